From an optimization exercise on the open Yosys and OpenROAD flow, aimed at small area, a short achievable clock period and few clock cycles; shortcuts taken in it are not production practice.
Only simulation tests tie the RTL to the original design; equivalence was not proved.
Runs are listed by start time; runs that overlapped did not see each other's results, and the first one shown may already differ from the original design.
The series may have gaps, and a smaller design here may also do less where the tests do not look.
Power figures rest on the tool's default switching activity, not on a simulated workload.

===== design/flow/design.v =====
module simple_ram #(
	parameter AddrBusWidth     = 16,
	parameter DataBusByteWidth = 4
) 
(
	input  wire                          clk   ,
	input  wire                          rst   ,
	input  wire                          re    ,
	input  wire [      AddrBusWidth-1:0] r_addr,
	input  wire                          we    ,
	input  wire [8*DataBusByteWidth-1:0] w_data,
	input  wire [      AddrBusWidth-1:0] w_addr,
	input  wire [  DataBusByteWidth-1:0] w_sel ,
	output reg  [8*DataBusByteWidth-1:0] r_data
);
	reg [8*DataBusByteWidth-1:0] data[(1<<AddrBusWidth)-1:0];
	always @ (posedge clk) begin
		if (!rst && we) begin
			if(w_sel[0]) data[w_addr][7:0] <= w_data[7:0];
			if(w_sel[1]) data[w_addr][15:8] <= w_data[15:8];
			if(w_sel[2]) data[w_addr][23:16] <= w_data[23:16];
			if(w_sel[3]) data[w_addr][31:24] <= w_data[31:24];
		end
	end
	always @ (posedge clk) begin
		if (rst) begin
			r_data <= 0;
		end else if (re) begin
			r_data <= data[r_addr];
		end else begin
			r_data <= 0;
		end
	end
endmodule  
module cache #(
	parameter WORD_SELECT_BIT = 3,  
	parameter INDEX_BIT       = 2,  
	parameter NASSOC          = 4
) (
	input             clk           ,
	input             rst           ,
	input      [ 1:0] rw_flag_      ,  
	input      [31:0] addr_         ,
	output     [31:0] read_data     ,
	input      [31:0] write_data_   ,
	input      [ 3:0] write_mask_   ,
	output reg        busy          ,
	output reg        done          ,
	input             flush_flag    ,
	input      [31:0] flush_addr    ,
	output reg [ 1:0] mem_rw_flag   ,
	output reg [31:0] mem_addr      ,
	input      [31:0] mem_read_data ,
	output reg [31:0] mem_write_data,
	output reg [ 3:0] mem_write_mask,
	input             mem_busy      ,
	input             mem_done
);
	localparam TAG_BIT			= 32 - 2 - INDEX_BIT - WORD_SELECT_BIT;
	localparam BYTE_SELECT_BIT	= WORD_SELECT_BIT + 2;
	localparam SET_SELECT_BIT	= 
	((NASSOC <= 0)		? -1 : 
	(NASSOC == 1)		? 0 : 
	(NASSOC <= 2) 		? 1 : 
	(NASSOC <= 4) 		? 2 : 
	(NASSOC <= 8) 		? 3 : 
	(NASSOC <= 16) 		? 4 : 
	(NASSOC <= 32)		? 5 : 
	(NASSOC <= 64)		? 6 : 
	(NASSOC <= 128)		? 7 : 
	(NASSOC <= 256)		? 8 : 
	(NASSOC <= 512)		? 9 : 
	(NASSOC <= 1024)		? 10 : 
	(NASSOC <= 2048)		? 11 : 
	(NASSOC <= 4096)		? 12 : 
	(NASSOC <= 8192)		? 13 : 
	(NASSOC <= 16384)	? 14 : 
	(NASSOC <= 32768)	? 15 : 
	(NASSOC <= 65536)	? 16 : 
	(NASSOC <= 131072)	? 17 : 
	(NASSOC <= 262144)	? 18 : 
	(NASSOC <= 524288)	? 19 : 
	(NASSOC <= 1048576)	? 20 : -1);
	localparam NBLOCK 			= 1 << INDEX_BIT;
	localparam NWORD			= 1 << WORD_SELECT_BIT;
	localparam BLOCK_SIZE 		= (1 << WORD_SELECT_BIT) * 4 * 8;
	reg [1:0]	pending_rw_flag;
	reg [31:0]	pending_addr;
	reg [31:0]	pending_write_data;
	reg [3:0]	pending_write_mask;
	wire [1:0]	rw_flag			= busy ? pending_rw_flag	: rw_flag_;
	wire [31:0]	addr			= busy ? pending_addr		: addr_;
	wire [31:0]	write_data_in	= busy ? pending_write_data : write_data_;
	wire [3:0]	write_mask_in	= busy ? pending_write_mask : write_mask_;
	wire [TAG_BIT-1:0] 			addr_tag 	= addr[31:31-TAG_BIT+1];
	wire [INDEX_BIT-1:0]		addr_index	= addr[BYTE_SELECT_BIT+INDEX_BIT-1:BYTE_SELECT_BIT];
	wire [WORD_SELECT_BIT-1:0]	addr_ws		= addr[WORD_SELECT_BIT+2-1:2];
	wire [TAG_BIT-1:0]			addr_flush_tag		= flush_addr[31:31-TAG_BIT+1];
	wire [INDEX_BIT-1:0]		addr_flush_index	= flush_addr[BYTE_SELECT_BIT+INDEX_BIT-1:BYTE_SELECT_BIT];
	reg [TAG_BIT-1:0]			tag[NASSOC-1:0][NBLOCK-1:0];
	reg 						valid[NASSOC-1:0][NBLOCK-1:0];
	reg [SET_SELECT_BIT-1:0]	recuse[NASSOC-1:0][NBLOCK-1:0];
	reg [SET_SELECT_BIT-1:0]	recent_use_counter[NBLOCK-1:0];
	wire [NASSOC-1:0]			found_in_cache, found_in_cache_flush;
	wire [SET_SELECT_BIT-1:0]	one_hot_lookup[(1<<NASSOC)-1:0];
	wire [SET_SELECT_BIT-1:0]	lru_tmp[(1<<SET_SELECT_BIT)*2-1:1];
	wire [SET_SELECT_BIT-1:0]	mru_tmp[(1<<SET_SELECT_BIT)*2-1:1];
	wire [SET_SELECT_BIT-1:0]	lru_id_tmp[(1<<SET_SELECT_BIT)*2-1:1];
	wire [SET_SELECT_BIT-1:0]	mru_id_tmp[(1<<SET_SELECT_BIT)*2-1:1];
	genvar i;
	generate
		for(i=0; i<(1<<NASSOC); i=i+1) begin: cinst
			assign one_hot_lookup[i] = 
	((i <= 0)		? -1 : 
	(i == 1)		? 0 : 
	(i <= 2) 		? 1 : 
	(i <= 4) 		? 2 : 
	(i <= 8) 		? 3 : 
	(i <= 16) 		? 4 : 
	(i <= 32)		? 5 : 
	(i <= 64)		? 6 : 
	(i <= 128)		? 7 : 
	(i <= 256)		? 8 : 
	(i <= 512)		? 9 : 
	(i <= 1024)		? 10 : 
	(i <= 2048)		? 11 : 
	(i <= 4096)		? 12 : 
	(i <= 8192)		? 13 : 
	(i <= 16384)	? 14 : 
	(i <= 32768)	? 15 : 
	(i <= 65536)	? 16 : 
	(i <= 131072)	? 17 : 
	(i <= 262144)	? 18 : 
	(i <= 524288)	? 19 : 
	(i <= 1048576)	? 20 : -1);
		end
		for(i=0; i<NASSOC; i=i+1) begin: dinst
			assign found_in_cache[i] 		= valid[i][addr_index] && tag[i][addr_index] == addr_tag;
			assign found_in_cache_flush[i]	= valid[i][addr_flush_index] && tag[i][addr_flush_index] == addr_flush_tag;
		end
		for(i=0; i<NASSOC; i=i+1) begin: einst
			assign lru_tmp[i+(1<<SET_SELECT_BIT)]		= recent_use_counter[addr_index] - recuse[i][addr_index];
			assign mru_tmp[i+(1<<SET_SELECT_BIT)]		= recent_use_counter[addr_index] - recuse[i][addr_index];
			assign lru_id_tmp[i+(1<<SET_SELECT_BIT)]	= i;
			assign mru_id_tmp[i+(1<<SET_SELECT_BIT)]	= i;
		end
		for(i=NASSOC; i<(1<<SET_SELECT_BIT); i=i+1) begin: finst
			assign lru_tmp[i+(1<<SET_SELECT_BIT)]		= {SET_SELECT_BIT{1'b1}};
			assign mru_tmp[i+(1<<SET_SELECT_BIT)]		= 0;
			assign lru_id_tmp[i+(1<<SET_SELECT_BIT)]	= 0;
			assign mru_id_tmp[i+(1<<SET_SELECT_BIT)]	= 0;
		end
		for(i=1; i<(1<<SET_SELECT_BIT); i=i+1) begin: hinst
			assign lru_tmp[i]		= lru_tmp[i*2] >= lru_tmp[i*2+1] ? lru_tmp[i*2]		: lru_tmp[i*2+1];
			assign mru_tmp[i]		= mru_tmp[i*2] <  mru_tmp[i*2+1] ? mru_tmp[i*2]		: mru_tmp[i*2+1];
			assign lru_id_tmp[i]	= lru_tmp[i*2] >= lru_tmp[i*2+1] ? lru_id_tmp[i*2]	: lru_id_tmp[i*2+1];
			assign mru_id_tmp[i]	= mru_tmp[i*2] <  mru_tmp[i*2+1] ? mru_id_tmp[i*2]	: mru_id_tmp[i*2+1];
		end
	endgenerate
	wire [SET_SELECT_BIT-1:0]	lru_id, mru_id;
	assign lru_id = lru_id_tmp[1];
	assign mru_id = mru_id_tmp[1];
	task use_cache;
		input [NASSOC-1:0]		cache_id;
		if(cache_id != mru_id) begin
			recent_use_counter[addr_index] <= recent_use_counter[addr_index] + 1;
			recuse[cache_id][addr_index] <= recent_use_counter[addr_index] + 1;
		end else if(recuse[cache_id][addr_index] != recent_use_counter[addr_index])
			$display("Assertion Failed: recuse[cache_id][addr_index] == recent_use_counter");
	endtask
	localparam STATE_IDLE					= 0;
	localparam STATE_WAIT_FOR_READ_PHASE_1	= 1;	 
	localparam STATE_WAIT_FOR_READ_PHASE_2	= 2;	 
	localparam STATE_WAIT_FOR_WRITE			= 4;
	reg [2:0] state;
	reg [2:0] next_state;
	reg [SET_SELECT_BIT-1:0]	current_cache;
	reg [TAG_BIT-1:0]			current_tag;
	reg [INDEX_BIT-1:0]			current_block;
	reg [WORD_SELECT_BIT-1:0]	current_word;
	reg [WORD_SELECT_BIT-1:0]	critical_word;
	reg signed [SET_SELECT_BIT:0]	write_cache;	 
	reg [INDEX_BIT-1:0]				write_block;
	reg [WORD_SELECT_BIT-1:0]		write_word;
	reg [31:0]						write_data;
	reg [3:0]						write_mask;
	reg signed [SET_SELECT_BIT:0]	read_cache;		 
	reg [INDEX_BIT-1:0]				read_block;
	reg [WORD_SELECT_BIT-1:0]		read_word;
	reg [SET_SELECT_BIT-1:0]	valid_cache;
	reg [INDEX_BIT-1:0]			valid_block;
	reg 						valid_flag;
	reg [TAG_BIT-1:0]			valid_tag;
	reg 						next_done;
	reg [NASSOC-1:0]			next_current_cache;
	reg [TAG_BIT-1:0]			next_current_tag;
	reg [INDEX_BIT-1:0]			next_current_block;
	reg [WORD_SELECT_BIT-1:0]	next_current_word;
	reg [WORD_SELECT_BIT-1:0]	next_critical_word;
	wire [31:0]					RAM_read_data[NASSOC-1:0];
	reg [SET_SELECT_BIT-1:0]	RAM_read_select;
	assign read_data = RAM_read_data[RAM_read_select];
	generate
		for(i=0; i<NASSOC; i=i+1) begin: jinst
			wire RAM_read_flag = read_cache == i;
			wire RAM_write_flag = write_cache == i;
			simple_ram #(.AddrBusWidth(INDEX_BIT+WORD_SELECT_BIT), .DataBusByteWidth(4)) RAM(
				clk, rst, RAM_read_flag,  {read_block, read_word}, 
				RAM_write_flag, write_data, {write_block, write_word}, write_mask, RAM_read_data[i]); 
		end
	endgenerate
	always @(posedge clk) begin
		if(rst) begin
			busy <= 0;
			pending_rw_flag		<= 0;
			pending_addr		<= 0;
			pending_write_data	<= 0;
			pending_write_mask 	<= 0;
		end else if (!busy) begin
			if(!next_done && rw_flag_ != 0) begin
				busy <= 1;
				pending_rw_flag		<= rw_flag_;
				pending_addr		<= addr_;
				pending_write_data	<= write_data_;
				pending_write_mask	<= write_mask_;
			end
		end else if (next_done)
			busy <= 0;
	end
	integer j, k;
	always @(posedge clk ) begin
		if(rst) begin
			done <= 0;
			for(j=0; j<NASSOC; j=j+1)
				for(k=0; k<NBLOCK; k=k+1) begin
					recuse[j][k] <= 0;
					valid[j][k] <= 0;
				end
			for(j=0; j<NBLOCK; j=j+1)
				recent_use_counter[j] <= 0;
			state <= STATE_IDLE;
			current_cache <= 0;
			current_block <= 0;
			current_block <= 0;
			current_word <= 0;
			critical_word <= 0;
			RAM_read_select <= 0;
		end else begin
			if(!read_cache[SET_SELECT_BIT]) begin
				if(read_block != addr_index)
					$display("Assertion Failed: read_block == addr_index");
				RAM_read_select <= read_cache[SET_SELECT_BIT-1:0];
				use_cache(read_cache);
			end
			if(valid_flag) begin
				valid[valid_cache][valid_block] <= 1;
				tag[valid_cache][valid_block] <= valid_tag;
			end
			if(flush_flag)
				valid[one_hot_lookup[found_in_cache_flush]][addr_flush_index] <= 0;
			state <= next_state;
			done <= next_done;
			current_cache <= next_current_cache;
			current_tag <= next_current_tag;
			current_block <= next_current_block;
			current_word <= next_current_word;
			critical_word <= next_critical_word;
		end
	end
	always @(*) begin
		next_state = state;
		next_current_cache = current_cache;
		next_current_tag = current_tag;
		next_current_block = current_block;
		next_current_word = current_word;
		next_critical_word = critical_word;
		next_done = 0;
		read_cache = -1;
		read_block = 0;
		read_word = 0;
		write_cache = -1;
		write_block = 0;
		write_word = 0;
		write_mask = 0;
		write_data = 0;
		valid_cache = 0;
		valid_block = 0;
		valid_flag = 0;
		valid_tag = 0;
		mem_rw_flag = 0;
		mem_addr = 0;
		mem_write_data = 0;
		mem_write_mask = 0;
		case(state)
		STATE_IDLE: begin
			case(1'b1)
			rw_flag[0]: begin
				if(found_in_cache != 0) begin
					read_cache = one_hot_lookup[found_in_cache];
					read_block = addr_index;
					read_word = addr_ws;
					next_done = 1;
				end else begin
					mem_rw_flag = 1;
					mem_addr = {addr_tag, addr_index, addr_ws, 2'b00};
					next_current_cache = lru_id;
					next_current_tag = addr_tag;
					next_current_block = addr_index;
					next_current_word = addr_ws;
					next_critical_word = addr_ws;
					next_state = STATE_WAIT_FOR_READ_PHASE_1;
					valid_cache = lru_id;
					valid_block = addr_index;
					valid_flag = 1;
					valid_tag = addr_tag;
				end
			end
			rw_flag[1]: begin
				if(found_in_cache != 0) begin
					write_cache = one_hot_lookup[found_in_cache];
					write_block = addr_index;
					write_word = addr_ws;
					write_data = write_data_in;
					write_mask = write_mask_in;
				end
				mem_rw_flag = 2;
				mem_addr = {addr_tag, addr_index, addr_ws, 2'b00};
				mem_write_data = write_data_in;
				mem_write_mask = write_mask_in;
				next_state = STATE_WAIT_FOR_WRITE;
				next_done = 1;
			end
			endcase
		end
		STATE_WAIT_FOR_READ_PHASE_1: begin
			if(mem_done) begin
				write_cache = current_cache;
				write_block = current_block;
				write_word = current_word;
				write_data = mem_read_data;
				write_mask = 4'b1111;
				next_current_word = critical_word == 0 ? 1 : 0;
				mem_rw_flag = 1;
				mem_addr = {current_tag, current_block, next_current_word, 2'b00};
				next_state = STATE_WAIT_FOR_READ_PHASE_2;
			end
		end
		STATE_WAIT_FOR_READ_PHASE_2: begin
			if(mem_done) begin
				write_cache = current_cache;
				write_block = current_block;
				write_word = current_word;
				write_data = mem_read_data;
				write_mask = 4'b1111;
				next_current_word = critical_word == current_word + 1 ? current_word + 2 : current_word + 1;
				if(next_current_word != 0) begin
					mem_rw_flag = 1;
					mem_addr = {current_tag, current_block, next_current_word, 2'b00};
				end else 
					next_state = STATE_IDLE;
			end
			if(rw_flag[0]) begin
				if(found_in_cache != 0) begin
					if(one_hot_lookup[found_in_cache] == current_cache && addr_index == current_block) begin
						if(addr_ws < current_word) begin
							read_cache = current_cache;
							read_block = current_block;
							read_word = addr_ws;
							next_done = 1;
						end
					end else begin
						read_cache = one_hot_lookup[found_in_cache];
						read_block = addr_index;
						read_word = addr_ws;
						next_done = 1;
					end
				end
			end
		end
		STATE_WAIT_FOR_WRITE: begin
			if(mem_done) begin
				next_state <= STATE_IDLE;
			end
		end
		endcase
	end
endmodule  
module dcache (
	input         clk           ,
	input         rst           ,
	input  [ 1:0] rw_flag       ,
	input  [31:0] addr          ,
	input  [31:0] write_data    ,
	input  [ 3:0] write_mask    ,
	output [31:0] read_data     ,
	output        busy          ,
	output        done          ,
	output [ 1:0] mem_rw_flag   ,
	output [31:0] mem_addr      ,
	output [31:0] mem_write_data,
	output [ 3:0] mem_write_mask,
	input  [31:0] mem_read_data ,
	input         mem_done
);
	cache dcache0 (
		.clk           (clk           ),
		.rst           (rst           ),
		.rw_flag_      (rw_flag       ),
		.addr_         (addr          ),
		.read_data     (read_data     ),
		.write_data_   (write_data    ),
		.write_mask_   (write_mask    ),
		.busy          (busy          ),
		.done          (done          ),
		.flush_flag    (1'b0          ),
		.flush_addr    (32'd0         ),
		.mem_rw_flag   (mem_rw_flag   ),
		.mem_addr      (mem_addr      ),
		.mem_read_data (mem_read_data ),
		.mem_write_data(mem_write_data),
		.mem_write_mask(mem_write_mask),
		.mem_busy      (1'b0          ),
		.mem_done      (mem_done      )
	);
endmodule

===== design/flow/run.sh =====
#!/bin/bash
# synth_recipe.tcl (not shown) runs the flow's synth.tcl, then flattens the netlist and writes it again
# the make line also repeats each setting of config.mk as NAME=value (left out here)
make -C /OpenROAD-flow-scripts/flow DESIGN_CONFIG=/design/flow/config.mk WORK_HOME=/design/flow/orfs CLKGATE_MAP_FILE= SYNTH_SCRIPT=/design/flow/synth_recipe.tcl finish

===== design/flow/config.mk =====
export PLATFORM = sky130hd
export DESIGN_NAME = dcache
export DESIGN_NICKNAME = dcache
export VERILOG_FILES = /design/flow/design.v
export SDC_FILE = /design/flow/constraint.sdc
export NUM_CORES = 4
export LEC_CHECK = 0
export CAP_MARGIN = 20
export CORE_MARGIN = 2
export CORE_UTILIZATION = 40
export SLEW_MARGIN = 20

===== design/flow/constraint.sdc =====
create_clock -name core_clock -period 9.0 [get_ports {clk}]
set_input_delay 1.8000 -clock core_clock [delete_from_list [all_inputs] [get_ports {clk}]]
set_output_delay 1.8000 -clock core_clock [all_outputs]
set_load 0.01 [all_outputs]

==> results_dict.tcl, run 1 <==
set metrics [dict create \
    drtIter0Drc 15300 \
    min_period_ps 8880 \
    num_vias 120000 \
    place_ws_ps 265 \
    worstSkewPairLatency_ps 1060 \
    wl_um 608000 \
    crit_chain "clkdlybuf4s50_1 -> mux2i_4 -> buf_4 -> and3_1 -> a2111oi_0 -> xnor2_1 -> nand3_1 -> nor4b_1 -> buf_4 -> and2_1 -> nor4_1 -> or2_2 -> nand3_1 -> buf_12 -> o22ai_1 -> clkdlybuf4s50_1" \
    ys_seq_elements 4790 \
    ys_warn_count 2 \
    max_freq_mhz 113 \
    avgSynthCellArea_um2 14.4 \
    grt_max_degree 145 \
    wl_per_cell_um 29.8 \
    pwr-share-clk 0.373 \
    slowest_delay_ps 780 \
    min_from "dcache0.valid[4]" \
    ys.flop_type "edfxtp_1" \
    cp-start-kind "input port" \
    post_cts_resized 0 \
    dp.cells 19500 \
    antenna_found_initial 46 \
    final_core_util 0.470 \
    gp_congestion 0.882 \
    rsz0062_at_grt "no" \
    leakage_nw 73.4 \
    critPathKind "in -> out" \
    fin_nets 13900 \
    start_util 0.402 \
    met1_usage 0.337 \
    p_sw_frac 0.266 \
    end_kind "output port" \
    dieArea_mm2 0.474 \
    cts_tree "yes" \
    via_per_inst 5.88 \
    internal_power_w 0.0388 \
    cts-buffers-inserted 472 \
    hold_buffers 0 \
    crit_start "addr[6]" \
    synthesis.area_mm2 0.188 \
    die_x_um 689 \
    ant_nets 0 \
    fin_area_mm2 0.220 \
    fin_ws_ps 116 \
    grt_overflow 0 \
    final_cells 20400 \
    layout_common_cells "edfxtp_1 (4,561), nand2_1 (1,687), nor2_1 (1,207), buf_4 (826), a21oi_1 (654)" \
    p_comb_frac 0.141 \
    hold_path_class "reg -> reg" \
    synthArstFlopShare 0 \
    path_buf_inv 5 \
    clkTransAtPathRegs_ps 50 \
    root_buffer "clkbuf_16" \
    grt_pass1_wl_um 855000 \
    drc 0 \
    clock_sinks 4790 \
    synth_cell_types 108 \
    top_usage_layer "met2" \
    grt_pass1_vias 114000 \
    timing.slew.headroom 0.144 \
    r2r-start "dcache0.busy" \
    portBuffers 204 \
    fin_crit_sh 0.987 \
    synth_cells 13000 \
    firstDrtPassIters 6 \
    power.density_mw_per_mm2 241 \
    grt_util_met3 0.0504 \
    synthToLayoutAreaGrowth_pct 17.0 \
    cp_max_fo 28 \
    clk_path_buf_depth 4 \
    pwr-share-seq 0.486 \
    dieHeight_um 689 \
    ioPinCount 209 \
    drive_gt1_frac 0.136 \
    htree_levels 5 \
    status "finished clean" \
    setup_viol 0 \
    critPathSlowestCell "a2111oi_0" \
    core_area_mm2 0.467 \
    timing.final.hold_violations 0 \
    place_hpwl_um 373000 \
    ir_worst_vdd_mv 0.192 \
    yosysSeqAreaShare 0.755 \
    tightest_slew_ps 1280 \
    grt_util_all_layers 0.250 \
    post_dp_cell_area_mm2 0.204 \
    path_delay_family "buffers and inverters" \
    synth_edf_count 4561 \
    fin_skew_ps 97.9 \
    switchingPower_w 0.0141 \
    cap_violations 0 \
    crit_arrival_ps 7080 \
    met2_usage 0.394 \
    post_cts_buffers 0 \
    rows 251 \
    report.final.slew_viol_count 0 \
    required_ps 7200 \
    final_common_cell "edfxtp_1" \
    finalSetupTns_ps 0 \
]
## final cells by class
class | instances | area (um^2)
Fill cell | 40100 | 247000
Sequential cell | 4790 | 142000
Multi-Input combinational cell | 7269 | 43100
Clock buffer | 668 | 13300
Timing Repair Buffer | 1187 | 11400
Tap cell | 6198 | 7750
Clock inverter | 220 | 2180
Inverter | 48 | 188
Antenna cell | 20 | 50.0
## synth_stat cells (all sizes together) (38+ instances only)
| cell | instances | area, um^2 |
|---|---|---|
| edfxtp | 4561 | 137000 |
| nand2 | 1728 | 6490 |
| nor2 | 1237 | 4650 |
| clkbuf | 687 | 2580 |
| a21oi | 658 | 3300 |
| o21ai | 547 | 2740 |
| mux2i | 498 | 5020 |
| o22ai | 258 | 1610 |
| nand3 | 248 | 1240 |
| buf | 234 | 1190 |
| dfxtp | 229 | 4580 |
| a31oi | 219 | 1370 |
| o211ai | 185 | 1390 |
| a2111oi | 184 | 1660 |
| o32ai | 158 | 1380 |
| nor3 | 147 | 736 |
| xnor2 | 142 | 1240 |
| and2 | 110 | 688 |
| nand4 | 87 | 544 |
| o32a | 67 | 671 |
| o221ai | 58 | 508 |
| nor4 | 57 | 378 |
| inv | 46 | 173 |
| a32o | 43 | 430 |
| o21a | 41 | 308 |
| a21o | 40 | 300 |
| a221o | 39 | 390 |
| and3 | 38 | 238 |
## worst reg2reg max path, cell delays in order, from the launching register on
cell and delay (ps):
dfxtp_4 870, mux2_8 590, buf_12 280, buf_4 380, mux2i_1 280, xnor2_1 90
nor3_1 560, o211ai_1 240, or4_1 540, a2111o_1 430, a211oi_2 460, o31ai_1 270
nor4_4 370, buf_4 410, nor2_4 180, buf_12 220, a2111oi_0 700, buf_4 230
o32ai_1 100
## registers in the layout, summed over array words and instances (netlist names)
register,cells
dcache0.RAM_read_select,2
dcache0.busy,1
dcache0.critical_word,3
dcache0.current_block,2
dcache0.current_cache,2
dcache0.current_tag,25
dcache0.current_word,3
dcache0.done,1
dcache0.jinst.RAM.data,4096
dcache0.jinst.RAM.r_data,128
dcache0.pending_addr,30
dcache0.pending_rw_flag,2
dcache0.pending_write_data,32
dcache0.pending_write_mask,4
dcache0.recent_use_counter,8
dcache0.recuse,32
dcache0.state,3
dcache0.tag,400
dcache0.valid,16
## through the flow
step / total power, W / hold WS [ps]
floorplan: 0.0302 / 426
global route: 0.0543 / 470
finish: 0.0528 / 451
global placement: 0.0334 / 433
detailed placement: 0.0335 / 439
CTS: 0.0530 / 454
## power by group through the flow
stage               logic [W]  clock network (W)  registers (W)
finish                0.00746             0.0197         0.0257
global placement      0.00730                  0         0.0261
CTS                   0.00740             0.0199         0.0257
floorplan             0.00400                  0         0.0262
detailed placement    0.00738                  0         0.0261
global route          0.00789             0.0207         0.0257
## logic make-up (layout without fill, tap and decap cells)
logic type | after synthesis | in the layout | synth area share
other | 1 | 22 | 0.0000200
AO/OA/AOI/OAI | 2814 | 2814 | 0.101
adder cells (fa/ha/maj) | 19 | 19 | 0.00127
multiplexers | 548 | 548 | 0.0320
buffers and inverters | 969 | 2123 | 0.0211
XOR/XNOR | 146 | 146 | 0.00682
AND/OR/NAND/NOR | 3740 | 3740 | 0.0836
flip-flops | 4790 | 4790 | 0.755
## worst paths after layout
kind	end	slack, ps	cells past startpoint
min	dcache0.valid[4]	450	1
min reg2reg	dcache0.valid[4]	450	1
max reg2reg	dcache0.jinst[2].RAM.r_data[5]	1680	18
max	mem_addr[4]	120	16
## routing by layer
layer / wire [um] / share of wire / vias up
met5: 215 / 0.00035 / -
li1: - / - / 51500
met2: 281000 / 0.46 / 6067
met4: 29800 / 0.049 / 34
met3: 60000 / 0.099 / 1023
met1: 237000 / 0.39 / 61400
Testbench counts, summed over its fixed seeds: cycles 182,230.
==> inputs of run 2 (changes only) <==
==> design/flow/design.v (replaced) <==
module simple_ram (
	input             clk   ,
	input             we    ,
	input      [ 6:0] w_idx ,
	input      [ 3:0] w_sel ,
	input      [31:0] w_data,
	input      [ 4:0] r_idx ,  
	output     [127:0] r_data  
);
	wire [31:0] q [0:127];
	genvar i, b;
	generate
		for (i = 0; i < 128; i = i + 1) begin : word
			reg [31:0] d;
			wire hit = we && (w_idx == i);
			for (b = 0; b < 4; b = b + 1) begin : byte_
				always @(posedge clk)
					if (hit && w_sel[b])
						d[8*b+7:8*b] <= w_data[8*b+7:8*b];
			end
			assign q[i] = d;
		end
		for (i = 0; i < 4; i = i + 1) begin : way
			assign r_data[32*i+31:32*i] = q[{i[1:0], r_idx}];
		end
	endgenerate
endmodule
module cache (
	input         clk           ,
	input         rst           ,
	input  [ 1:0] rw_flag       ,
	input  [31:0] addr          ,
	input  [31:0] write_data    ,
	input  [ 3:0] write_mask    ,
	output [31:0] read_data     ,
	output        busy          ,
	output        done          ,
	output [ 1:0] mem_rw_flag   ,
	output [31:0] mem_addr      ,
	output [31:0] mem_write_data,
	output [ 3:0] mem_write_mask,
	input  [31:0] mem_read_data ,
	input         mem_done
);
	function [1:0] mru_way;
		input [1:0] c;
		input [7:0] r;
		reg [1:0] a0, a1, a2, a3, am0, am1;
		reg [1:0] m0, m1;
		begin
			a0 = c - r[1:0];
			a1 = c - r[3:2];
			a2 = c - r[5:4];
			a3 = c - r[7:6];
			m0  = (a0 < a1) ? 2'd0 : 2'd1;
			am0 = (a0 < a1) ? a0 : a1;
			m1  = (a2 < a3) ? 2'd2 : 2'd3;
			am1 = (a2 < a3) ? a2 : a3;
			mru_way = (am0 < am1) ? m0 : m1;
		end
	endfunction
	function [1:0] lru_way;
		input [1:0] c;
		input [7:0] r;
		reg [1:0] a0, a1, a2, a3, al0, al1;
		reg [1:0] l0, l1;
		begin
			a0 = c - r[1:0];
			a1 = c - r[3:2];
			a2 = c - r[5:4];
			a3 = c - r[7:6];
			l0  = (a0 >= a1) ? 2'd0 : 2'd1;
			al0 = (a0 >= a1) ? a0 : a1;
			l1  = (a2 >= a3) ? 2'd2 : 2'd3;
			al1 = (a2 >= a3) ? a2 : a3;
			lru_way = (al0 >= al1) ? l0 : l1;
		end
	endfunction
	function [1:0] enc4;
		input [3:0] oh;
		enc4 = {oh[3] | oh[2], oh[3] | oh[1]};
	endfunction
	function [3:0] dec4;
		input [1:0] v;
		dec4 = 4'b0001 << v;
	endfunction
	reg         req_v;       
	reg         req_w;
	reg  [31:2] req_addr;
	reg  [31:0] req_wdata;
	reg  [ 3:0] req_mask;
	reg  [ 3:0] req_hit;     
	reg         done_r;
	reg  [31:0] rdata_r;
	reg  [15:0] valid;       
	reg  [ 7:0] cnt;         
	reg  [31:0] stamp;       
	reg         fill_active;
	reg  [31:5] fill_line;
	reg  [ 1:0] fill_way;
	reg  [ 2:0] fill_crit;
	reg  [ 2:0] fill_cur;    
	reg  [ 2:0] fill_next;   
	reg  [ 2:0] fill_rem;    
	reg  [ 7:0] filled;
	reg         mo;          
	reg         mo_read;     
	reg  [ 1:0] wb_cnt;
	reg  [31:2] wb0_addr, wb1_addr;
	reg  [31:0] wb0_data, wb1_data;
	reg  [ 3:0] wb0_mask, wb1_mask;
	wire        rd_in   = rw_flag[0];
	wire        wr_in   = rw_flag[1];
	wire [ 1:0] set_in  = addr[6:5];
	wire [ 2:0] word_in = addr[4:2];
	wire [24:0] tag_q [0:15];
	wire [ 3:0] hit_in;
	genvar gi;
	generate
		for (gi = 0; gi < 4; gi = gi + 1) begin : cmp
			assign hit_in[gi] = valid[{gi[1:0], set_in}] && tag_q[{gi[1:0], set_in}] == addr[31:7];
		end
	endgenerate
	wire        hit_any_in = |hit_in;
	wire        arr_now   = mem_done && mo_read;    
	wire        infill_in = fill_active && set_in == fill_line[6:5] && hit_in[fill_way];
	wire        unf_in    = infill_in && !filled[word_in];
	wire        match_in  = arr_now && word_in == fill_cur;
	wire [ 1:0] req_set   = req_addr[6:5];
	wire [ 2:0] req_word  = req_addr[4:2];
	wire        req_hany  = |req_hit;
	wire        infill_r  = fill_active && req_set == fill_line[6:5] && req_hit[fill_way];
	wire        unf_r     = infill_r && !filled[req_word];
	wire        memfree   = !mo || mem_done;
	wire        fill_more = fill_rem != 3'd0;
	wire        wb_any    = wb_cnt != 2'd0;
	wire        iss_fill  = fill_more && mem_done;
	wire        iss_wb    = !fill_more && wb_any && memfree;
	wire        iss_miss  = !fill_more && !wb_any && req_v && !req_w && !req_hany && memfree;
	wire        wb_ok     = wb_cnt != 2'd2 || iss_wb;
	assign mem_rw_flag    = {iss_wb, iss_fill || iss_miss};
	assign mem_addr       = fill_more ? {fill_line, fill_next, 2'b00} :
	                        wb_any    ? {wb0_addr, 2'b00} : {req_addr, 2'b00};
	assign mem_write_data = wb0_data;
	assign mem_write_mask = wb0_mask;
	wire        rd_fast   = rd_in && hit_any_in && (!unf_in || match_in);
	wire        wr_ok_in  = wr_in && wb_ok && !(hit_any_in && (arr_now || unf_in));
	wire        byp       = req_v && !req_w && req_hany && arr_now && fill_cur == req_word;
	wire        wr_ok_r   = req_v && req_w && wb_ok && !(req_hany && (arr_now || unf_r));
	assign done      = done_r || byp;
	assign read_data = byp ? mem_read_data : rdata_r;
	assign busy      = 1'b0;
	wire        wr_arr_in = wr_ok_in && hit_any_in;
	wire        wr_arr_r  = wr_ok_r && req_hany;
	wire        ram_we    = arr_now || wr_arr_in || wr_arr_r;
	wire [ 6:0] ram_widx  = arr_now ? {fill_way, fill_line[6:5], fill_cur} :
	                        wr_in   ? {enc4(hit_in), set_in, word_in} :
	                                  {enc4(req_hit), req_set, req_word};
	wire [ 3:0] ram_wsel  = arr_now ? 4'b1111 : wr_in ? write_mask : req_mask;
	wire [31:0] ram_wdata = arr_now ? mem_read_data : wr_in ? write_data : req_wdata;
	wire [127:0] ram_q;
	simple_ram ram (
		.clk   (clk      ),
		.we    (ram_we   ),
		.w_idx (ram_widx ),
		.w_sel (ram_wsel ),
		.w_data(ram_wdata),
		.r_idx ({set_in, word_in}),
		.r_data(ram_q    )
	);
	wire [31:0] rd_word = ({32{hit_in[0]}} & ram_q[ 31: 0]) |
	                      ({32{hit_in[1]}} & ram_q[ 63:32]) |
	                      ({32{hit_in[2]}} & ram_q[ 95:64]) |
	                      ({32{hit_in[3]}} & ram_q[127:96]);
	wire [ 1:0] victim  = lru_way(cnt[2*req_set +: 2], stamp[8*req_set +: 8]);
	wire        use_en  = (rd_in && hit_any_in) || iss_miss;
	wire [ 1:0] use_set = rd_in ? set_in : req_set;
	wire [ 1:0] use_way = rd_in ? enc4(hit_in) : victim;
	wire [ 1:0] use_c   = cnt[2*use_set +: 2];
	wire        use_upd = use_en && use_way != mru_way(use_c, stamp[8*use_set +: 8]);
	always @(posedge clk) begin
		if (rst) begin
			valid <= 16'd0;
			cnt   <= 8'd0;
			stamp <= 32'd0;
		end else begin
			if (use_upd) begin
				cnt[2*use_set +: 2] <= use_c + 2'd1;
				stamp[8*use_set + 2*use_way +: 2] <= use_c + 2'd1;
			end
			if (iss_miss)
				valid[{victim, req_set}] <= 1'b1;
		end
	end
	generate
		for (gi = 0; gi < 16; gi = gi + 1) begin : tags
			reg [24:0] t;
			always @(posedge clk)
				if (iss_miss && {victim, req_set} == gi)
					t <= req_addr[31:7];
			assign tag_q[gi] = t;
		end
	endgenerate
	always @(posedge clk) begin
		if (rst) begin
			req_v  <= 1'b0;
			done_r <= 1'b0;
		end else begin
			done_r <= rd_fast || wr_ok_in || wr_ok_r;
			if (rd_in || wr_in)
				req_v <= (rd_in && !rd_fast) || (wr_in && !wr_ok_in);
			else if (byp || wr_ok_r)
				req_v <= 1'b0;
		end
		if (rd_in || wr_in) begin
			req_w     <= wr_in;
			req_addr  <= addr[31:2];
			req_wdata <= write_data;
			req_mask  <= write_mask;
			req_hit   <= hit_in;
		end else if (iss_miss)
			req_hit   <= dec4(victim);
		if (rd_in)
			rdata_r <= match_in && unf_in ? mem_read_data : rd_word;
	end
	always @(posedge clk) begin
		if (rst) begin
			fill_active <= 1'b0;
			fill_rem    <= 3'd0;
			mo          <= 1'b0;
			mo_read     <= 1'b0;
		end else begin
			if (iss_miss) begin
				fill_active <= 1'b1;
				fill_line   <= req_addr[31:5];
				fill_way    <= victim;
				fill_crit   <= req_word;
				fill_cur    <= req_word;
				fill_next   <= (req_word == 3'd0) ? 3'd1 : 3'd0;
				fill_rem    <= 3'd7;
				filled      <= 8'd0;
			end else if (arr_now) begin
				filled[fill_cur] <= 1'b1;
				if (fill_more) begin
					fill_cur  <= fill_next;
					fill_next <= (fill_next + 3'd1 == fill_crit) ? fill_next + 3'd2 : fill_next + 3'd1;
					fill_rem  <= fill_rem - 3'd1;
				end else
					fill_active <= 1'b0;
			end
			if (iss_fill || iss_miss || iss_wb) begin
				mo      <= 1'b1;
				mo_read <= !iss_wb;
			end else if (mem_done) begin
				mo      <= 1'b0;
				mo_read <= 1'b0;
			end
		end
	end
	wire        push   = wr_ok_in || wr_ok_r;
	wire [31:2] p_addr = wr_in ? addr[31:2] : req_addr;
	wire [31:0] p_data = wr_in ? write_data : req_wdata;
	wire [ 3:0] p_mask = wr_in ? write_mask : req_mask;
	always @(posedge clk) begin
		if (rst)
			wb_cnt <= 2'd0;
		else
			wb_cnt <= wb_cnt + {1'b0, push} - {1'b0, iss_wb};
		if (iss_wb) begin
			wb0_addr <= (push && wb_cnt == 2'd1) ? p_addr : wb1_addr;
			wb0_data <= (push && wb_cnt == 2'd1) ? p_data : wb1_data;
			wb0_mask <= (push && wb_cnt == 2'd1) ? p_mask : wb1_mask;
		end else if (push && wb_cnt == 2'd0) begin
			wb0_addr <= p_addr;
			wb0_data <= p_data;
			wb0_mask <= p_mask;
		end
		if (push && (iss_wb ? wb_cnt == 2'd2 : wb_cnt == 2'd1)) begin
			wb1_addr <= p_addr;
			wb1_data <= p_data;
			wb1_mask <= p_mask;
		end
	end
endmodule
module dcache (
	input         clk           ,
	input         rst           ,
	input  [ 1:0] rw_flag       ,
	input  [31:0] addr          ,
	input  [31:0] write_data    ,
	input  [ 3:0] write_mask    ,
	output [31:0] read_data     ,
	output        busy          ,
	output        done          ,
	output [ 1:0] mem_rw_flag   ,
	output [31:0] mem_addr      ,
	output [31:0] mem_write_data,
	output [ 3:0] mem_write_mask,
	input  [31:0] mem_read_data ,
	input         mem_done
);
	cache dcache0 (
		.clk           (clk           ),
		.rst           (rst           ),
		.rw_flag       (rw_flag       ),
		.addr          (addr          ),
		.write_data    (write_data    ),
		.write_mask    (write_mask    ),
		.read_data     (read_data     ),
		.busy          (busy          ),
		.done          (done          ),
		.mem_rw_flag   (mem_rw_flag   ),
		.mem_addr      (mem_addr      ),
		.mem_write_data(mem_write_data),
		.mem_write_mask(mem_write_mask),
		.mem_read_data (mem_read_data ),
		.mem_done      (mem_done      )
	);
endmodule
==> run 2 against run 1 <==
Sequential share of layout area is 3.4 points higher. Synthesized cell count is 22% lower. Non-clock buffer count is 145 lower. Maximum frequency is 19% higher. Flip-flop and latch count is 53 higher. Area after synthesis is 2.4% lower. Clock-buffer cell count is 114 lower. Combinational power is 52% lower.
==> results_dict.tcl, run 2 <==
set metrics [dict create \
    timing.final.hold_violations 0 \
    ir_worst_vdd_mv 0.195 \
    grt_overflow 0 \
    synth_fa_ha_area_frac 0.00280 \
    final_common_cell "edfxtp_1" \
    dp.cells 16400 \
    hold_ws_ps 482 \
    timing.slew.headroom 0.0576 \
    layout_common_cells "edfxtp_1 (4,777), a221oi_1 (832), a22o_1 (827), buf_4 (775), nor3_1 (511)" \
    grt_pass1_vias 108000 \
    wl_um 626000 \
    slowest_delay_ps 720 \
    avgSynthCellArea_um2 18.1 \
    rows 248 \
    yosysTopAreaCell "edfxtp_1" \
    clk_path_buf_depth 4 \
    largest_reg_flops 4096 \
    rr_worst_depth 22 \
    synthSimpleGateAreaFrac 0.0406 \
    final_core_util 0.467 \
    met2_usage 0.405 \
    met1_usage 0.361 \
    cts-buffers-inserted 464 \
    drive_gt1_frac 0.174 \
    ioPinCount 209 \
    post_cts_buffers 0 \
    r2r-start "dcache0.req_addr[5]" \
    tightest_slew_ps 1410 \
    synth_cells 10100 \
    critPathSlowestCell "o21ai_1" \
    fin_skew_ps 86.9 \
    clock_sinks 4843 \
    firstDrtPassIters 7 \
    cpMostUsedCell "ha_1" \
    power.density_mw_per_mm2 232 \
    status "finished clean" \
    synthTopCellsByArea "edfxtp_1 (78%), a221oi_1 (4.0%), a22o_1 (4.0%)" \
    drc 0 \
    multi_input_area_mm2 0.0360 \
    core_area_mm2 0.456 \
    top_register "dcache0.ram.word.d" \
    dieArea_mm2 0.463 \
    whs_path_depth 2 \
    synth.top_cells.by_count "edfxtp_1 (4,777), a221oi_1 (832), a22o_1 (827)" \
    regToRegEndpoint "dcache0.stamp[12]" \
    min_to "dcache0.valid[15]" \
    leakage_nw 67.0 \
    synthesis.area_mm2 0.183 \
    grt_util_all_layers 0.263 \
    setup_viol 0 \
    cp-start-kind "flop" \
    min_period_ps 7450 \
    synth-xor-area-share 0.00641 \
    ys.flop_type "edfxtp_1" \
    pwr-share-clk 0.405 \
    synthMuxAreaShare 0.0313 \
    required_ps 9840 \
    rsz0062_at_grt "no" \
    root_buffer "clkbuf_16" \
    drtIter0Drc 18500 \
    min_from "dcache0.valid[15]" \
    synth_edf_count 4777 \
    ant_nets 0 \
    place_hpwl_um 370000 \
    yosysSeqAreaShare 0.791 \
    top_regs "dcache0.ram.word.d x4096, dcache0.tags.t x400" \
    grt_util_met3 0.0630 \
    start_util 0.401 \
    ys_seq_elements 4843 \
    fin_crit_sh 0.828 \
    internal_power_w 0.0381 \
    cp_max_fo 11 \
    synth_compound_area_frac 0.111 \
    grt_pass1_wl_um 861000 \
    switchingPower_w 0.0113 \
    dieHeight_um 681 \
    post_cts_resized 0 \
    clkTransAtPathRegs_ps 70 \
    pwr-share-seq 0.524 \
    path_buf_inv 2 \
    p_comb_frac 0.072 \
    end_kind "flop" \
    wl_per_cell_um 36.1 \
    seqCellArea_mm2 0.145 \
    path_delay_family "compound AO/OA/AOI/OAI gates" \
    report.final.slew_viol_count 0 \
    top_usage_layer "met2" \
    yosysMostFrequentCell "edfxtp_1" \
    synthToLayoutAreaGrowth_pct 16.4 \
    reg2reg_slack_ps 1550 \
    fillers 38100 \
    gp_congestion 0.902 \
    die_x_um 681 \
    via_per_inst 6.49 \
    finalSetupTns_ps 0 \
    max_freq_mhz 134 \
    cts_tree "yes" \
    crit_chain "buf_4 -> mux4_2 -> ha_1 -> xnor2_1 -> xor2_1 -> ha_1 -> o21bai_1 -> nor2_1 -> a21oi_1 -> ha_1 -> nand2b_1 -> a21oi_1 -> buf_4 -> nand2b_1 -> nand2_1 -> o21ai_1 -> o21a_1 -> ha_1 -> and3_1 -> nand2_1 -> a2111oi_4 -> mux2_1" \
    hold_path_class "reg -> reg" \
    final_cells 17300 \
    p_sw_frac 0.229 \
    num_vias 112000 \
    fin_nets 11100 \
    ys_warn_count 2 \
    cap_violations 0 \
    hold_buffers 0 \
    critPathKind "reg -> reg" \
    grt_max_degree 129 \
    portBuffers 203 \
    synth_top_area_share 0.783 \
    synth_cell_types 89 \
    antenna_found_initial 35 \
    worstSkewPairLatency_ps 1030 \
    synth_top_family_by_area "compound AO/OA/AOI/OAI gates" \
    crit_arrival_ps 8300 \
    htree_levels 5 \
    synthArstFlopShare 0 \
]
[run 2: cell types whose count changed in the layout (fill, tap and decap cells not counted), sizes merged, moves of 206 or more]
cell,delta
a21oi,-561
a221oi,+820
a22o,+790
a22oi,+346
a31oi,-206
edfxtp,+216
mux2i,-365
nand2,-1542
nor2,-1009
nor3,+394
o21ai,-405
o22ai,-247
[run 2: kinds of logic (layout without fill, tap and decap cells)]
group	after synthesis	in the layout
buffers and inverters	768	1944
AOI/OAI and AO/OA	2461	2461
xor gates and xnor gates	134	134
adders and majority gates	41	41
other	1	16
muxes	433	433
and+or+nand+nor	1457	1457
DFF	4843	4843
[run 2: metal layers]
layer  routed length, um  vias up
li1                    -    44300
met1              233000    58200
met2              283000     8621
met3               81900     1426
met4               27800       24
met5                 175        -
[run 2: worst max path at each step]
stage / from / endpoint / slack [ps] / cells past startpoint
6_report: dcache0.req_addr[5] / dcache0.stamp[12] / 1550 / 22
5_1_grt: dcache0.req_addr[5] / dcache0.stamp[12] / 1130 / 21
4_1_cts: dcache0.req_addr[5] / dcache0.stamp[12] / 1580 / 21
3_5_place_dp: addr[5] / dcache0.ram.word[12].d[8] / 1120 / 15
3_3_place_gp: addr[5] / dcache0.ram.word[14].d[31] / 1100 / 13
2_1_floorplan: addr[5] / dcache0.stamp[8] / 2040 / 23
[run 2: power by group through the flow]
stage	sequential, W	combinational [W]	clock [W]
after CTS	0.0259	0.00349	0.0201
after detailed placement	0.0263	0.00348	0
after floorplan	0.0264	0.00170	0
after global routing	0.0259	0.00370	0.0209
final	0.0259	0.00355	0.0200
after global placement	0.0263	0.00341	0
[run 2: final cells by class]
cell class	instances	area share
Antenna cell	13	0.000153
Clock buffer	554	0.0565
Clock inverter	308	0.0161
Inverter	40	0.000716
Multi-Input combinational cell	4529	0.169
Sequential cell	4843	0.679
Tap cell	6000	0.0352
Timing Repair Buffer	1042	0.0432
[run 2: per-stage QoR]
step | cell area (um^2) | power [W] | worst slack [ps]
after floorplan | 183000 | 0.0281 | 2040
final | 213000 | 0.0494 | 1550
after global routing | 213000 | 0.0505 | 1130
after CTS | 213000 | 0.0494 | 1580
after global placement | 197000 | 0.0297 | 1100
after detailed placement | 197000 | 0.0298 | 1120
[run 2: worst register-to-register path, cell delays in order, from the launching register on]
cell and delay [ps]:
edfxtp_1 690, buf_4 360, mux4_2 560, ha_1 230
xnor2_1 190, xor2_1 220, ha_1 270, o21bai_1 480
nor2_1 90, a21oi_1 190, ha_1 260, nand2b_1 140
a21oi_1 150, buf_4 210, nand2b_1 560, nand2_1 250
o21ai_1 720, o21a_1 220, ha_1 190, and3_1 420
nand2_1 160, a2111oi_4 420, mux2_1 360
Testbench counts for the RTL of run 2, summed over its fixed seeds: cycles 134,254.
==> inputs of run 3 (changes only) <==
--- a/design/flow/design.v
+++ b/design/flow/design.v
@@ -80,18 +80,20 @@
 		input [3:0] oh;
 		enc4 = {oh[3] | oh[2], oh[3] | oh[1]};
 	endfunction
-	function [3:0] dec4;
-		input [1:0] v;
-		dec4 = 4'b0001 << v;
-	endfunction
 	reg         req_v;       
 	reg         req_w;
 	reg  [31:2] req_addr;
 	reg  [31:0] req_wdata;
 	reg  [ 3:0] req_mask;
 	reg  [ 3:0] req_hit;     
+	reg  [ 1:0] req_victim;  
+	reg         req_vupd;    
+	reg         rsel;        
+	reg         rr;          
+	reg         req_unf;     
 	reg         done_r;
-	reg  [31:0] rdata_r;
+	reg  [ 3:0] hit_q;       
+	reg  [127:0] word_q;     
 	reg  [15:0] valid;       
 	reg  [ 7:0] cnt;         
 	reg  [31:0] stamp;       
@@ -114,50 +116,59 @@
 	wire [ 1:0] set_in  = addr[6:5];
 	wire [ 2:0] word_in = addr[4:2];
 	wire [24:0] tag_q [0:15];
+	wire [15:0] match;       
+	wire [ 3:0] set_oh  = 4'b0001 << set_in;
 	wire [ 3:0] hit_in;
 	genvar gi;
 	generate
-		for (gi = 0; gi < 4; gi = gi + 1) begin : cmp
-			assign hit_in[gi] = valid[{gi[1:0], set_in}] && tag_q[{gi[1:0], set_in}] == addr[31:7];
+		for (gi = 0; gi < 16; gi = gi + 1) begin : cmp
+			assign match[gi] = valid[gi] && tag_q[gi] == addr[31:7];
+		end
+		for (gi = 0; gi < 4; gi = gi + 1) begin : sel
+			assign hit_in[gi] = |(match[4*gi +: 4] & set_oh);
 		end
 	endgenerate
 	wire        hit_any_in = |hit_in;
 	wire        arr_now   = mem_done && mo_read;    
 	wire        infill_in = fill_active && set_in == fill_line[6:5] && hit_in[fill_way];
 	wire        unf_in    = infill_in && !filled[word_in];
-	wire        match_in  = arr_now && word_in == fill_cur;
+	wire        match_in  = mo_read && word_in == fill_cur;  
 	wire [ 1:0] req_set   = req_addr[6:5];
 	wire [ 2:0] req_word  = req_addr[4:2];
 	wire        req_hany  = |req_hit;
-	wire        infill_r  = fill_active && req_set == fill_line[6:5] && req_hit[fill_way];
-	wire        unf_r     = infill_r && !filled[req_word];
+	wire        req_wmatch = fill_cur == req_word;
 	wire        memfree   = !mo || mem_done;
 	wire        fill_more = fill_rem != 3'd0;
 	wire        wb_any    = wb_cnt != 2'd0;
+	wire        wb_ok     = wb_cnt != 2'd2 || (!fill_more && memfree);
+	wire        wr_go     = req_v && req_w && wb_ok && !(req_hany && (arr_now || req_unf));
 	wire        iss_fill  = fill_more && mem_done;
 	wire        iss_wb    = !fill_more && wb_any && memfree;
+	wire        iss_wreq  = !fill_more && !wb_any && memfree && wr_go;
 	wire        iss_miss  = !fill_more && !wb_any && req_v && !req_w && !req_hany && memfree;
-	wire        wb_ok     = wb_cnt != 2'd2 || iss_wb;
-	assign mem_rw_flag    = {iss_wb, iss_fill || iss_miss};
+	wire        push      = wr_go && !iss_wreq;
+	assign mem_rw_flag    = {iss_wb || iss_wreq, iss_fill || iss_miss};
 	assign mem_addr       = fill_more ? {fill_line, fill_next, 2'b00} :
 	                        wb_any    ? {wb0_addr, 2'b00} : {req_addr, 2'b00};
-	assign mem_write_data = wb0_data;
-	assign mem_write_mask = wb0_mask;
-	wire        rd_fast   = rd_in && hit_any_in && (!unf_in || match_in);
-	wire        wr_ok_in  = wr_in && wb_ok && !(hit_any_in && (arr_now || unf_in));
-	wire        byp       = req_v && !req_w && req_hany && arr_now && fill_cur == req_word;
-	wire        wr_ok_r   = req_v && req_w && wb_ok && !(req_hany && (arr_now || unf_r));
-	assign done      = done_r || byp;
-	assign read_data = byp ? mem_read_data : rdata_r;
+	assign mem_write_data = wb_any ? wb0_data : req_wdata;
+	assign mem_write_mask = wb_any ? wb0_mask : req_mask;
+	wire        byp       = rsel && req_wmatch && arr_now;
+	wire        wr_hit_go = wr_go && req_hany;
+	wire [ 4:0] in_idx    = {set_in, word_in};
+	wire        raw_in    = wr_hit_go && in_idx == req_addr[6:2];
+	wire        rd_fast   = rd_in && hit_any_in && !unf_in && !raw_in;
+	assign done      = done_r || byp || wr_go;
+	assign read_data = rsel ? mem_read_data :
+	                   ({32{hit_q[0]}} & word_q[ 31: 0]) |
+	                   ({32{hit_q[1]}} & word_q[ 63:32]) |
+	                   ({32{hit_q[2]}} & word_q[ 95:64]) |
+	                   ({32{hit_q[3]}} & word_q[127:96]);
 	assign busy      = 1'b0;
-	wire        wr_arr_in = wr_ok_in && hit_any_in;
-	wire        wr_arr_r  = wr_ok_r && req_hany;
-	wire        ram_we    = arr_now || wr_arr_in || wr_arr_r;
+	wire        ram_we    = arr_now || wr_hit_go;
 	wire [ 6:0] ram_widx  = arr_now ? {fill_way, fill_line[6:5], fill_cur} :
-	                        wr_in   ? {enc4(hit_in), set_in, word_in} :
 	                                  {enc4(req_hit), req_set, req_word};
-	wire [ 3:0] ram_wsel  = arr_now ? 4'b1111 : wr_in ? write_mask : req_mask;
-	wire [31:0] ram_wdata = arr_now ? mem_read_data : wr_in ? write_data : req_wdata;
+	wire [ 3:0] ram_wsel  = arr_now ? 4'b1111 : req_mask;
+	wire [31:0] ram_wdata = arr_now ? mem_read_data : req_wdata;
 	wire [127:0] ram_q;
 	simple_ram ram (
 		.clk   (clk      ),
@@ -165,28 +176,41 @@
 		.w_idx (ram_widx ),
 		.w_sel (ram_wsel ),
 		.w_data(ram_wdata),
-		.r_idx ({set_in, word_in}),
+		.r_idx (rr ? req_addr[6:2] : in_idx),
 		.r_data(ram_q    )
 	);
-	wire [31:0] rd_word = ({32{hit_in[0]}} & ram_q[ 31: 0]) |
-	                      ({32{hit_in[1]}} & ram_q[ 63:32]) |
-	                      ({32{hit_in[2]}} & ram_q[ 95:64]) |
-	                      ({32{hit_in[3]}} & ram_q[127:96]);
-	wire [ 1:0] victim  = lru_way(cnt[2*req_set +: 2], stamp[8*req_set +: 8]);
-	wire        use_en  = (rd_in && hit_any_in) || iss_miss;
-	wire [ 1:0] use_set = rd_in ? set_in : req_set;
-	wire [ 1:0] use_way = rd_in ? enc4(hit_in) : victim;
-	wire [ 1:0] use_c   = cnt[2*use_set +: 2];
-	wire        use_upd = use_en && use_way != mru_way(use_c, stamp[8*use_set +: 8]);
+	always @(posedge clk) begin
+		word_q <= ram_q;
+		hit_q  <= rr ? req_hit : hit_in;
+	end
+	wire [ 1:0] c_in    = cnt[2*set_in +: 2];
+	wire [ 7:0] r_in    = stamp[8*set_in +: 8];
+	wire [ 1:0] mru_in  = mru_way(c_in, r_in);
+	wire [ 1:0] lru_in  = lru_way(c_in, r_in);
+	wire [ 3:0] nmru_in = ~(4'b0001 << mru_in);
+	wire [ 1:0] c_inc   = c_in + 2'd1;
+	wire [ 3:0] use_w   = {4{rd_in}} & hit_in & nmru_in;   
+	wire        use_hit = |use_w;
+	wire [ 1:0] victim  = req_victim;
+	wire        use_vic = iss_miss && req_vupd;
+	wire [ 1:0] c_req   = cnt[2*req_set +: 2];
+	integer s, w;
 	always @(posedge clk) begin
 		if (rst) begin
 			valid <= 16'd0;
 			cnt   <= 8'd0;
 			stamp <= 32'd0;
 		end else begin
-			if (use_upd) begin
-				cnt[2*use_set +: 2] <= use_c + 2'd1;
-				stamp[8*use_set + 2*use_way +: 2] <= use_c + 2'd1;
+			for (s = 0; s < 4; s = s + 1) begin
+				if (set_oh[s] && use_hit)
+					cnt[2*s +: 2] <= c_inc;
+				for (w = 0; w < 4; w = w + 1)
+					if (set_oh[s] && use_w[w])
+						stamp[8*s + 2*w +: 2] <= c_inc;
+			end
+			if (use_vic) begin
+				cnt[2*req_set +: 2] <= c_req + 2'd1;
+				stamp[8*req_set + 2*victim +: 2] <= c_req + 2'd1;
 			end
 			if (iss_miss)
 				valid[{victim, req_set}] <= 1'b1;
@@ -205,23 +229,38 @@
 		if (rst) begin
 			req_v  <= 1'b0;
 			done_r <= 1'b0;
+			rsel   <= 1'b0;
+			rr     <= 1'b0;
 		end else begin
-			done_r <= rd_fast || wr_ok_in || wr_ok_r;
-			if (rd_in || wr_in)
-				req_v <= (rd_in && !rd_fast) || (wr_in && !wr_ok_in);
-			else if (byp || wr_ok_r)
-				req_v <= 1'b0;
+			done_r <= rd_fast || rr;
+			if (rd_in || wr_in) begin
+				req_v <= !rd_fast;
+				rsel  <= rd_in && hit_any_in && unf_in && !(mem_done && match_in);
+				rr    <= rd_in && hit_any_in && ((unf_in && mem_done && match_in) || (!unf_in && raw_in));
+			end else begin
+				if (byp || wr_go || rr)
+					req_v <= 1'b0;
+				if (iss_miss)
+					rsel <= 1'b1;
+				else if (byp)
+					rsel <= 1'b0;
+				rr <= 1'b0;
+			end
 		end
+		if (rd_in || wr_in)
+			req_unf    <= unf_in && !(mem_done && match_in);
+		else if (arr_now && req_wmatch)
+			req_unf    <= 1'b0;
 		if (rd_in || wr_in) begin
-			req_w     <= wr_in;
-			req_addr  <= addr[31:2];
-			req_wdata <= write_data;
-			req_mask  <= write_mask;
-			req_hit   <= hit_in;
+			req_w      <= wr_in;
+			req_addr   <= addr[31:2];
+			req_wdata  <= write_data;
+			req_mask   <= write_mask;
+			req_hit    <= hit_in;
+			req_victim <= lru_in;
+			req_vupd   <= lru_in != mru_in;
 		end else if (iss_miss)
-			req_hit   <= dec4(victim);
-		if (rd_in)
-			rdata_r <= match_in && unf_in ? mem_read_data : rd_word;
+			req_hit    <= 4'b0001 << victim;
 	end
 	always @(posedge clk) begin
 		if (rst) begin
@@ -248,37 +287,33 @@
 				end else
 					fill_active <= 1'b0;
 			end
-			if (iss_fill || iss_miss || iss_wb) begin
+			if (iss_fill || iss_miss || iss_wb || iss_wreq) begin
 				mo      <= 1'b1;
-				mo_read <= !iss_wb;
+				mo_read <= iss_fill || iss_miss;
 			end else if (mem_done) begin
 				mo      <= 1'b0;
 				mo_read <= 1'b0;
 			end
 		end
 	end
-	wire        push   = wr_ok_in || wr_ok_r;
-	wire [31:2] p_addr = wr_in ? addr[31:2] : req_addr;
-	wire [31:0] p_data = wr_in ? write_data : req_wdata;
-	wire [ 3:0] p_mask = wr_in ? write_mask : req_mask;
 	always @(posedge clk) begin
 		if (rst)
 			wb_cnt <= 2'd0;
 		else
 			wb_cnt <= wb_cnt + {1'b0, push} - {1'b0, iss_wb};
 		if (iss_wb) begin
-			wb0_addr <= (push && wb_cnt == 2'd1) ? p_addr : wb1_addr;
-			wb0_data <= (push && wb_cnt == 2'd1) ? p_data : wb1_data;
-			wb0_mask <= (push && wb_cnt == 2'd1) ? p_mask : wb1_mask;
+			wb0_addr <= (push && wb_cnt == 2'd1) ? req_addr  : wb1_addr;
+			wb0_data <= (push && wb_cnt == 2'd1) ? req_wdata : wb1_data;
+			wb0_mask <= (push && wb_cnt == 2'd1) ? req_mask  : wb1_mask;
 		end else if (push && wb_cnt == 2'd0) begin
-			wb0_addr <= p_addr;
-			wb0_data <= p_data;
-			wb0_mask <= p_mask;
+			wb0_addr <= req_addr;
+			wb0_data <= req_wdata;
+			wb0_mask <= req_mask;
 		end
 		if (push && (iss_wb ? wb_cnt == 2'd2 : wb_cnt == 2'd1)) begin
-			wb1_addr <= p_addr;
-			wb1_data <= p_data;
-			wb1_mask <= p_mask;
+			wb1_addr <= req_addr;
+			wb1_data <= req_wdata;
+			wb1_mask <= req_mask;
 		end
 	end
 endmodule
==> design/flow/flow/run.sh (new file) <==
#!/bin/bash
set -euo pipefail
bash standard.sh BUFFER_PORTS_ARGS="-buffer_cell sky130_fd_sc_hd__buf_4" finish > make.log 2>&1
==> design/flow/standard.sh (new file) <==
#!/bin/bash
# synth_recipe.tcl (not shown) runs the flow's synth.tcl, then flattens the netlist and writes it again
# the make line also repeats each setting of config.mk as NAME=value (left out here)
make -C /OpenROAD-flow-scripts/flow DESIGN_CONFIG=/design/flow/config.mk WORK_HOME=/design/flow/orfs CLKGATE_MAP_FILE= SYNTH_SCRIPT=/design/flow/synth_recipe.tcl "${@:-finish}"
--- a/design/flow/config.mk
+++ b/design/flow/config.mk
@@ -7,5 +7,9 @@
 export LEC_CHECK = 0
 export CAP_MARGIN = 20
 export CORE_MARGIN = 2
-export CORE_UTILIZATION = 40
+export CORE_UTILIZATION = 60
+export CTS_BUF_LIST = sky130_fd_sc_hd__clkbuf_16
+export CTS_CLUSTER_DIAMETER = 60
+export CTS_CLUSTER_SIZE = 25
+export SETUP_SLACK_MARGIN = 4.5
 export SLEW_MARGIN = 20
removed: design/flow/run.sh
==> run 3 against run 2 <==
Still clean. Area after synthesis up 0.31%. Die area fell by 33%. Sequential power is 2% higher. Clock skew shrank 31 ps. Flip-flop and latch count grew 106. Global-route usage increased by 12 points. Combinational power increased by 8.2%. Design area is 3.7% lower. Synthesized cell count is 3.3% higher. Non-clock buffer count shrank 531. Clock power is about 20% lower. Critical path type is now in -> reg.
==> results_dict.tcl, run 3 <==
set metrics [dict create \
    status "finished clean" \
    synth_cell_types 78 \
    grt_util_all_layers 0.384 \
    ioPinCount 209 \
    grt_pass1_wl_um 823000 \
    path_delay_family "simple AND/OR/NAND/NOR gates" \
    path_buf_inv 3 \
    ir_worst_vdd_mv 0.256 \
    setup_viol 0 \
    fin_crit_sh 0.525 \
    drive_gt1_frac 0.174 \
    clk_path_buf_depth 4 \
    yosysMostFrequentCell "edfxtp_1" \
    cts-buffers-inserted 316 \
    grt_overflow 0 \
    whs_path_depth 1 \
    finalSetupTns_ps 0 \
    top_register "dcache0.ram.word.d" \
    drtIter0Drc 19300 \
    dp.cells 14400 \
    leakage_nw 63.5 \
    fin_nets 10800 \
    synth.top_cells.by_count "edfxtp_1 (4,749), a22oi_1 (1,136), nor2_1 (640)" \
    regToRegEndpoint "dcache0.word_q[108]" \
    end_kind "flop" \
    clock_sinks 4949 \
    synthesis.area_mm2 0.184 \
    min_period_ps 4730 \
    post_dp_cell_area_mm2 0.191 \
    fin_area_mm2 0.205 \
    rr_worst_depth 9 \
    finalPower_w 0.0460 \
    ys.flop_type "edfxtp_1" \
    antenna_found_initial 35 \
    r2r-start "dcache0.req_addr[5]" \
    cts_tree "yes" \
    synth_top_area_share 0.776 \
    grt_pass1_vias 102000 \
    rsz0062_at_grt "yes" \
    clkTransAtPathRegs_ps 100 \
    fillers 20400 \
    firstDrtPassIters 6 \
    grt_max_degree 110 \
    synthTopCellsByArea "edfxtp_1 (78%), a22oi_1 (4.6%), a22o_1 (2.3%)" \
    reg2reg_slack_ps 4500 \
    fin_skew_ps 56.1 \
    die_x_um 557 \
    htree_levels 5 \
    report.final.slew_viol_count 0 \
    gp_congestion 0.907 \
    timing.final.hold_violations 0 \
    seqCellArea_mm2 0.147 \
    num_vias 109000 \
    required_ps 9560 \
    timing.slew.headroom 0.162 \
    yosysTopAreaCell "edfxtp_1" \
    crit_arrival_ps 5280 \
    avgSynthCellArea_um2 17.5 \
    final_cells 15000 \
    wl_um 602000 \
    wl_per_cell_um 40.1 \
    cap_violations 0 \
    dieHeight_um 557 \
    tightest_slew_ps 1250 \
    hold_path_class "reg -> reg" \
    critPathSlowestCell "nor2_1" \
    portBuffers 203 \
    multi_input_area_mm2 0.0377 \
    crit_chain "buf_8 -> nand2_2 -> buf_4 -> nor2_1 -> a21o_1 -> nor3_4 -> buf_4 -> nand2_1 -> nor2_1" \
    min_from "dcache0.ram.word[0].d[4]" \
    rows 203 \
    slowest_delay_ps 1150 \
    via_per_inst 7.24 \
    synth_edf_count 4749 \
    synth_cells 10500 \
    ant_nets 0 \
    cp_max_fo 54 \
    layout_common_cells "edfxtp_1 (4,749), a22oi_1 (1,125), a22o_1 (474), a221oi_1 (470), buf_4 (434)" \
    dieArea_mm2 0.311 \
    critPathKind "in -> reg" \
    final_common_cell "edfxtp_1" \
    synthArstFlopShare 0 \
    synthToLayoutAreaGrowth_pct 11.8 \
    start_util 0.602 \
    largest_reg_flops 4096 \
    top_regs "dcache0.ram.word.d x4096, dcache0.tags.t x400, dcache0.word_q x128" \
    root_buffer "clkbuf_16" \
    power.density_mw_per_mm2 224 \
    place_hpwl_um 350000 \
    cp-start-kind "input port" \
    worstSkewPairLatency_ps 970 \
    ys_warn_count 2 \
    min_to "dcache0.word_q[4]" \
    core_area_mm2 0.305 \
    drc 0 \
    ys_seq_elements 4949 \
    yosysSeqAreaShare 0.798 \
    max_freq_mhz 212 \
]
-- run 3: layer usage --
| layer | vias up | GRT usage | routed length, um |
|---|---|---|---|
| met5 | - | 0 | 124 |
| met4 | 18 | 0.150 | 29100 |
| met3 | 1383 | 0.0817 | 77900 |
| met2 | 8206 | 0.587 | 275000 |
| met1 | 55900 | 0.546 | 221000 |
| li1 | 43100 | - | - |
-- run 3: where the power goes --
part           internal, W  switching, W
clock              0.00753       0.00838
sequential          0.0261      0.000189
combinational      0.00112       0.00272
-- run 3: how the worst max path moves through the flow --
stage | startpoint | endpoint | slack [ps] | cells after the start
6_report | mem_done | dcache0.ram.word[126].d[21] | 4270 | 9
5_1_grt | mem_done | dcache0.ram.word[116].d[5] | 4200 | 9
4_1_cts | mem_done | dcache0.ram.word[49].d[28] | 4230 | 8
3_5_place_dp | mem_done | dcache0.ram.word[64].d[4] | 2150 | 9
3_3_place_gp | mem_done | dcache0.ram.word[64].d[4] | 2180 | 9
2_1_floorplan | addr[5] | dcache0.stamp[28] | 3740 | 17
-- run 3: repair_timing --
action                                  4_1_cts  5_1_grt
cloned                                        3        2
buffers inserted                             26       20
pin swaps                                    14       18
hold buffers                                  0        0
hold endpoints to repair                      0        0
resized for setup                           550      189
endpoints found under the setup margin     4149     2882
-- run 3: cells by family after synthesis --
kind of cell / after synthesis / synth area share
muxes: 245 / 0.0153
xor gates and xnor gates: 438 / 0.0209
DFF: 4949 / 0.798
and+or+nand+nor: 1774 / 0.0472
AOI/OAI and AO/OA: 2324 / 0.100
buffers and inverters: 712 / 0.0155
adders and majority gates: 34 / 0.00232
other: 1 / 0.0000204
-- run 3: area by class of cell --
type / count / area share
antenna: 19 / 0.000232
clock buffer: 329 / 0.0401
clock inverter: 246 / 0.0131
inverter: 30 / 0.000561
multi-input combinational: 4820 / 0.184
sequential: 4949 / 0.714
tap: 4100 / 0.0250
timing repair buffer: 511 / 0.0229
-- run 3: worst reg2reg max path, cell delays in order (launching register included) --
cell and delay [ps]:
edfxtp_1 360, clkinv_1 510, a32oi_4 820, nor3_2 130, buf_4 300, buf_4 600
a22o_1 370, a221oi_1 520, nand4_1 290, or3_1 480
-- run 3: per-stage QoR --
stage | hold slack (ps) | utilization | worst slack [ps]
final | 455 | 0.672 | 4270
after global routing | 462 | 0.672 | 4200
after CTS | 460 | 0.668 | 4230
after floorplan | 429 | - | 3740
after global placement | 444 | 0.625 | 2180
after detailed placement | 451 | 0.625 | 2150
Testbench counts for the RTL of run 3, summed over its fixed seeds: cycles 133,262.
==> inputs of run 4 (changes only) <==
--- a/design/flow/design.v
+++ b/design/flow/design.v
@@ -1,8 +1,12 @@
 module simple_ram (
 	input             clk   ,
-	input             we    ,
-	input      [ 6:0] w_idx ,
-	input      [ 3:0] w_sel ,
+	input             sel   ,  
+	input             f_en  ,
+	input      [ 6:0] f_idx ,
+	input             c_en1 ,
+	input             c_en0 ,
+	input      [ 6:0] c_idx ,
+	input      [ 3:0] c_sel ,
 	input      [31:0] w_data,
 	input      [ 4:0] r_idx ,  
 	output     [127:0] r_data  
@@ -12,10 +16,13 @@
 	generate
 		for (i = 0; i < 128; i = i + 1) begin : word
 			reg [31:0] d;
-			wire hit = we && (w_idx == i);
+			wire f_hit = f_en && (f_idx == i);
+			wire c_hit1 = c_en1 && (c_idx == i);
+			wire c_hit0 = c_en0 && (c_idx == i);
 			for (b = 0; b < 4; b = b + 1) begin : byte_
+				wire en = sel ? f_hit || (c_hit1 && c_sel[b]) : c_hit0 && c_sel[b];
 				always @(posedge clk)
-					if (hit && w_sel[b])
+					if (en)
 						d[8*b+7:8*b] <= w_data[8*b+7:8*b];
 			end
 			assign q[i] = d;
@@ -43,39 +50,38 @@
 	input         mem_done
 );
 	function [1:0] mru_way;
-		input [1:0] c;
-		input [7:0] r;
-		reg [1:0] a0, a1, a2, a3, am0, am1;
+		input [7:0] a;   
+		reg [1:0] am0, am1;
 		reg [1:0] m0, m1;
 		begin
-			a0 = c - r[1:0];
-			a1 = c - r[3:2];
-			a2 = c - r[5:4];
-			a3 = c - r[7:6];
-			m0  = (a0 < a1) ? 2'd0 : 2'd1;
-			am0 = (a0 < a1) ? a0 : a1;
-			m1  = (a2 < a3) ? 2'd2 : 2'd3;
-			am1 = (a2 < a3) ? a2 : a3;
+			m0  = (a[1:0] < a[3:2]) ? 2'd0 : 2'd1;
+			am0 = (a[1:0] < a[3:2]) ? a[1:0] : a[3:2];
+			m1  = (a[5:4] < a[7:6]) ? 2'd2 : 2'd3;
+			am1 = (a[5:4] < a[7:6]) ? a[5:4] : a[7:6];
 			mru_way = (am0 < am1) ? m0 : m1;
 		end
 	endfunction
 	function [1:0] lru_way;
-		input [1:0] c;
-		input [7:0] r;
-		reg [1:0] a0, a1, a2, a3, al0, al1;
+		input [7:0] a;
+		reg [1:0] al0, al1;
 		reg [1:0] l0, l1;
 		begin
-			a0 = c - r[1:0];
-			a1 = c - r[3:2];
-			a2 = c - r[5:4];
-			a3 = c - r[7:6];
-			l0  = (a0 >= a1) ? 2'd0 : 2'd1;
-			al0 = (a0 >= a1) ? a0 : a1;
-			l1  = (a2 >= a3) ? 2'd2 : 2'd3;
-			al1 = (a2 >= a3) ? a2 : a3;
+			l0  = (a[1:0] >= a[3:2]) ? 2'd0 : 2'd1;
+			al0 = (a[1:0] >= a[3:2]) ? a[1:0] : a[3:2];
+			l1  = (a[5:4] >= a[7:6]) ? 2'd2 : 2'd3;
+			al1 = (a[5:4] >= a[7:6]) ? a[5:4] : a[7:6];
 			lru_way = (al0 >= al1) ? l0 : l1;
 		end
 	endfunction
+	function [7:0] aged;
+		input [7:0] a;
+		input [3:0] u;
+		integer k;
+		begin
+			for (k = 0; k < 4; k = k + 1)
+				aged[2*k +: 2] = u[k] ? 2'd0 : a[2*k +: 2] + 2'd1;
+		end
+	endfunction
 	function [1:0] enc4;
 		input [3:0] oh;
 		enc4 = {oh[3] | oh[2], oh[3] | oh[1]};
@@ -90,13 +96,13 @@
 	reg         req_vupd;    
 	reg         rsel;        
 	reg         rr;          
+	reg         req_sent;    
 	reg         req_unf;     
 	reg         done_r;
-	reg  [ 3:0] hit_q;       
+	reg  [ 3:0] sel_q;       
 	reg  [127:0] word_q;     
 	reg  [15:0] valid;       
-	reg  [ 7:0] cnt;         
-	reg  [31:0] stamp;       
+	reg  [31:0] age;         
 	reg         fill_active;
 	reg  [31:5] fill_line;
 	reg  [ 1:0] fill_way;
@@ -140,78 +146,85 @@
 	wire        memfree   = !mo || mem_done;
 	wire        fill_more = fill_rem != 3'd0;
 	wire        wb_any    = wb_cnt != 2'd0;
-	wire        wb_ok     = wb_cnt != 2'd2 || (!fill_more && memfree);
-	wire        wr_go     = req_v && req_w && wb_ok && !(req_hany && (arr_now || req_unf));
+	wire        wr_ok     = req_v && req_w && !(req_hany && req_unf);
+	wire        wr_go0    = wr_ok && (req_sent || wb_cnt != 2'd2 || (!fill_more && !mo));
+	wire        wr_go1    = wr_ok && (req_sent || wb_cnt != 2'd2 || !fill_more) && !(req_hany && mo_read);
+	wire        wr_go     = mem_done ? wr_go1 : wr_go0;
+	wire        mem_idle  = !fill_more && !wb_any;    
 	wire        iss_fill  = fill_more && mem_done;
 	wire        iss_wb    = !fill_more && wb_any && memfree;
-	wire        iss_wreq  = !fill_more && !wb_any && memfree && wr_go;
-	wire        iss_miss  = !fill_more && !wb_any && req_v && !req_w && !req_hany && memfree;
-	wire        push      = wr_go && !iss_wreq;
-	assign mem_rw_flag    = {iss_wb || iss_wreq, iss_fill || iss_miss};
+	wire        iss_wreq  = mem_idle && memfree && wr_go && !req_sent;
+	wire        iss_win   = mem_idle && memfree && wr_in && !req_v;
+	wire        iss_miss  = mem_idle && req_v && !req_w && !req_hany && memfree;
+	wire        push      = wr_go && !iss_wreq && !req_sent;
+	wire        miss_rdy  = mem_idle && req_v && !req_w && !req_hany;
+	wire        wb_rdy    = !fill_more && wb_any;
+	wire        wr_rdy1   = mem_idle && wr_go1 && !req_sent;
+	wire        wr_rdy0   = mem_idle && wr_go0 && !req_sent;
+	wire        win_rdy   = mem_idle && !req_v;
+	assign mem_rw_flag[0] = mem_done ? fill_more || miss_rdy : !mo && miss_rdy;
+	assign mem_rw_flag[1] = (mem_done ? wb_rdy || wr_rdy1 : !mo && (wb_rdy || wr_rdy0)) ||
+	                        (wr_in && win_rdy && (mem_done || !mo));
 	assign mem_addr       = fill_more ? {fill_line, fill_next, 2'b00} :
-	                        wb_any    ? {wb0_addr, 2'b00} : {req_addr, 2'b00};
-	assign mem_write_data = wb_any ? wb0_data : req_wdata;
-	assign mem_write_mask = wb_any ? wb0_mask : req_mask;
-	wire        byp       = rsel && req_wmatch && arr_now;
+	                        wb_any    ? {wb0_addr, 2'b00} :
+	                        req_v     ? {req_addr, 2'b00} : {addr[31:2], 2'b00};
+	assign mem_write_data = wb_any ? wb0_data : req_v ? req_wdata : write_data;
+	assign mem_write_mask = wb_any ? wb0_mask : req_v ? req_mask : write_mask;
+	wire        byp1      = rsel && req_wmatch && mo_read;
+	wire        byp       = byp1 && mem_done;
+	wire        rsel_d    = rst ? 1'b0 :
+	                        (rd_in || wr_in) ? rd_in && hit_any_in && unf_in && !(mem_done && match_in) :
+	                        iss_miss ? 1'b1 : byp ? 1'b0 : rsel;
 	wire        wr_hit_go = wr_go && req_hany;
 	wire [ 4:0] in_idx    = {set_in, word_in};
 	wire        raw_in    = wr_hit_go && in_idx == req_addr[6:2];
 	wire        rd_fast   = rd_in && hit_any_in && !unf_in && !raw_in;
-	assign done      = done_r || byp || wr_go;
+	assign done      = done_r || (mem_done ? (wr_go1 || byp1) : wr_go0);
 	assign read_data = rsel ? mem_read_data :
-	                   ({32{hit_q[0]}} & word_q[ 31: 0]) |
-	                   ({32{hit_q[1]}} & word_q[ 63:32]) |
-	                   ({32{hit_q[2]}} & word_q[ 95:64]) |
-	                   ({32{hit_q[3]}} & word_q[127:96]);
+	                   ({32{sel_q[0]}} & word_q[ 31: 0]) |
+	                   ({32{sel_q[1]}} & word_q[ 63:32]) |
+	                   ({32{sel_q[2]}} & word_q[ 95:64]) |
+	                   ({32{sel_q[3]}} & word_q[127:96]);
 	assign busy      = 1'b0;
-	wire        ram_we    = arr_now || wr_hit_go;
-	wire [ 6:0] ram_widx  = arr_now ? {fill_way, fill_line[6:5], fill_cur} :
-	                                  {enc4(req_hit), req_set, req_word};
-	wire [ 3:0] ram_wsel  = arr_now ? 4'b1111 : req_mask;
 	wire [31:0] ram_wdata = arr_now ? mem_read_data : req_wdata;
 	wire [127:0] ram_q;
 	simple_ram ram (
 		.clk   (clk      ),
-		.we    (ram_we   ),
-		.w_idx (ram_widx ),
-		.w_sel (ram_wsel ),
+		.sel   (mem_done ),
+		.f_en  (mo_read  ),
+		.f_idx ({fill_way, fill_line[6:5], fill_cur}),
+		.c_en1 (wr_go1 && req_hany),
+		.c_en0 (wr_go0 && req_hany),
+		.c_idx ({enc4(req_hit), req_set, req_word}),
+		.c_sel (req_mask ),
 		.w_data(ram_wdata),
 		.r_idx (rr ? req_addr[6:2] : in_idx),
 		.r_data(ram_q    )
 	);
 	always @(posedge clk) begin
 		word_q <= ram_q;
-		hit_q  <= rr ? req_hit : hit_in;
+		sel_q  <= (rr ? req_hit : hit_in) & {4{!rsel_d}};
 	end
-	wire [ 1:0] c_in    = cnt[2*set_in +: 2];
-	wire [ 7:0] r_in    = stamp[8*set_in +: 8];
-	wire [ 1:0] mru_in  = mru_way(c_in, r_in);
-	wire [ 1:0] lru_in  = lru_way(c_in, r_in);
+	wire [ 7:0] a_in    = age[8*set_in +: 8];
+	wire [ 1:0] mru_in  = mru_way(a_in);
+	wire [ 1:0] lru_in  = lru_way(a_in);
 	wire [ 3:0] nmru_in = ~(4'b0001 << mru_in);
-	wire [ 1:0] c_inc   = c_in + 2'd1;
 	wire [ 3:0] use_w   = {4{rd_in}} & hit_in & nmru_in;   
 	wire        use_hit = |use_w;
 	wire [ 1:0] victim  = req_victim;
 	wire        use_vic = iss_miss && req_vupd;
-	wire [ 1:0] c_req   = cnt[2*req_set +: 2];
-	integer s, w;
+	wire [ 7:0] a_req   = age[8*req_set +: 8];
+	integer s;
 	always @(posedge clk) begin
 		if (rst) begin
 			valid <= 16'd0;
-			cnt   <= 8'd0;
-			stamp <= 32'd0;
+			age   <= 32'd0;
 		end else begin
-			for (s = 0; s < 4; s = s + 1) begin
+			for (s = 0; s < 4; s = s + 1)
 				if (set_oh[s] && use_hit)
-					cnt[2*s +: 2] <= c_inc;
-				for (w = 0; w < 4; w = w + 1)
-					if (set_oh[s] && use_w[w])
-						stamp[8*s + 2*w +: 2] <= c_inc;
-			end
-			if (use_vic) begin
-				cnt[2*req_set +: 2] <= c_req + 2'd1;
-				stamp[8*req_set + 2*victim +: 2] <= c_req + 2'd1;
-			end
+					age[8*s +: 8] <= aged(a_in, use_w);
+			if (use_vic)
+				age[8*req_set +: 8] <= aged(a_req, 4'b0001 << victim);
 			if (iss_miss)
 				valid[{victim, req_set}] <= 1'b1;
 		end
@@ -226,24 +239,19 @@
 		end
 	endgenerate
 	always @(posedge clk) begin
+		rsel <= rsel_d;
 		if (rst) begin
 			req_v  <= 1'b0;
 			done_r <= 1'b0;
-			rsel   <= 1'b0;
 			rr     <= 1'b0;
 		end else begin
 			done_r <= rd_fast || rr;
 			if (rd_in || wr_in) begin
 				req_v <= !rd_fast;
-				rsel  <= rd_in && hit_any_in && unf_in && !(mem_done && match_in);
 				rr    <= rd_in && hit_any_in && ((unf_in && mem_done && match_in) || (!unf_in && raw_in));
 			end else begin
 				if (byp || wr_go || rr)
 					req_v <= 1'b0;
-				if (iss_miss)
-					rsel <= 1'b1;
-				else if (byp)
-					rsel <= 1'b0;
 				rr <= 1'b0;
 			end
 		end
@@ -253,6 +261,7 @@
 			req_unf    <= 1'b0;
 		if (rd_in || wr_in) begin
 			req_w      <= wr_in;
+			req_sent   <= iss_win;
 			req_addr   <= addr[31:2];
 			req_wdata  <= write_data;
 			req_mask   <= write_mask;
@@ -287,7 +296,7 @@
 				end else
 					fill_active <= 1'b0;
 			end
-			if (iss_fill || iss_miss || iss_wb || iss_wreq) begin
+			if (iss_fill || iss_miss || iss_wb || iss_wreq || iss_win) begin
 				mo      <= 1'b1;
 				mo_read <= iss_fill || iss_miss;
 			end else if (mem_done) begin
==> run 4 against run 3 <==
Maximum frequency is 6.3% lower. Wire length grew 15%. Clock skew grew 16 ps. Register-to-register slack got worse by 420 ps. Non-clock buffer count rose by 229. Highest routed layer unchanged. Combinational power decreased by 5.2%.
==> results_dict.tcl, run 4 <==
set metrics [dict create \
    yosysSeqAreaShare 0.778 \
    ioPinCount 209 \
    status "finished clean" \
    worstSkewPairLatency_ps 1010 \
    root_buffer "clkbuf_16" \
    fin_crit_sh 0.561 \
    grt_util_all_layers 0.431 \
    cap_violations 0 \
    cts-buffers-inserted 309 \
    firstDrtPassIters 7 \
    top_register "dcache0.ram.word.d" \
    setup_viol 0 \
    top_regs "dcache0.ram.word.d x4096, dcache0.tags.t x400, dcache0.word_q x128" \
    synth_top_area_share 0.758 \
    rows 205 \
    rr_worst_depth 32 \
    clkTransAtPathRegs_ps 100 \
    layout_common_cells "edfxtp_1 (4,750), a22oi_1 (1,113), nand2_1 (752), buf_4 (617), a22o_1 (470)" \
    dieArea_mm2 0.318 \
    min_period_ps 5050 \
    synthesis.area_mm2 0.188 \
    ant_nets 0 \
    end_kind "output port" \
    cp_max_fo 5 \
    multi_input_area_mm2 0.0399 \
    seqCellArea_mm2 0.146 \
    start_util 0.603 \
    synthToLayoutAreaGrowth_pct 11.3 \
    wl_um 694000 \
    yosysMostFrequentCell "edfxtp_1" \
    hold_path_class "reg -> reg" \
    rsz0062_at_grt "yes" \
    ys_warn_count 2 \
    synth.top_cells.by_count "edfxtp_1 (4,750), a22oi_1 (1,142), nand2_1 (799)" \
    report.final.slew_viol_count 0 \
    die_x_um 564 \
    grt_pass1_wl_um 928000 \
    power.density_mw_per_mm2 217 \
    gp_congestion 1.03 \
    drtIter0Drc 23200 \
    timing.final.hold_violations 0 \
    required_ps 7200 \
    r2r-start "dcache0.fill_cur[2]" \
    endpoint "done" \
    max_freq_mhz 198 \
    synthTopCellsByArea "edfxtp_1 (76%), a22oi_1 (4.6%), a22o_1 (2.2%)" \
    critPathKind "in -> out" \
    ir_worst_vdd_mv 0.211 \
    largest_reg_flops 4096 \
    grt_pass1_vias 110000 \
    grt_max_degree 117 \
    tightest_slew_ps 1230 \
    wl_per_cell_um 43.3 \
    crit_arrival_ps 3250 \
    cts_tree "yes" \
    place_hpwl_um 405000 \
    ys_seq_elements 4942 \
    dieHeight_um 564 \
    synthArstFlopShare 0 \
    core_area_mm2 0.312 \
    htree_levels 5 \
    fin_nets 11700 \
    antenna_found_initial 37 \
    via_per_inst 7.51 \
    num_vias 120000 \
    cp-start-kind "input port" \
    ys.flop_type "edfxtp_1" \
    final_cells 16000 \
    avgSynthCellArea_um2 16.6 \
    leakage_nw 68.4 \
    dp.cells 15300 \
    clk_path_buf_depth 4 \
    crit_start "mem_done" \
    synth_edf_count 4750 \
    drive_gt1_frac 0.141 \
    regToRegEndpoint "dcache0.req_v" \
    clock_sinks 4942 \
    finalSetupTns_ps 0 \
    portBuffers 203 \
    fin_skew_ps 72.0 \
    fillers 20900 \
    grt_overflow 0 \
    final_common_cell "edfxtp_1" \
    yosysTopAreaCell "edfxtp_1" \
    synth_cell_types 55 \
    reg2reg_slack_ps 4080 \
    timing.slew.headroom 0.180 \
    synth_cells 11300 \
    drc 0 \
]
run 4: cells by family (layout without fill, tap and decap cells):
group,count (synthesis),count (layout),share of synthesized area
AO/OA/AOI/OAI,2956,2956,0.119
XOR/XNOR,435,435,0.0202
adder cells (fa/ha/maj),27,27,0.00180
buffers and inverters,806,1350,0.0170
flip-flops,4942,4942,0.778
multiplexers,254,254,0.0156
other,1,28,0.0000199
AND/OR/NAND/NOR,1897,1897,0.0478
run 4: metrics by stage:
step / cell area (um^2) / total power [W] / hold slack (ps) / util / setup WS (ps)
floorplan: 188000 / 0.0284 / 424 / - / 4230
global placement: 196000 / 0.0299 / 446 / 0.628 / 2990
detailed placement: 196000 / 0.0300 / 448 / 0.628 / 2910
CTS: 208000 / 0.0453 / 470 / 0.667 / 4150
global route: 209000 / 0.0465 / 481 / 0.672 / 3920
finish: 210000 / 0.0455 / 470 / 0.672 / 3950
run 4: worst min-delay path by stage:
stage | start | cells after the start | end
CTS | dcache0.ram.word[0].d[23] | 1 | dcache0.word_q[23]
global placement | dcache0.ram.word[0].d[16] | 1 | dcache0.word_q[16]
global route | dcache0.ram.word[0].d[23] | 1 | dcache0.word_q[23]
floorplan | dcache0.req_victim[0] | 0 | dcache0.fill_way[0]
finish | dcache0.ram.word[0].d[23] | 1 | dcache0.word_q[23]
detailed placement | dcache0.ram.word[0].d[21] | 1 | dcache0.word_q[21]
run 4: per-layer routing:
metal / track usage / vias up / part of all wire
li1: - / 46600 / -
met1: 0.612 / 61300 / 0.36
met2: 0.628 / 10700 / 0.43
met3: 0.130 / 1816 / 0.16
met4: 0.174 / 30 / 0.052
met5: 0 / - / 0.00036
run 4: power breakdown:
part           switching, W  internal (W)  total, W  leakage (nW)
sequential         0.000246        0.0260    0.0262          44.4
clock               0.00845       0.00723    0.0157          5.37
combinational       0.00251       0.00112   0.00364          18.7
total                0.0112        0.0343    0.0455          68.4
run 4: layout make-up:
| type | count | area share |
|---|---|---|
| Antenna cell | 25 | 0.000299 |
| Clock buffer | 314 | 0.0375 |
| Clock inverter | 256 | 0.0139 |
| Inverter | 40 | 0.000746 |
| Multi-Input combinational cell | 5572 | 0.190 |
| Sequential cell | 4942 | 0.699 |
| Tap cell | 4140 | 0.0247 |
| Timing Repair Buffer | 740 | 0.0331 |
run 4: critical path, stage by stage:
cell and delay (ps):
buf_16 100, nand2_4 50, or4_4 450, inv_2 70, nand2_2 60, buf_4 190
nand3b_1 340, buf_6 170
run 4: repair_timing:
action	4_1_cts	5_1_grt
hold endpoints to repair	0	0
pin swaps	42	51
hold buffers	0	0
gates resized for setup	181	117
gates cloned	5	4
endpoints found under the setup margin	209	810
setup buffers	59	86
Testbench counts for the RTL of run 4, summed over its fixed seeds: cycles 132,549.
==> inputs of run 5 (changes only) <==
--- a/design/flow/design.v
+++ b/design/flow/design.v
@@ -117,8 +117,24 @@
 	reg  [31:2] wb0_addr, wb1_addr;
 	reg  [31:0] wb0_data, wb1_data;
 	reg  [ 3:0] wb0_mask, wb1_mask;
+	reg         t_wg0;       
+	reg         t_wg1;       
+	reg         t_byp;       
+	reg         t_miss;      
+	reg         t_f1;        
+	reg         t_f0;        
+	reg         t_w1;        
+	reg         t_w0;        
+	reg         t_i1;        
+	reg         t_i0;        
+	reg         t_wb1;       
+	reg         t_wb0;       
+	reg         t_wr1;       
+	reg         t_wr0;       
+	reg  [ 3:0] t_src;       
 	wire        rd_in   = rw_flag[0];
 	wire        wr_in   = rw_flag[1];
+	wire        pres    = rd_in || wr_in;
 	wire [ 1:0] set_in  = addr[6:5];
 	wire [ 2:0] word_in = addr[4:2];
 	wire [24:0] tag_q [0:15];
@@ -141,51 +157,83 @@
 	wire        match_in  = mo_read && word_in == fill_cur;  
 	wire [ 1:0] req_set   = req_addr[6:5];
 	wire [ 2:0] req_word  = req_addr[4:2];
-	wire        req_hany  = |req_hit;
 	wire        req_wmatch = fill_cur == req_word;
-	wire        memfree   = !mo || mem_done;
 	wire        fill_more = fill_rem != 3'd0;
-	wire        wb_any    = wb_cnt != 2'd0;
-	wire        wr_ok     = req_v && req_w && !(req_hany && req_unf);
-	wire        wr_go0    = wr_ok && (req_sent || wb_cnt != 2'd2 || (!fill_more && !mo));
-	wire        wr_go1    = wr_ok && (req_sent || wb_cnt != 2'd2 || !fill_more) && !(req_hany && mo_read);
-	wire        wr_go     = mem_done ? wr_go1 : wr_go0;
-	wire        mem_idle  = !fill_more && !wb_any;    
+	wire        wr_go     = mem_done ? t_wg1 : t_wg0;
 	wire        iss_fill  = fill_more && mem_done;
-	wire        iss_wb    = !fill_more && wb_any && memfree;
-	wire        iss_wreq  = mem_idle && memfree && wr_go && !req_sent;
-	wire        iss_win   = mem_idle && memfree && wr_in && !req_v;
-	wire        iss_miss  = mem_idle && req_v && !req_w && !req_hany && memfree;
+	wire        iss_miss  = t_miss && (mem_done || !mo);
+	wire        iss_wb    = mem_done ? t_wb1 : t_wb0;
+	wire        iss_wreq  = mem_done ? t_wr1 : t_wr0;
+	wire        iss_win   = wr_in && (mem_done ? t_i1 : t_i0);
 	wire        push      = wr_go && !iss_wreq && !req_sent;
-	wire        miss_rdy  = mem_idle && req_v && !req_w && !req_hany;
-	wire        wb_rdy    = !fill_more && wb_any;
-	wire        wr_rdy1   = mem_idle && wr_go1 && !req_sent;
-	wire        wr_rdy0   = mem_idle && wr_go0 && !req_sent;
-	wire        win_rdy   = mem_idle && !req_v;
-	assign mem_rw_flag[0] = mem_done ? fill_more || miss_rdy : !mo && miss_rdy;
-	assign mem_rw_flag[1] = (mem_done ? wb_rdy || wr_rdy1 : !mo && (wb_rdy || wr_rdy0)) ||
-	                        (wr_in && win_rdy && (mem_done || !mo));
-	assign mem_addr       = fill_more ? {fill_line, fill_next, 2'b00} :
-	                        wb_any    ? {wb0_addr, 2'b00} :
-	                        req_v     ? {req_addr, 2'b00} : {addr[31:2], 2'b00};
-	assign mem_write_data = wb_any ? wb0_data : req_v ? req_wdata : write_data;
-	assign mem_write_mask = wb_any ? wb0_mask : req_v ? req_mask : write_mask;
-	wire        byp1      = rsel && req_wmatch && mo_read;
-	wire        byp       = byp1 && mem_done;
-	wire        rsel_d    = rst ? 1'b0 :
-	                        (rd_in || wr_in) ? rd_in && hit_any_in && unf_in && !(mem_done && match_in) :
-	                        iss_miss ? 1'b1 : byp ? 1'b0 : rsel;
-	wire        wr_hit_go = wr_go && req_hany;
+	assign mem_rw_flag[0] = mem_done ? t_f1 : t_f0;
+	assign mem_rw_flag[1] = (mem_done ? t_w1 : t_w0) || (wr_in && (mem_done ? t_i1 : t_i0));
+	assign mem_addr       = {({30{t_src[0]}} & {fill_line, fill_next}) |
+	                         ({30{t_src[1]}} & wb0_addr) |
+	                         ({30{t_src[2]}} & req_addr) |
+	                         ({30{t_src[3]}} & addr[31:2]), 2'b00};
+	assign mem_write_data = ({32{t_src[1]}} & wb0_data) |
+	                        ({32{t_src[2]}} & req_wdata) |
+	                        ({32{t_src[3]}} & write_data);
+	assign mem_write_mask = ({4{t_src[1]}} & wb0_mask) |
+	                        ({4{t_src[2]}} & req_mask) |
+	                        ({4{t_src[3]}} & write_mask);
+	wire        byp       = t_byp && mem_done;
+	wire        wr_hit_go = wr_go && |req_hit;
 	wire [ 4:0] in_idx    = {set_in, word_in};
 	wire        raw_in    = wr_hit_go && in_idx == req_addr[6:2];
 	wire        rd_fast   = rd_in && hit_any_in && !unf_in && !raw_in;
-	assign done      = done_r || (mem_done ? (wr_go1 || byp1) : wr_go0);
+	assign done      = done_r || (mem_done ? t_wg1 || t_byp : t_wg0);
 	assign read_data = rsel ? mem_read_data :
 	                   ({32{sel_q[0]}} & word_q[ 31: 0]) |
 	                   ({32{sel_q[1]}} & word_q[ 63:32]) |
 	                   ({32{sel_q[2]}} & word_q[ 95:64]) |
 	                   ({32{sel_q[3]}} & word_q[127:96]);
 	assign busy      = 1'b0;
+	wire        req_v_d    = rst ? 1'b0 : pres ? !rd_fast : (byp || wr_go || rr) ? 1'b0 : req_v;
+	wire        req_w_d    = pres ? wr_in : req_w;
+	wire        req_sent_d = pres ? iss_win : req_sent;
+	wire [ 2:0] req_word_d = pres ? word_in : req_word;
+	wire [ 3:0] req_hit_d  = pres ? hit_in : iss_miss ? 4'b0001 << req_victim : req_hit;
+	wire        req_unf_d  = pres ? unf_in && !(mem_done && match_in) :
+	                         (arr_now && req_wmatch) ? 1'b0 : req_unf;
+	wire        rsel_d     = rst ? 1'b0 :
+	                         pres ? rd_in && hit_any_in && unf_in && !(mem_done && match_in) :
+	                         iss_miss ? 1'b1 : byp ? 1'b0 : rsel;
+	wire [ 2:0] fill_rem_d = rst ? 3'd0 : iss_miss ? 3'd7 :
+	                         (arr_now && fill_more) ? fill_rem - 3'd1 : fill_rem;
+	wire [ 2:0] fill_cur_d = iss_miss ? req_word : (arr_now && fill_more) ? fill_next : fill_cur;
+	wire        iss_any    = iss_fill || iss_miss || iss_wb || iss_wreq || iss_win;
+	wire        mo_d       = rst ? 1'b0 : iss_any ? 1'b1 : mem_done ? 1'b0 : mo;
+	wire        mo_read_d  = rst ? 1'b0 : iss_any ? iss_fill || iss_miss : mem_done ? 1'b0 : mo_read;
+	wire [ 1:0] wb_cnt_d   = rst ? 2'd0 : wb_cnt + {1'b0, push} - {1'b0, iss_wb};
+	wire        n_more  = fill_rem_d != 3'd0;
+	wire        n_wbany = wb_cnt_d != 2'd0;
+	wire        n_wbok  = wb_cnt_d != 2'd2;
+	wire        n_hany  = |req_hit_d;
+	wire        n_idle  = !n_more && !n_wbany;
+	wire        n_wrok  = req_v_d && req_w_d && !(n_hany && req_unf_d);
+	wire        n_wg0   = n_wrok && (req_sent_d || n_wbok || (!n_more && !mo_d));
+	wire        n_wg1   = n_wrok && (req_sent_d || n_wbok || !n_more) && !(n_hany && mo_read_d);
+	wire        n_miss  = n_idle && req_v_d && !req_w_d && !n_hany;
+	wire        n_wbrdy = !n_more && n_wbany;
+	always @(posedge clk) begin
+		t_wg0  <= n_wg0;
+		t_wg1  <= n_wg1;
+		t_byp  <= rsel_d && fill_cur_d == req_word_d && mo_read_d;
+		t_miss <= n_miss;
+		t_f1   <= n_more || n_miss;
+		t_f0   <= !mo_d && n_miss;
+		t_wb1  <= n_wbrdy;
+		t_wb0  <= n_wbrdy && !mo_d;
+		t_wr1  <= n_idle && n_wg1 && !req_sent_d;
+		t_wr0  <= n_idle && n_wg0 && !req_sent_d && !mo_d;
+		t_w1   <= n_wbrdy || (n_idle && n_wg1 && !req_sent_d);
+		t_w0   <= !mo_d && (n_wbrdy || (n_idle && n_wg0 && !req_sent_d));
+		t_i1   <= n_idle && !req_v_d;
+		t_i0   <= n_idle && !req_v_d && !mo_d;
+		t_src  <= n_more ? 4'b0001 : n_wbany ? 4'b0010 : req_v_d ? 4'b0100 : 4'b1000;
+	end
 	wire [31:0] ram_wdata = arr_now ? mem_read_data : req_wdata;
 	wire [127:0] ram_q;
 	simple_ram ram (
@@ -193,8 +241,8 @@
 		.sel   (mem_done ),
 		.f_en  (mo_read  ),
 		.f_idx ({fill_way, fill_line[6:5], fill_cur}),
-		.c_en1 (wr_go1 && req_hany),
-		.c_en0 (wr_go0 && req_hany),
+		.c_en1 (t_wg1 && |req_hit),
+		.c_en0 (t_wg0 && |req_hit),
 		.c_idx ({enc4(req_hit), req_set, req_word}),
 		.c_sel (req_mask ),
 		.w_data(ram_wdata),
@@ -239,77 +287,52 @@
 		end
 	endgenerate
 	always @(posedge clk) begin
-		rsel <= rsel_d;
+		req_v    <= req_v_d;
+		req_w    <= req_w_d;
+		req_sent <= req_sent_d;
+		req_hit  <= req_hit_d;
+		req_unf  <= req_unf_d;
+		rsel     <= rsel_d;
 		if (rst) begin
-			req_v  <= 1'b0;
 			done_r <= 1'b0;
 			rr     <= 1'b0;
 		end else begin
 			done_r <= rd_fast || rr;
-			if (rd_in || wr_in) begin
-				req_v <= !rd_fast;
-				rr    <= rd_in && hit_any_in && ((unf_in && mem_done && match_in) || (!unf_in && raw_in));
-			end else begin
-				if (byp || wr_go || rr)
-					req_v <= 1'b0;
-				rr <= 1'b0;
-			end
-		end
-		if (rd_in || wr_in)
-			req_unf    <= unf_in && !(mem_done && match_in);
-		else if (arr_now && req_wmatch)
-			req_unf    <= 1'b0;
-		if (rd_in || wr_in) begin
-			req_w      <= wr_in;
-			req_sent   <= iss_win;
+			rr     <= pres && rd_in && hit_any_in &&
+			          ((unf_in && mem_done && match_in) || (!unf_in && raw_in));
+		end
+		if (pres) begin
 			req_addr   <= addr[31:2];
 			req_wdata  <= write_data;
 			req_mask   <= write_mask;
-			req_hit    <= hit_in;
 			req_victim <= lru_in;
 			req_vupd   <= lru_in != mru_in;
-		end else if (iss_miss)
-			req_hit    <= 4'b0001 << victim;
+		end
 	end
 	always @(posedge clk) begin
-		if (rst) begin
+		fill_rem <= fill_rem_d;
+		fill_cur <= fill_cur_d;
+		mo       <= mo_d;
+		mo_read  <= mo_read_d;
+		if (rst)
 			fill_active <= 1'b0;
-			fill_rem    <= 3'd0;
-			mo          <= 1'b0;
-			mo_read     <= 1'b0;
-		end else begin
-			if (iss_miss) begin
-				fill_active <= 1'b1;
-				fill_line   <= req_addr[31:5];
-				fill_way    <= victim;
-				fill_crit   <= req_word;
-				fill_cur    <= req_word;
-				fill_next   <= (req_word == 3'd0) ? 3'd1 : 3'd0;
-				fill_rem    <= 3'd7;
-				filled      <= 8'd0;
-			end else if (arr_now) begin
-				filled[fill_cur] <= 1'b1;
-				if (fill_more) begin
-					fill_cur  <= fill_next;
-					fill_next <= (fill_next + 3'd1 == fill_crit) ? fill_next + 3'd2 : fill_next + 3'd1;
-					fill_rem  <= fill_rem - 3'd1;
-				end else
-					fill_active <= 1'b0;
-			end
-			if (iss_fill || iss_miss || iss_wb || iss_wreq || iss_win) begin
-				mo      <= 1'b1;
-				mo_read <= iss_fill || iss_miss;
-			end else if (mem_done) begin
-				mo      <= 1'b0;
-				mo_read <= 1'b0;
-			end
+		else if (iss_miss) begin
+			fill_active <= 1'b1;
+			fill_line   <= req_addr[31:5];
+			fill_way    <= victim;
+			fill_crit   <= req_word;
+			fill_next   <= (req_word == 3'd0) ? 3'd1 : 3'd0;
+			filled      <= 8'd0;
+		end else if (arr_now) begin
+			filled[fill_cur] <= 1'b1;
+			if (fill_more)
+				fill_next <= (fill_next + 3'd1 == fill_crit) ? fill_next + 3'd2 : fill_next + 3'd1;
+			else
+				fill_active <= 1'b0;
 		end
 	end
 	always @(posedge clk) begin
-		if (rst)
-			wb_cnt <= 2'd0;
-		else
-			wb_cnt <= wb_cnt + {1'b0, push} - {1'b0, iss_wb};
+		wb_cnt <= wb_cnt_d;
 		if (iss_wb) begin
 			wb0_addr <= (push && wb_cnt == 2'd1) ? req_addr  : wb1_addr;
 			wb0_data <= (push && wb_cnt == 2'd1) ? req_wdata : wb1_data;
--- a/design/flow/config.mk
+++ b/design/flow/config.mk
@@ -7,7 +7,7 @@
 export LEC_CHECK = 0
 export CAP_MARGIN = 20
 export CORE_MARGIN = 2
-export CORE_UTILIZATION = 60
+export CORE_UTILIZATION = 50
 export CTS_BUF_LIST = sky130_fd_sc_hd__clkbuf_16
 export CTS_CLUSTER_DIAMETER = 60
 export CTS_CLUSTER_SIZE = 25
==> run 5 against run 4 <==
Still clean. Clock power up 9.6%. Synthesized cell count is 3.7% lower. Worst setup slack gained 410 ps. Hold slack got worse by 32 ps. Register-to-register slack better by 290 ps. Sequential share of layout area fell by 0.18 points. Combinational power about the same. Flip-flop and latch count rose by 18. Area after synthesis barely moved. Wire length shrank 2.9%. First-iteration DRC count decreased by 11%. Largest cell class unchanged.
==> results_dict.tcl, run 5 <==
set metrics [dict create \
    drive_gt1_frac 0.144 \
    yosysSeqAreaShare 0.780 \
    clock_sinks 4960 \
    required_ps 9910 \
    grt_overflow 0 \
    pwr-share-clk 0.364 \
    grt_pass1_vias 109000 \
    p_comb_frac 0.077 \
    synth_compound_area_frac 0.131 \
    synthMuxAreaShare 0.0129 \
    leakage_nw 68.4 \
    slowest_delay_ps 860 \
    pwr-share-seq 0.559 \
    wl_um 674000 \
    grt_max_degree 123 \
    hold_path_class "reg -> reg" \
    synth_edf_count 4740 \
    layout_common_cells "edfxtp_1 (4,740), a22oi_1 (1,119), buf_4 (523), nand4_1 (443), a22o_1 (382)" \
    portBuffers 203 \
    cts-buffers-inserted 348 \
    via_per_inst 7.16 \
    htree_levels 5 \
    top_regs "dcache0.ram.word.d x4096, dcache0.tags.t x400, dcache0.word_q x128" \
    place_hpwl_um 391000 \
    ys_warn_count 2 \
    firstDrtPassIters 8 \
    dieArea_mm2 0.381 \
    clkTransAtPathRegs_ps 90 \
    finalPower_w 0.0474 \
    drtIter0Drc 20700 \
    ys.flop_type "edfxtp_1" \
    rows 225 \
    timing.slew.headroom 0.163 \
    dieHeight_um 617 \
    hold_buffers 0 \
    antenna_found_initial 21 \
    dp.cells 15700 \
    synthSimpleGateAreaFrac 0.0351 \
    crit_chain "nor2_1 -> a21oi_1 -> buf_4 -> nor2_4 -> buf_4 -> buf_4 -> a222oi_1 -> nand4_1 -> a2111o_1" \
    fin_crit_sh 0.515 \
    fin_skew_ps 77.0 \
    power.density_mw_per_mm2 225 \
    min_period_ps 4630 \
    grt_pass1_wl_um 909000 \
    synth_top_family_by_area "compound AO/OA/AOI/OAI gates" \
    crit_start "dcache0.req_addr[2]" \
    start_util 0.501 \
    endpoint "dcache0.word_q[109]" \
    grt_util_all_layers 0.346 \
    r2r-start "dcache0.req_addr[2]" \
    ys_seq_elements 4960 \
    largest_reg_flops 4096 \
    synth_cell_types 82 \
    max_freq_mhz 216 \
    wl_per_cell_um 41.2 \
    gp_congestion 0.913 \
    yosysMostFrequentCell "edfxtp_1" \
    reg2reg_slack_ps 4370 \
    worstSkewPairLatency_ps 1030 \
    synthesis.area_mm2 0.188 \
    synth-xor-area-share 0.0204 \
    final_cells 16400 \
    cap_violations 0 \
    tightest_slew_ps 1260 \
    synthArstFlopShare 0 \
    drc 0 \
    critPathKind "reg -> reg" \
    cp-start-kind "flop" \
    synth.top_cells.by_count "edfxtp_1 (4,740), a22oi_1 (1,154), clkbuf_1 (490)" \
    rsz0062_at_grt "yes" \
    ant_nets 0 \
    critPathSlowestCell "nor2_1" \
    cp_max_fo 23 \
    crit_arrival_ps 5540 \
    die_x_um 617 \
    p_sw_frac 0.254 \
    setup_viol 0 \
    rr_worst_depth 9 \
    regToRegEndpoint "dcache0.word_q[109]" \
    ir_worst_vdd_mv 0.150 \
    root_buffer "clkbuf_16" \
    report.final.slew_viol_count 0 \
    yosysTopAreaCell "edfxtp_1" \
    ioPinCount 209 \
    status "finished clean" \
    cts_tree "yes" \
    core_area_mm2 0.375 \
    internal_power_w 0.0353 \
    synthToLayoutAreaGrowth_pct 11.8 \
    synth_fa_ha_area_frac 0.00180 \
    top_register "dcache0.ram.word.d" \
    switchingPower_w 0.0120 \
    finalSetupTns_ps 0 \
    synth_cells 10900 \
    final_common_cell "edfxtp_1" \
    num_vias 117000 \
    fin_nets 11200 \
    cpMostUsedCell "buf_4" \
    clk_path_buf_depth 4 \
    synth_top_area_share 0.756 \
    avgSynthCellArea_um2 17.3 \
    synthTopCellsByArea "edfxtp_1 (76%), a22oi_1 (4.6%), dfxtp_1 (2.3%)" \
    timing.final.hold_violations 0 \
    end_kind "flop" \
]
run 5: cell families after synthesis:
family / after synthesis
flip-flops: 4960
XOR/XNOR: 436
multiplexers: 201
other: 1
adder cells (fa/ha/maj): 27
AND/OR/NAND/NOR: 1297
buffers and inverters: 852
AO/OA/AOI/OAI: 3123
run 5: power by group through the flow:
stage | combinational (W) | clock, W | sequential (W)
after floorplan | 0.00190 | 0 | 0.0268
after global placement | 0.00331 | 0 | 0.0270
after detailed placement | 0.00339 | 0 | 0.0271
after CTS | 0.00351 | 0.0173 | 0.0265
after global routing | 0.00380 | 0.0181 | 0.0265
final | 0.00363 | 0.0172 | 0.0265
run 5: worst min-delay path by stage:
stage | from | to | slack [ps] | cells after the start
after floorplan | dcache0.req_victim[0] | dcache0.fill_way[0] | 420 | 0
after global placement | dcache0.ram.word[32].d[8] | dcache0.word_q[40] | 440 | 1
after detailed placement | dcache0.ram.word[32].d[29] | dcache0.word_q[61] | 450 | 1
after CTS | dcache0.ram.word[32].d[15] | dcache0.word_q[47] | 450 | 1
after global routing | dcache0.ram.word[32].d[15] | dcache0.word_q[47] | 470 | 1
final | dcache0.ram.word[32].d[15] | dcache0.word_q[47] | 440 | 1
run 5: per-stage QoR:
step | hold slack [ps] | instance area (um^2) | worst slack (ps) | utilization
finish | 439 | 210000 | 4370 | 0.561
global route | 474 | 210000 | 4410 | 0.561
CTS | 452 | 210000 | 4340 | 0.560
detailed placement | 445 | 197000 | 3120 | 0.525
global placement | 440 | 197000 | 3150 | 0.525
floorplan | 424 | 188000 | 4130 | -
run 5: layout make-up:
class                   instances  area, um^2
multi-input cells            5087       39600
clock buffers                 348        8710
clock inverters               302        3760
fillers                     28400      165000
repair buffers                586        5100
flip-flops and latches       4960      147000
diodes                          7        17.5
well taps                    4994        6250
inverters                      71         272
run 5: metal layers:
layer / GRT usage / part of all wire
met4: 0.119 / 0.042
met1: 0.490 / 0.37
met5: 0.000505 / 0.00012
met2: 0.526 / 0.45
met3: 0.0839 / 0.14
run 5: what timing repair did:
item,4_1_cts,5_1_grt
gates cloned,3,0
resized for setup,91,22
setup endpoints to repair,130,80
setup buffers,11,6
pin swaps,30,10
run 5: worst max-delay path: cells and delay by family (launching register included):
family	cells	cell delay, ps
buf+inv	3	1190
simple gates	3	2050
flops	1	770
compound gates	3	450
Testbench counts for the RTL of run 5, summed over its fixed seeds: cycles 132,549.
==> inputs of run 6 (changes only) <==
--- a/design/flow/config.mk
+++ b/design/flow/config.mk
@@ -11,5 +11,5 @@
 export CTS_BUF_LIST = sky130_fd_sc_hd__clkbuf_16
 export CTS_CLUSTER_DIAMETER = 60
 export CTS_CLUSTER_SIZE = 25
-export SETUP_SLACK_MARGIN = 4.5
+export SETUP_SLACK_MARGIN = 4.7
 export SLEW_MARGIN = 20
==> run 6 against run 5 <==
Design area grew 1.1%. First-iteration DRC count grew 8.2%. Sequential power is essentially flat. Register-to-register slack gained 250 ps. Maximum frequency grew 0.51%. Clock power grew 3%. Global-route usage grew 1.4 points. Flip-flop and latch count is the same. Critical path depth shrank 3. Wire length grew 4.2%. Sequential share of layout area shrank 0.76 points. Final cell count grew 0.64%.
==> results_dict.tcl, run 6 <==
set metrics [dict create \
    status "finished clean" \
    timing.final.hold_violations 0 \
    grt_pass1_wl_um 938000 \
    crit_arrival_ps 2810 \
    synthArstFlopShare 0 \
    p_comb_frac 0.079 \
    synthTopCellsByArea "edfxtp_1 (76%), a22oi_1 (4.6%), dfxtp_1 (2.3%)" \
    finalPower_w 0.0480 \
    power.density_mw_per_mm2 226 \
    final_core_util 0.567 \
    yosysMostFrequentCell "edfxtp_1" \
    avgSynthCellArea_um2 17.3 \
    whs_path_depth 1 \
    root_buffer "clkbuf_16" \
    synthToLayoutAreaGrowth_pct 13.1 \
    ir_worst_vdd_mv 0.216 \
    core_area_mm2 0.375 \
    drc 0 \
    dieHeight_um 617 \
    fin_ws_ps 4390 \
    hold_path_class "reg -> reg" \
    max_freq_mhz 217 \
    yosysSeqAreaShare 0.780 \
    slowest_delay_ps 370 \
    portBuffers 203 \
    top_register "dcache0.ram.word.d" \
    end_kind "output port" \
    fin_area_mm2 0.213 \
    num_vias 119000 \
    gp_congestion 0.955 \
    critPathKind "reg -> out" \
    setup_viol 0 \
    report.final.slew_viol_count 0 \
    synthesis.area_mm2 0.188 \
    wl_per_cell_um 42.7 \
    required_ps 7200 \
    post_dp_cell_area_mm2 0.197 \
    switchingPower_w 0.0123 \
    worstSkewPairLatency_ps 1040 \
    grt_overflow 0 \
    layout_common_cells "edfxtp_1 (4,740), a22oi_1 (1,087), buf_4 (494), nand4_1 (443), a22o_1 (382)" \
    rsz0062_at_grt "yes" \
    synth_cell_types 82 \
    crit_chain "buf_16 -> buf_12 -> a22oi_2 -> nand2_4 -> mux2_4 -> buf_6" \
    min_from "dcache0.ram.word[32].d[5]" \
    leakage_nw 69.3 \
    reg2reg_slack_ps 4620 \
    min_to "dcache0.word_q[37]" \
    cts_tree "yes" \
    finalSetupTns_ps 0 \
    die_x_um 617 \
    synth_top_area_share 0.756 \
    ys_seq_elements 4960 \
    cp_max_fo 7 \
    via_per_inst 7.25 \
    rr_worst_depth 5 \
    pwr-share-seq 0.551 \
    ioPinCount 209 \
    clk_path_buf_depth 4 \
    synth.top_cells.by_count "edfxtp_1 (4,740), a22oi_1 (1,154), clkbuf_1 (490)" \
    largest_reg_flops 4096 \
    timing.slew.headroom 0.145 \
    cap_violations 0 \
    place_ws_ps 2910 \
    synth_edf_count 4740 \
    cts-buffers-inserted 358 \
    synth_cells 10900 \
    clkTransAtPathRegs_ps 90 \
    ys_warn_count 2 \
    internal_power_w 0.0357 \
    p_sw_frac 0.257 \
    rows 225 \
    pwr-share-clk 0.369 \
    cp-start-kind "flop" \
    fin_crit_sh 0.512 \
    top_regs "dcache0.ram.word.d x4096, dcache0.tags.t x400, dcache0.word_q x128" \
    fin_nets 11300 \
    htree_levels 5 \
    fin_skew_ps 61.6 \
    dieArea_mm2 0.381 \
    tightest_slew_ps 1280 \
    regToRegEndpoint "dcache0.ram.word[58].d[3]" \
    drive_gt1_frac 0.157 \
    ant_nets 0 \
    drtIter0Drc 22400 \
    critPathSlowestCell "dfxtp_4" \
    fillers 28300 \
    ys.flop_type "edfxtp_1" \
    min_period_ps 4610 \
    grt_pass1_vias 110000 \
    seqCellArea_mm2 0.147 \
    clock_sinks 4960 \
    yosysTopAreaCell "edfxtp_1" \
    wl_um 702000 \
    grt_util_all_layers 0.359 \
    start_util 0.501 \
    grt_max_degree 186 \
    antenna_found_initial 29 \
    place_hpwl_um 403000 \
    firstDrtPassIters 10 \
    r2r-start "dcache0.fill_way[0]" \
    multi_input_area_mm2 0.0401 \
    final_common_cell "edfxtp_1" \
]
## run 6: area by class of cell
| cell class | count | area share |
|---|---|---|
| antenna | 35 | 0.000412 |
| tap | 4994 | 0.0294 |
| timing repair buffer | 641 | 0.0297 |
| multi-input combinational | 5090 | 0.188 |
| clock inverter | 304 | 0.0184 |
| sequential | 4960 | 0.690 |
| clock buffer | 364 | 0.0428 |
| inverter | 71 | 0.00128 |
## run 6: worst max-delay path, delay by kind of cell, from the launching register on
kind	cells	cell delay, ps
DFF	1	370
and+or+nand+nor	1	250
muxes	1	340
AOI/OAI and AO/OA	1	310
buffers and inverters	3	500
## run 6: how the worst max path moves through the flow
stage	start	slack, ps	cells after the start	to
2_1_floorplan	addr[5]	4120	15	dcache0.age[0]
4_1_cts	dcache0.sel_q[3]	4390	5	read_data[16]
6_report	dcache0.sel_q[3]	4390	6	read_data[20]
5_1_grt	dcache0.sel_q[3]	4410	7	read_data[27]
3_3_place_gp	addr[2]	3080	11	dcache0.word_q[14]
3_5_place_dp	addr[2]	2910	11	dcache0.word_q[14]
## run 6: cells by family after synthesis
kind of cell | Yosys count | synth area share
flip-flops | 4960 | 0.780
AO/OA/AOI/OAI | 3123 | 0.131
XOR/XNOR | 436 | 0.0204
AND/OR/NAND/NOR | 1297 | 0.0351
multiplexers | 201 | 0.0129
other | 1 | 0.0000199
buffers and inverters | 852 | 0.0189
adder cells (fa/ha/maj) | 27 | 0.00180
## run 6: stage by stage
step           hold slack (ps)  cells
4_1_cts                    465  16400
6_report                   447  16500
5_1_grt                    464  16400
3_3_place_gp               438  15700
2_1_floorplan              424  10900
3_5_place_dp               442  15700
## run 6: power groups by stage
stage | Clock (W) | Sequential (W) | Combinational, W
final | 0.0177 | 0.0265 | 0.00381
after floorplan | 0 | 0.0268 | 0.00190
after detailed placement | 0 | 0.0271 | 0.00342
after global routing | 0.0186 | 0.0265 | 0.00396
after CTS | 0.0178 | 0.0265 | 0.00370
after global placement | 0 | 0.0271 | 0.00332
## run 6: per-layer routing
layer,vias to the layer above,track usage,share of wire,wire [um]
met1,61500,0.494,0.36,254000
li1,45800,-,-,-
met5,-,0.00101,0.00033,230
met2,10200,0.544,0.44,311000
met3,1812,0.100,0.14,101000
met4,18,0.145,0.052,36600
## run 6: what timing repair did
action                     CTS  global route
hold buffers                 0             0
pin swaps                   58            42
buffers inserted            47            25
gates resized for setup    233            69
setup endpoints to repair  320           208
gates cloned                12             2
==> inputs of run 7 (changes only) <==
--- a/design/flow/config.mk
+++ b/design/flow/config.mk
@@ -10,6 +10,6 @@
 export CORE_UTILIZATION = 50
 export CTS_BUF_LIST = sky130_fd_sc_hd__clkbuf_16
 export CTS_CLUSTER_DIAMETER = 60
-export CTS_CLUSTER_SIZE = 25
-export SETUP_SLACK_MARGIN = 4.7
+export CTS_CLUSTER_SIZE = 30
+export SETUP_SLACK_MARGIN = 4.5
 export SLEW_MARGIN = 20
==> run 7 against run 6 <==
Worst setup slack gained 14 ps. Total power shrank 0.88%. Highest routed layer unchanged. Critical path depth shrank 1. Sequential share of layout area grew 0.69 points. Area after synthesis is the same. Maximum frequency grew 0.30%. Sequential power is essentially flat. Critical endpoint is now read_data[14]. Largest cell class unchanged.
==> results_dict.tcl, run 7 <==
set metrics [dict create \
    htree_levels 5 \
    synth_top_area_share 0.756 \
    critPathKind "reg -> out" \
    finalSetupTns_ps 0 \
    cap_violations 0 \
    place_ws_ps 3120 \
    hold_path_class "reg -> reg" \
    regToRegEndpoint "dcache0.word_q[73]" \
    rsz0062_at_grt "yes" \
    grt_overflow 0 \
    start_util 0.501 \
    end_kind "output port" \
    multi_input_area_mm2 0.0396 \
    ys_seq_elements 4960 \
    drive_gt1_frac 0.144 \
    ir_worst_vdd_mv 0.178 \
    synth_edf_count 4740 \
    switchingPower_w 0.0121 \
    drc 0 \
    fin_crit_sh 0.511 \
    synth.top_cells.by_count "edfxtp_1 (4,740), a22oi_1 (1,154), clkbuf_1 (490)" \
    fin_skew_ps 74.1 \
    setup_viol 0 \
    antenna_found_initial 23 \
    largest_reg_flops 4096 \
    crit_arrival_ps 2790 \
    p_comb_frac 0.076 \
    worstSkewPairLatency_ps 1010 \
    clock_sinks 4960 \
    min_period_ps 4590 \
    synth_cells 10900 \
    synthToLayoutAreaGrowth_pct 12.0 \
    ys.flop_type "edfxtp_1" \
    yosysSeqAreaShare 0.780 \
    ys_warn_count 2 \
    cts-buffers-inserted 343 \
    synth_cell_types 82 \
    clk_path_buf_depth 4 \
    tightest_slew_ps 1270 \
    dieHeight_um 617 \
    top_register "dcache0.ram.word.d" \
    internal_power_w 0.0355 \
    crit_start "dcache0.sel_q[3]" \
    grt_pass1_vias 108000 \
    die_x_um 617 \
    gp_congestion 0.913 \
    pwr-share-seq 0.556 \
    clkTransAtPathRegs_ps 100 \
    cp-start-kind "flop" \
    synthArstFlopShare 0 \
    reg2reg_slack_ps 4430 \
    yosysMostFrequentCell "edfxtp_1" \
    synthesis.area_mm2 0.188 \
    fillers 28400 \
    timing.slew.headroom 0.154 \
    root_buffer "clkbuf_16" \
    wl_um 674000 \
    core_area_mm2 0.375 \
    grt_pass1_wl_um 908000 \
    report.final.slew_viol_count 0 \
    fin_ws_ps 4410 \
    cp_max_fo 24 \
    seqCellArea_mm2 0.147 \
    dieArea_mm2 0.381 \
    min_from "dcache0.ram.word[96].d[30]" \
    top_regs "dcache0.ram.word.d x4096, dcache0.tags.t x400, dcache0.word_q x128" \
    max_freq_mhz 218 \
    place_hpwl_um 391000 \
    ioPinCount 209 \
    rr_worst_depth 9 \
    grt_max_degree 123 \
    final_core_util 0.561 \
    yosysTopAreaCell "edfxtp_1" \
    power.density_mw_per_mm2 226 \
    grt_util_all_layers 0.345 \
    num_vias 117000 \
    status "finished clean" \
    cts_tree "yes" \
    timing.final.hold_violations 0 \
    firstDrtPassIters 11 \
    leakage_nw 68.4 \
    rows 225 \
    via_per_inst 7.16 \
    ant_nets 0 \
    required_ps 7200 \
    fin_nets 11200 \
    r2r-start "dcache0.req_addr[2]" \
    drtIter0Drc 20800 \
    portBuffers 203 \
    wl_per_cell_um 41.2 \
    layout_common_cells "edfxtp_1 (4,740), a22oi_1 (1,123), buf_4 (520), nand4_1 (443), a22o_1 (382)" \
    pwr-share-clk 0.368 \
    avgSynthCellArea_um2 17.3 \
    synthTopCellsByArea "edfxtp_1 (76%), a22oi_1 (4.6%), dfxtp_1 (2.3%)" \
    endpoint "read_data[14]" \
    p_sw_frac 0.255 \
    final_common_cell "edfxtp_1" \
]
## run 7: changes by cell type in the layout (fill, tap and decap cells not counted), moves of 16 or more
cell,change
buf_6,-28
nand2_1,+16
nand2_2,-17
buf_4,+26
inv_8,-24
clkbuf_16,-19
inv_12,+16
a22oi_2,-36
a22oi_1,+36
diode_2,-28
mux2_4,-26
buf_8,-19
buf_12,-20
mux2_2,+26
## run 7: worst min-delay path by stage
stage	endpoint	cells past startpoint
after global routing	dcache0.word_q[107]	1
after floorplan	dcache0.fill_way[0]	0
final	dcache0.word_q[126]	1
after detailed placement	dcache0.word_q[61]	1
after global placement	dcache0.word_q[40]	1
after CTS	dcache0.word_q[23]	1
## run 7: metrics by stage
stage | instance area (um^2) | hold slack, ps | power, W | cells
after floorplan | 188000 | 424 | 0.0287 | 10900
after global placement | 197000 | 440 | 0.0304 | 15700
after detailed placement | 197000 | 445 | 0.0304 | 15700
after CTS | 210000 | 460 | 0.0476 | 16300
after global routing | 211000 | 479 | 0.0487 | 16300
final | 211000 | 464 | 0.0476 | 16300
## run 7: logic make-up (layout without fill, tap and decap cells)
kind of cell,Yosys count,after routing,share of synthesized area
AND/OR/NAND/NOR,1297,1297,0.0351
flip-flops,4960,4960,0.780
AO/OA/AOI/OAI,3123,3123,0.131
multiplexers,201,201,0.0129
other,1,10,0.0000199
adder cells (fa/ha/maj),27,27,0.00180
XOR/XNOR,436,436,0.0204
buffers and inverters,852,1298,0.0189
## run 7: cell type report
type / count / share of cell area
Timing Repair Buffer: 584 / 0.0241
Tap cell: 4994 / 0.0297
Clock buffer: 347 / 0.0412
Clock inverter: 296 / 0.0192
Sequential cell: 4960 / 0.697
Multi-Input combinational cell: 5087 / 0.188
Inverter: 71 / 0.00129
Antenna cell: 7 / 0.0000831
## run 7: power by group through the flow
stage | clock, W | combinational, W | sequential (W)
after floorplan | 0 | 0.00190 | 0.0268
after global placement | 0 | 0.00331 | 0.0270
after detailed placement | 0 | 0.00339 | 0.0271
after CTS | 0.0176 | 0.00346 | 0.0265
after global routing | 0.0184 | 0.00380 | 0.0265
final | 0.0175 | 0.00363 | 0.0265
## run 7: worst max-delay path, cell delays in order (launching register included)
cell and delay, ps:
dfxtp_4 430, buf_12 220, a22oi_2 410, nand2_2 240
mux2_2 330, buf_4 150
## run 7: layer usage
metal,global-route usage,up-vias,wire length (um)
li1,-,45600,-
met1,0.490,60900,253000
met2,0.524,9140,301000
met3,0.0835,1430,91800
met4,0.120,12,28400
met5,0.000505,-,73
## run 7: timing repair
action,in CTS,in global routing
pin swaps,25,10
gates resized for setup,88,22
hold buffers,0,0
setup endpoints to repair,127,75
endpoints found under the hold margin,0,0
cloned,3,0
setup buffers,9,7

[static timing again, ports no longer ideal]
Ports are ideal in the flow. The routed layouts listed here were re-timed in OpenROAD.
Step 1 sets driving cells, clkbuf_16 on the clock port and buf_2 on the other inputs (assumed; they add their load-dependent delay and slew).
Step 2, shift: input delay + t, output delay - t, t = (earliest + latest rising clock arrival at the registers) / 2. This alone moves slack from input paths to output paths.
a / b / c = no drivers / after step 1 / after step 2; a / b = the first two.
run	t, ns	slack for setup (ns)	worst setup path after step 2
run 1	1.126	0.116 / 0.058 / 0.058	input to output
run 2	1.099	1.545 / 1.545 / 1.040	input to register
run 3	1.047	4.272 / 4.255 / 3.289	input to register
run 4	1.069	3.953 / 3.532 / 2.569	input to register
run 5	1.095	4.368 / 4.176 / 3.442	input to register
run 6	1.104	4.391 / 4.204 / 3.556	input to register
run 7	1.077	4.405 / 4.179 / 3.500	input to register
After both steps every run listed still meets setup and hold. For run 4, which loses most, drivers alone change the setup slack by -0.421 ns; drivers and shift together by -1.384 ns.
